This is an optimization exercise on Yosys and OpenROAD, whose aim is small area, not a production implementation. In this exercise RTL edits were held to simulation tests only and were not proved equivalent to the original. Order is by start time. A run may have started before the one above it ended, and the first run may already hold edits. Not every run is shown, and edits may drop behaviour that the tests do not exercise. Power and IR drop assume default switching activity.

## flow/config.mk

```make
export PLATFORM = sky130hd
export DESIGN_NAME = i2c_controller
export DESIGN_NICKNAME = i2c_controller
export VERILOG_FILES = /design/flow/design.v
export SDC_FILE = /design/flow/constraint.sdc
export NUM_CORES = 4
export LEC_CHECK = 0
export CAP_MARGIN = 20
export CORE_MARGIN = 2
export CORE_UTILIZATION = 40
export PLACE_DENSITY = 0.6
export SLEW_MARGIN = 20
```

## flow/constraint.sdc

```tcl
create_clock -name core_clock -period 10.0 [get_ports {clk_i}]
set_input_delay 2.0000 -clock core_clock [delete_from_list [all_inputs] [get_ports {clk_i}]]
set_output_delay 2.0000 -clock core_clock [all_outputs]
set_load 0.01 [all_outputs]
```

## flow/design.v

```verilog
module i2c_transmitter #(
    parameter SCL_DIV = 60
)  (
    input clock,
    input reset,
    input frame_mode_i,
    input [1:0] frame_end_condition_i,
    input do_rd_ack_i,
    input [7:0] wr_data_i,
    input start_frame_strobe_i,
    output logic ready_o,
    output logic nak_in_o,
    output logic nak_in_valid_o,
    output logic [7:0] read_data_o,
    output logic read_data_valid_o,
    output sda_o,
    output scl_o,
    input sda_i
);
    reg sda, scl;
    assign sda_o = sda;
    assign scl_o = scl;
    logic [15:0] scl_counter;
    logic scl_freq, scl_freq_prev, scl_freq_rose, scl_freq_fell;
    always_ff @(posedge clock) begin
        scl_counter <= scl_counter + 1;
        if (scl_counter == (SCL_DIV - 1)) begin
            scl_counter <= 0;
        end
        {scl_freq_rose, scl_freq_fell} <= '0;
        if (scl_counter == 0) scl_freq_fell <= 1;
        if (scl_counter == (SCL_DIV >> 1)) scl_freq_rose <= 1;
        if (reset) scl_counter <= 0;
    end
    enum logic [2:0] {
        IDLE=0,
        PRE_START_COND=1,
        START_COND=2,
        TXRX_FRAME = 3,
        TERMINATE_REGULAR_COND = 5,
        TERMINATE_RS_COND = 6,
        TERMINATE_STOP_COND = 7
    } state;
    logic frame_mode_latch;
    logic [1:0] frame_end_condition_latch;
    logic do_rd_ack_latch;
    logic [7:0] wr_data_latch;
    logic [7:0] rd_data_latch;
    logic start_cond_needed;
    logic [3:0] bit_addr;
    always_ff @(posedge clock) begin
        nak_in_valid_o <= 0;
        read_data_valid_o <= 0;
        case (state)
            IDLE: begin
                scl <= start_cond_needed ? '1 : '0;
                ready_o <= '1;
                frame_mode_latch <= frame_mode_i;
                frame_end_condition_latch <= frame_end_condition_i;
                do_rd_ack_latch <= do_rd_ack_i;
                wr_data_latch <= wr_data_i;
                if (start_frame_strobe_i) begin
                    ready_o <= '0;
                    state <= PRE_START_COND;
                end
            end
            PRE_START_COND: begin
                if (scl_freq_fell) state <= START_COND;
            end
            START_COND: begin
                if (scl_freq_rose) begin
                    sda <= '0;
                    state <= TXRX_FRAME;
                    bit_addr <= '0;
                end
            end
            TXRX_FRAME: begin
                logic in_rx_mode;
                in_rx_mode = (frame_mode_latch == 1'b1);
                if (scl_freq_fell) begin
                    scl <= '0;
                    if (in_rx_mode && (bit_addr == 4'h9)) begin
                        read_data_o <= rd_data_latch;
                        rd_data_latch <= 'x;
                        read_data_valid_o <= '1;
                    end
                    if (bit_addr >= 4'h8) begin
                        sda <= 1'b1;
                        if (in_rx_mode && do_rd_ack_latch) sda <= 1'b0;
                    end else begin
                        if (in_rx_mode) sda <= '1;
                        else sda <= wr_data_latch[7 - bit_addr];
                    end
                end
                if (scl_freq_rose) begin
                    if (bit_addr == 4'h9) begin
                        case (frame_end_condition_latch)
                            2'b00: state <= TERMINATE_REGULAR_COND;
                            2'b01: state <= TERMINATE_RS_COND;
                            2'b10: state <= TERMINATE_STOP_COND;
                        endcase
                        bit_addr <= '0;
                    end else if (bit_addr == 4'h8) begin
                        if (!in_rx_mode) {nak_in_o, nak_in_valid_o} <= {sda_i, 1'b1};
                        scl <= '1;
                        bit_addr <= bit_addr + 1;
                    end else begin
                        scl <= '1;
                        bit_addr <= bit_addr + 1;
                        if (in_rx_mode) rd_data_latch[7 - bit_addr] <= sda_i;
                    end
                end
            end
            TERMINATE_REGULAR_COND: begin
                scl <= '0;
                sda <= '1;
                if (scl_freq_fell) begin
                    bit_addr <= bit_addr + 1;
                end
                if (scl_freq_rose) begin
                    start_cond_needed <= '0;
                    bit_addr <= 0;
                    state <= IDLE;
                end
            end
            TERMINATE_RS_COND: begin
                if (scl_freq_fell) begin
                    bit_addr <= bit_addr + 1;
                    sda <= (bit_addr >= 1) ? '1 : '0;
                    scl <= (bit_addr >= 2) ? '1 : '0;
                end
                if (scl_freq_rose) begin
                    if (bit_addr == 2) begin
                        start_cond_needed <= '1;
                        state <= IDLE;
                        ready_o <= '1;
                    end
                end
            end
            TERMINATE_STOP_COND: begin
                if (scl_freq_fell) begin
                    bit_addr <= bit_addr + 1;
                    if (bit_addr == 0) scl <= '0;
                    sda <= (bit_addr >= 2) ? '1 : '0;
                end
                if (scl_freq_rose) begin
                    scl <= '1;
                    if (bit_addr == 2) begin
                        start_cond_needed <= '1;
                        state <= IDLE;
                        ready_o <= '1;
                        sda <= '1;
                    end
                end
            end
        endcase  
        if (reset) begin
            state <= IDLE;
            sda <= '1;
            scl <= '1;
            start_cond_needed <= '1;
        end
    end
endmodule
module i2c_transmitter_controller (
    input clock,
    input reset,
    output logic [11:0] imem_addr_o,
    input [15:0] imem_data_i,
    output logic frame_mode_o,
    output logic [1:0] frame_end_condition_o,
    output logic do_rd_ack_o,
    output logic [7:0] wr_data_o,
    output logic start_frame_strobe_o,
    input i2c_transmitter_ready_i,
    input nak_in_i,
    input nak_in_valid_i,
    output logic nak_o,
    output logic nak_valid_o,
    input [7:0] transmitter_read_data_i,
    input transmitter_read_data_valid_i,
    output logic [11:0] read_tag_o,
    output logic [7:0] read_data_o,
    output logic read_data_valid_o,
    output logic [5:0] trigger_o,
    input [5:0] trigger_i
);
    logic signed [11:0] pc;
    assign imem_addr_o = pc;
    localparam logic [3:0] OPCODE_XFER = 4'b0000;
    localparam logic [3:0] OPCODE_SET_READ_TAG = 4'b0001;
    localparam logic [3:0] OPCODE_WAIT = 4'b0100;
    localparam logic [3:0] OPCODE_TRIG = 4'b0101;
    localparam logic [3:0] OPCODE_OUTPUT_TRIG = 4'b0110;
    localparam logic [3:0] OPCODE_JMP = 4'b1000;
    localparam logic [3:0] OPCODE_JMP_RELATIVE = 4'b1001;
    localparam logic [3:0] OPCODE_JMP_COND = 4'b1010;
    logic [15:0] ir;
    logic [31:0] arg;
    logic [7:0] arg_count;
    logic [23:0] cycle_count;
    logic set_read_tag;
    logic [11:0] read_tag_base;
    enum logic [3:0] {
        FETCH=0,
        DECODE=1,
        XFER_FETCH=2,
        XFER_EX=3,
        COND_BRANCH_EX=4
    } state;
    logic [5:0] trigger_signals;
    always_ff @(posedge clock) begin
        trigger_signals <= trigger_i;
        start_frame_strobe_o <= 0;
        set_read_tag <= 0;
        cycle_count <= cycle_count + 1;
        case (state)
            FETCH: begin
                ir <= imem_data_i;
                pc <= pc + 1;
                state <= DECODE;
                cycle_count <= '0;
            end
            DECODE: begin
                case (ir[12 +: 4])
                    OPCODE_XFER: begin
                        if (ir[10] == 0) frame_mode_o <= 1'b0;
                        else frame_mode_o <= 1'b1;
                        arg_count <= 0;
                        state <= XFER_FETCH;
                    end
                    OPCODE_SET_READ_TAG: begin
                        if (i2c_transmitter_ready_i) begin
                            set_read_tag <= 1;
                            read_tag_base <= ir[0 +: 12];
                            state <= FETCH;
                        end
                    end
                    OPCODE_WAIT: begin
                        if (cycle_count == 0) arg <= ir[0 +: 8] << ir [8 +: 4];
                        if ((cycle_count == arg) || (arg == 0)) state <= FETCH;
                    end
                    OPCODE_TRIG: begin
                        logic high_sig_detected;
                        logic low_sig_detected;
                        high_sig_detected = |(ir[0 +: 6] & trigger_signals);
                        low_sig_detected = |(ir[6 +: 6] & ~trigger_signals);
                        if (high_sig_detected || low_sig_detected) begin
                            state <= FETCH;
                        end
                    end
                    OPCODE_OUTPUT_TRIG: begin
                        trigger_o <= ir[0 +: 6];
                        state <= FETCH;
                    end
                    OPCODE_JMP_RELATIVE: begin
                        pc <= signed'(pc) + signed'(ir[0 +: 12]);
                        state <= FETCH;
                    end
                    OPCODE_JMP: begin
                        pc <= ir[0 +: 12];
                        state <= FETCH;
                    end
                    OPCODE_JMP_COND: begin
                        if (i2c_transmitter_ready_i) begin
                            arg <= imem_data_i;
                            pc <= pc + 1;
                            state <= COND_BRANCH_EX;
                        end
                    end
                    default: begin
                        state <= FETCH;
                    end
                endcase
            end
            XFER_FETCH: begin
                if ((arg_count[0] == 0) && (ir[10] == 0)) begin
                    arg <= imem_data_i;
                    pc <= pc + 1;
                end
                state <= XFER_EX;
            end
            XFER_EX: begin
                start_frame_strobe_o <= 0;
                if (i2c_transmitter_ready_i) begin
                    if ((arg_count + 1) == ir[0 +: 8]) begin
                        case (ir[8 +: 2])
                            2'b00: frame_end_condition_o <= 2'b00;
                            2'b01: frame_end_condition_o <= 2'b01;
                            2'b10: frame_end_condition_o <= 2'b10;
                        endcase
                        do_rd_ack_o <= ~ir[11];
                    end else begin
                        frame_end_condition_o <= 2'b00;
                        do_rd_ack_o <= 1;
                    end
                    wr_data_o <= arg_count[0] ? arg[0 +: 8] : arg[8 +: 8];
                    start_frame_strobe_o <= 1;
                    arg_count <= arg_count + 1;
                    if ((arg_count + 1) == ir[0 +: 8]) state <= FETCH;
                    else state <= XFER_FETCH;
                end
            end
            COND_BRANCH_EX: begin
                logic high_bits_ok;
                logic low_bits_ok;
                high_bits_ok = &((read_data_o & arg[0 +: 8]) | ~arg[0 +: 8]);
                low_bits_ok  = &((~read_data_o & arg[8 +: 8]) | ~arg[8 +: 8]);
                if (!(high_bits_ok && low_bits_ok)) begin
                    pc <= ir[0 +: 12];
                end else begin
                end
                state <= FETCH;
            end
        endcase
        if (reset) begin
            pc <= 0;
            state <= FETCH;
            trigger_o <= 0;
            read_tag_base <= 0;
        end
    end
    logic [11:0] read_tag;
    always_ff @(posedge clock) begin
        read_data_valid_o <= 0;
        nak_valid_o <= 0;
        if (transmitter_read_data_valid_i) begin
            read_data_o <= transmitter_read_data_i;
            read_data_valid_o <= 1;
            read_tag <= read_tag + 1;
            read_tag_o <= read_tag;
        end
        if (set_read_tag) read_tag <= read_tag_base;
        if (reset) read_tag <= 0;
        if (nak_in_valid_i) begin
            nak_o <= nak_in_i;
            nak_valid_o <= 1;
            read_tag_o <= 0;
        end
    end
endmodule  
module i2c_controller #(
    parameter SCL_DIV = 60
)  (
    input clk_i,
    input reset_i,
    output sda_o,
    output scl_o,
    input sda_i,
    output [11:0] imem_addr_o,
    input [15:0] imem_data_i,
    output logic [11:0] read_tag_o,
    output logic [7:0] read_data_o,
    output logic read_data_valid_o,
    output logic nak_o,
    output logic nak_valid_o,
    output logic [5:0] trigger_o,
    input [5:0] trigger_i
);
    wire frame_mode;
    wire [1:0] frame_end_condition;
    wire do_rd_ack;
    wire [7:0] wr_data;
    wire start_frame_strobe;
    wire i2c_transmitter_ready;
    wire nak_in;
    wire nak_in_valid;
    wire [7:0] transmitter_read_data;
    wire transmitter_read_data_valid;
    i2c_transmitter_controller controller (
        .clock(clk_i), .reset(reset_i),
        .imem_addr_o(imem_addr_o), .imem_data_i(imem_data_i),
        .frame_mode_o(frame_mode), .frame_end_condition_o(frame_end_condition),
        .do_rd_ack_o(do_rd_ack), .wr_data_o(wr_data), .start_frame_strobe_o(start_frame_strobe),
        .i2c_transmitter_ready_i(i2c_transmitter_ready),
        .nak_in_i(nak_in), .nak_in_valid_i(nak_in_valid),
        .transmitter_read_data_i(transmitter_read_data),
        .transmitter_read_data_valid_i(transmitter_read_data_valid),
        .read_tag_o(read_tag_o), .read_data_o(read_data_o), .read_data_valid_o(read_data_valid_o),
        .nak_o(nak_o), .nak_valid_o(nak_valid_o),
        .trigger_o(trigger_o), .trigger_i(trigger_i)
    );
    i2c_transmitter #(.SCL_DIV(SCL_DIV)) transmitter (
        .clock(clk_i), .reset(reset_i),
        .frame_mode_i(frame_mode), .frame_end_condition_i(frame_end_condition),
        .do_rd_ack_i(do_rd_ack), .wr_data_i(wr_data), .start_frame_strobe_i(start_frame_strobe),
        .ready_o(i2c_transmitter_ready),
        .nak_in_o(nak_in), .nak_in_valid_o(nak_in_valid),
        .read_data_o(transmitter_read_data), .read_data_valid_o(transmitter_read_data_valid),
        .sda_o(sda_o), .scl_o(scl_o), .sda_i(sda_i)
    );
endmodule
```

## flow/run.sh

```bash
#!/bin/bash
# synth_recipe.tcl (not shown) runs the flow's synth.tcl, then flattens the netlist and writes it again
# the make line also repeats each setting of config.mk as NAME=value (left out here)
make -C /OpenROAD-flow-scripts/flow DESIGN_CONFIG=/design/flow/config.mk WORK_HOME=/design/flow/orfs CLKGATE_MAP_FILE= SYNTH_SCRIPT=/design/flow/synth_recipe.tcl finish
```

==> results of run 1 <==
-- where the power goes --
| part | switching, mW | internal [mW] |
|---|---|---|
| sequential | 0.0650 | 0.971 |
| clock | 0.363 | 0.548 |
| combinational | 0.143 | 0.128 |
-- routing by layer --
layer | up-vias | GRT usage, %
li1 | 4392 | -
met1 | 4291 | 26.28
met2 | 213 | 30.18
met3 | 53 | 2.588
met4 | 0 | 4.867
met5 | - | 0
-- area by class of cell --
| class | count | area (um^2) |
|---|---|---|
| Inverter | 32 | 120.1 |
| Tap cell | 384 | 480.5 |
| Sequential cell | 219 | 5405 |
| Timing Repair Buffer | 76 | 733.2 |
| Multi-Input combinational cell | 877 | 5771 |
| Clock buffer | 31 | 668.1 |
| Fill cell | 2768 | 15230 |
| Clock inverter | 12 | 141.4 |
-- cells in the mapped netlist (all sizes together) (27+ instances only) --
master / n
dfxtp: 117
edfxtp: 102
o21ai: 50
nor2: 154
nand4: 27
clkbuf: 38
ha: 36
nand3: 32
a21oi: 64
nand2: 113
mux2i: 47
xor2: 31
inv: 31
xnor2: 61
-- path summary, 6_finish.rpt --
kind,endpoint,start,slack [ns]
worst max-delay path,imem_addr_o[2],controller.pc[2]$_SDFFE_PP0P_,6.35
worst min-delay path,transmitter.do_rd_ack_latch$_DFFE_PN_,controller.do_rd_ack_o$_SDFFCE_PP1P_,0.42
worst max register to register,transmitter.rd_data_latch[4]$_DFFE_PP_,transmitter.bit_addr[0]$_SDFFCE_PN0P_,6.79
worst min register to register,transmitter.do_rd_ack_latch$_DFFE_PN_,controller.do_rd_ack_o$_SDFFCE_PP1P_,0.42
-- state kept, by name (all words and copies together) (netlist names), 4 cells and up --
signal / flops
controller.cycle_count: 24
controller.arg: 23
controller.ir: 16
transmitter.scl_counter: 16
controller.pc: 12
controller.read_tag: 12
controller.read_tag_base: 12
controller.read_tag_o: 12
controller.arg_count: 8
controller.read_data_o: 8
controller.wr_data_o: 8
transmitter.rd_data_latch: 8
transmitter.read_data_o: 8
transmitter.wr_data_latch: 8
controller.trigger_o: 6
controller.trigger_signals: 6
transmitter.bit_addr: 4
-- metrics by stage --
| step | total power, mW | util, % | area, um^2 |
|---|---|---|---|
| 2_1_floorplan | 1.227 | - | 11520 |
| 3_3_place_gp | 1.320 | 43.79 | 12500 |
| 3_5_place_dp | 1.323 | 43.79 | 12500 |
| 4_1_cts | 2.242 | 46.63 | 13310 |
| 5_1_grt | 2.312 | 46.66 | 13320 |
| 6_report | 2.218 | 46.66 | 13320 |
-- cells in the final DEF (no fill, tap or decap), types with 5 or more instances in the layout --
cell type	instances
xor2_1	31
mux2_2	23
and2_1	7
nor2b_1	6
edfxtp_1	102
clkdlybuf4s50_1	66
buf_4	9
clkbuf_16	25
inv_1	31
nor2_1	153
xnor2_1	61
nor4_1	25
and3_1	13
a22o_1	8
a21oi_1	64
nand3b_1	6
o22ai_1	7
nand2b_1	7
or3_1	15
mux2i_1	47
a2111oi_0	5
o211ai_1	6
nand3_1	32
nand4_1	26
dfxtp_1	117
a211oi_1	16
nand2_1	112
ha_1	36
a221oi_1	7
and4_1	5
o21a_1	7
o21ai_0	49
nor3_1	20
-- logic make-up (layout without fill, tap and decap cells) --
group                    count (synthesis)  count (layout)  share of synthesized area [%]
AO/OA/AOI/OAI                          217             217                          12.34
XOR/XNOR                                93              93                          7.190
adder cells (fa/ha/maj)                 37              37                          4.084
buffers and inverters                   89             151                          3.150
flip-flops                             219             219                          46.92
multiplexers                            73              73                          6.821
AND/OR/NAND/NOR                        457             457                          19.50
==> qor.txt, run 1 <==
final setup TNS -> 0 ns
P_leak -> 4.689 nW
CP Data Required Time -> 8.00 ns
Worst-Skew Late Latency -> 0.52 ns
type of origin of the critical path -> flop
worst setup margin -> 6.349 ns
Worst path slowest cell -> clkdlybuf4s50_1
status -> timing/DRC/antenna clean
gr ovfl total -> 0
Placed Instances -> 1,587
Starting Density -> 40.35%
CP cell instances -> clkdlybuf4s50_1
top routing layer in use -> met4
Reg2Reg Depth -> 11
ys async rst share -> 0%
sequential area share after synthesis -> 46.92%
period utilisation layout -> 36.51%
post-synth cell types -> 84
Crit Path Class -> flop to output port
Post-Layout Cell Count -> 1,631
met3 wire len -> 1421 um
post-route DRC violation count -> 0
metal2 WL -> 13,050 um
# clock sinks -> 219
Gate Count Post-Synth -> 1,185
Synthesis Warnings -> 2
fin nets -> 1,293
Post-Syn Area -> 0.01152 mm^2
routed via count -> 8,949
routed wire length -> 28,490 um
Fmax -> 273.9 MHz
Synth Register Bits -> 219
IO Count -> 68
synth-to-layout area growth -> 15.62%
Min-Delay Path Class -> flop to flop
crit-path max FO -> 8
max_cap viols -> 0
critical path depth in cells -> 1
Chip Width -> 173.7 um
CTS Hold Bufs -> 0
core area -> 0.02855 mm^2
Via density -> 5.487
Worst EP arrival -> 1.65 ns
Post-CTS Resized -> 0
Slew @ Worst Pin -> 1.044 ns
CTS HTree Levels -> 1
CTS tree -> done
layout cell share with drive strength beyond 1 -> 7.618%
biggest area consumer among synthesized cells -> edfxtp_1
main area contributors after synthesis -> edfxtp_1 (27%), dfxtp_1 (20%), nor2_1 (5.0%), xnor2_1 (4.6%), mux2i_1 (4.1%)
CTS max path bufs -> 3
Die Ht -> 173.7 um
initial antenna violation count -> 0
max-slew violation count -> 0
TritonRoute pass-1 iters -> 5
clock skew -> 0.008802 ns
n_diodes -> 0
Final Setup Violations -> 0
RSZ-0062 raised after global routing -> false
Cells on Worst Hold Path -> 0
Main synth FF type -> dfxtp_1
setup bufs post-CTS -> 0
Relative slew margins -> 30.43%
antenna viol nets, final -> 0
Final min period -> 3.651 ns
Avg Inst Size Synth -> 9.721 um^2
crit end category -> output port
GRT Overall Usage -> 18.63%
Root Driver -> clkbuf_16
CTS clock-pin slew for the worst setup and hold paths -> 0.06 ns
Metal-1 WL -> 13,400 um
wire per inst -> 17.47 um
WHS -> 0.4160 ns
vias in the first global route -> 8,506
Pwr Density -> 166.6 mW/mm^2
synthesized net count -> 1,247
# port buffers -> 67
global-route wire length before repair -> 45,890 um
cts bufs inserted -> 25
1st-iter DRT viols -> 608
Place WS -> 6.266 ns
worst path bufs/invs -> 1
Rows -> 62
Die ar. -> 0.03017 mm^2
gpl congestion -> 0.8844
worst vdd ir -> 0.0001137 V
final hold vios -> 0
post-DP HPWL -> 20,000 um
Post-synth EDFFs -> 102
crit-path leading delay family -> buffers and inverters
largest net degree at the start of global routing -> 48
Yosys top cell area share -> 26.59%
CP peak stage delay -> 0.61 ns
==> inputs of run 2 (changes only) <==
==> flow/design.v (replaced) <==
module i2c_controller #(
    parameter SCL_DIV = 60
)  (
    input clk_i,
    input reset_i,
    output sda_o,
    output scl_o,
    input sda_i,
    output [11:0] imem_addr_o,
    input [15:0] imem_data_i,
    output [11:0] read_tag_o,
    output [7:0] read_data_o,
    output read_data_valid_o,
    output nak_o,
    output nak_valid_o,
    output logic [5:0] trigger_o,
    input [5:0] trigger_i
);
    localparam CW = 6;   
    localparam [CW-1:0] C_LAST = SCL_DIV - 1;
    localparam [CW-1:0] C_FELL = 1;
    localparam [CW-1:0] C_ROSE = (SCL_DIV >> 1) + 1;
    localparam [CW-1:0] C_IDLE = (SCL_DIV >> 1) + 2;
    localparam [2:0] T_IDLE = 3'd0, T_ARMED = 3'd1, T_PRE = 3'd2, T_START = 3'd3,
                     T_TXRX = 3'd4, T_TREG = 3'd5, T_TRS = 3'd6, T_TSTOP = 3'd7;
    logic [CW-1:0] cnt;
    logic [2:0] tstate;
    logic [3:0] bit_addr;
    logic sda, scl, scn;
    logic mode;              
    logic [1:0] fec;         
    logic rdack;
    logic [7:0] wr;          
    logic [7:0] rd;          
    logic tx_ev;             
    logic ev_o;              
    wire fell = (cnt == C_FELL);
    wire rose = (cnt == C_ROSE);
    wire ready = (tstate[2:1] == 2'b00);
    assign sda_o = sda;
    assign scl_o = scl;
    assign read_data_o = rd;
    assign nak_o = wr[0];
    assign read_data_valid_o = ev_o & mode;
    assign nak_valid_o = ev_o & ~mode;
    localparam [2:0] C_FETCH = 3'd0, C_DECODE = 3'd1, C_XF = 3'd2, C_XE = 3'd3,
                     C_CB = 3'd4, C_WAIT = 3'd5;
    logic [2:0] cstate;
    logic [11:0] pc;
    logic [15:0] ir;
    logic [15:0] arg;
    logic zflag;
    logic hit;
    logic [11:0] read_tag;
    assign imem_addr_o = pc;
    assign read_tag_o = read_tag;
    wire [3:0] op = ir[15:12];
    wire dec = (cstate == C_DECODE);
    wire xe_go = (cstate == C_XE) && ready;
    wire last = (ir[7:0] == 8'd1);
    wire n_zero = (ir[7:0] == 8'd0);
    wire imem_zero = (imem_data_i == 16'd0);
    logic tick;
    always_comb begin
        tick = 1'b1;
        for (int i = 0; i < 15; i++)
            if (i < ir[11:8]) tick = tick & arg[i];
    end
    wire wait_done = n_zero | (last & tick);
    wire cb_ok = &((rd & arg[7:0]) | ~arg[7:0]) & &((~rd & arg[15:8]) | ~arg[15:8]);
    wire jrel = dec && (op == 4'b1001);
    wire jabs = (dec && (op == 4'b1000)) || ((cstate == C_CB) && !cb_ok);
    wire ld_arg = (dec && (op == 4'b1010) && ready) ||
                  ((cstate == C_XF) && !ir[13] && !ir[10]);
    wire pc_inc = (cstate == C_FETCH) || ld_arg;
    wire [11:0] pc_sum = pc + (jrel ? ir[11:0] : 12'd1);
    logic [15:0] ir_d;
    always_comb begin
        ir_d = ir;
        if (cstate == C_FETCH) ir_d = imem_data_i;
        else begin
            if (xe_go) ir_d[13] = ~ir[13];
            if ((xe_go && !n_zero) || ((cstate == C_WAIT) && tick)) ir_d[7:0] = ir[7:0] - 8'd1;
        end
    end
    wire set_tag = (cstate == C_FETCH) && (op == 4'b0001);
    always_ff @(posedge clk_i) begin
        ir <= ir_d;
        hit <= |(ir_d[5:0] & trigger_i) | |(ir_d[11:6] & ~trigger_i);
        ev_o <= tx_ev;
        if (jabs) pc <= ir[11:0];
        else if (pc_inc || jrel) pc <= pc_sum;
        if (ld_arg) begin
            arg <= imem_data_i;
            zflag <= imem_zero;
        end
        if (dec && (op == 4'b0100)) begin
            arg <= '0;
            zflag <= n_zero;
        end
        if (cstate == C_WAIT) arg[14:0] <= arg[14:0] + 15'd1;
        case (cstate)
            C_FETCH: cstate <= C_DECODE;
            C_DECODE: begin
                case (op)
                    4'b0000: cstate <= C_XF;
                    4'b0001: if (ready) cstate <= C_FETCH;
                    4'b0100: cstate <= zflag ? C_FETCH : C_WAIT;
                    4'b0101: if (hit) cstate <= C_FETCH;
                    4'b0110: begin
                        trigger_o <= ir[5:0];
                        cstate <= C_FETCH;
                    end
                    4'b1010: if (ready) cstate <= C_CB;
                    default: cstate <= C_FETCH;
                endcase
            end
            C_XF: cstate <= C_XE;
            C_XE: if (ready) cstate <= last ? C_FETCH : C_XF;
            C_CB: cstate <= C_FETCH;
            C_WAIT: if (wait_done) cstate <= C_FETCH;
            default: cstate <= C_FETCH;
        endcase
        if (!tx_ev) begin
            if (reset_i) read_tag <= '0;
            else if (set_tag) read_tag <= ir[11:0];
            else if (read_data_valid_o) read_tag <= read_tag + 12'd1;
        end
        if (reset_i) begin
            pc <= '0;
            cstate <= C_FETCH;
            trigger_o <= '0;
        end
    end
    always_ff @(posedge clk_i) begin
        cnt <= (cnt == C_LAST) ? '0 : cnt + 1'b1;
        tx_ev <= 1'b0;
        if (xe_go) begin
            mode <= ir[10];
            if (last) begin
                if (ir[9:8] != 2'b11) fec <= ir[9:8];
                rdack <= ~ir[11];
            end else begin
                fec <= 2'b00;
                rdack <= 1'b1;
            end
            wr <= ir[13] ? arg[7:0] : arg[15:8];
            tstate <= T_ARMED;
        end
        case (tstate)
            T_IDLE: scl <= scn;
            T_ARMED: begin
                scl <= scn;
                tstate <= T_PRE;
            end
            T_PRE: if (fell) tstate <= T_START;
            T_START: if (rose) begin
                sda <= 1'b0;
                tstate <= T_TXRX;
                bit_addr <= '0;
            end
            T_TXRX: begin
                if (fell) begin
                    scl <= 1'b0;
                    if (bit_addr[3]) sda <= ~(mode & rdack);
                    else sda <= mode | wr[7];
                    if (mode && (bit_addr == 4'd9)) tx_ev <= 1'b1;
                end
                if (rose) begin
                    if (bit_addr == 4'd9) begin
                        case (fec)
                            2'b00: tstate <= T_TREG;
                            2'b01: tstate <= T_TRS;
                            2'b10: tstate <= T_TSTOP;
                            default: ;
                        endcase
                        bit_addr <= '0;
                    end else begin
                        scl <= 1'b1;
                        bit_addr <= bit_addr + 1'b1;
                        if (!mode) wr <= {wr[6:0], sda_i};
                        else if (!bit_addr[3]) rd <= {rd[6:0], sda_i};
                        if (!mode && bit_addr[3]) tx_ev <= 1'b1;
                    end
                end
            end
            T_TREG: begin
                scl <= 1'b0;
                sda <= 1'b1;
                if (fell) bit_addr <= bit_addr + 1'b1;
                if ((cnt == C_IDLE) && bit_addr[0]) begin
                    scn <= 1'b0;
                    tstate <= T_IDLE;
                end
            end
            T_TRS: begin
                if (fell) begin
                    bit_addr <= bit_addr + 1'b1;
                    sda <= (bit_addr >= 4'd1);
                    scl <= (bit_addr >= 4'd2);
                end
                if (rose && (bit_addr == 4'd2)) begin
                    scn <= 1'b1;
                    tstate <= T_IDLE;
                end
            end
            T_TSTOP: begin
                if (fell) begin
                    bit_addr <= bit_addr + 1'b1;
                    if (bit_addr == 4'd0) scl <= 1'b0;
                    sda <= (bit_addr >= 4'd2);
                end
                if (rose) begin
                    scl <= 1'b1;
                    if (bit_addr == 4'd2) begin
                        scn <= 1'b1;
                        tstate <= T_IDLE;
                        sda <= 1'b1;
                    end
                end
            end
        endcase
        if (reset_i) begin
            cnt <= '0;
            tstate <= T_IDLE;
            sda <= 1'b1;
            scl <= 1'b1;
            scn <= 1'b1;
        end
    end
endmodule
==> run 2 against run 1 <==
  * Area after synthesis fell by 44%
  * Wire length fell by 40%
  * Worst hold slack got worse by 0.045 ns
  * Highest routed layer unchanged
  * Critical path depth grew 13
  * Final cell count decreased by 39%
  * Clock-buffer cell count is 18 lower
  * Sequential cell count is 114 lower
  * Register-to-register slack worse by 0.96 ns
  * Largest power group unchanged
  * Sequential share of layout area down 6.4 points
  * Clock power is about 60% lower
  * Global-route usage increased by 1.1 points
==> qor.txt, run 2 <==
Min-Delay Path Class -> flop to flop
Main synth FF type -> dfxtp_1
Multi-input gate area -> 0.003617 mm^2
Placed Instances -> 986
Post-Syn Area -> 0.006467 mm^2
Final min period -> 4.168 ns
global-route wire length before repair -> 27,920 um
final setup TNS -> 0 ns
ys async rst share -> 0%
post-route DRC violation count -> 0
most frequent cells in the layout -> nand2_1 (86), nor2_1 (78), clkdlybuf4s50_1 (67)
total power -> 1.106 mW
biggest regs -> arg: 16 flops, ir: 16 flops
Place WS -> 5.752 ns
Via density -> 5.603
wire per inst -> 16.97 um
Synth Register Bits -> 105
gpl congestion -> 0.8629
TritonRoute pass-1 iters -> 5
Starting Density -> 40.86%
Rows -> 46
M3 GR Usage -> 2.392%
worst setup margin -> 5.832 ns
met2 Use GR -> 32.11%
Die Ht -> 131.2 um
initial antenna violation count -> 0
gr ovfl total -> 0
Post-synth EDFFs -> 48
CP Data Required Time -> 10.21 ns
most frequent cell after synthesis -> nand2_1
CTS HTree Levels -> 3
type of origin of the critical path -> flop
commonest non-fill, non-tap cell in the layout -> nand2_1
synth-to-layout area growth -> 16.95%
layout cell share with drive strength beyond 1 -> 4.326%
met1 Use GR -> 26.62%
Chip Width -> 131.2 um
sequential area share after synthesis -> 39.93%
RSZ-0062 raised after global routing -> false
GRT Overall Usage -> 19.72%
Post-DP Area -> 0.007261 mm^2
n_diodes -> 0
routed wire length -> 17,010 um
routed via count -> 5,614
core area -> 0.01583 mm^2
period utilisation layout -> 41.68%
number of fill cells in the layout -> 1,487
cts bufs inserted -> 9
Synthesis Warnings -> 1
CTS tree -> done
Worst-Skew Late Latency -> 0.35 ns
Post-synth top cells -> nand2_1 (86), nor2_1 (78), dfxtp_1 (57)
main area contributors after synthesis -> edfxtp_1 (22%), dfxtp_1 (18%), ha_1 (5.2%), nand2_1 (5.0%), nor2_1 (4.5%)
crit-path max FO -> 15
# clock sinks -> 105
busiest grt layer -> met2
CTS clock-pin slew for the worst setup and hold paths -> 0.07 ns
Avg Inst Size Synth -> 8.681 um^2
Post-Layout Cell Count -> 1,002
Final Setup Violations -> 0
CTS max path bufs -> 2
Relative slew margins -> 34.87%
P_leak -> 2.921 nW
biggest area consumer among synthesized cells -> edfxtp_1
Worst EP arrival -> 4.38 ns
status -> timing/DRC/antenna clean
worst vdd ir -> 0.00009582 V
post-DP HPWL -> 12,270 um
Pwr Density -> 146.2 mW/mm^2
IO Count -> 68
max-slew violation count -> 0
crit end category -> flop
Die ar. -> 0.01720 mm^2
max_cap viols -> 0
post-synth cell types -> 65
Slew @ Worst Pin -> 0.9740 ns
Fmax -> 239.9 MHz
# port buffers -> 67
final hold vios -> 0
setup bufs post-CTS -> 0
Gate Count Post-Synth -> 745
Design Area, Final -> 0.007564 mm^2
Crit Path Class -> flop to flop
fin nets -> 834
CTS Hold Bufs -> 0
Yosys top cell area share -> 22.29%
vias in the first global route -> 5,467
synthesized net count -> 798
Root Driver -> clkbuf_16
clock skew -> 0.01164 ns
fin util -> 47.79%
1st-iter DRT viols -> 488
WHS -> 0.3708 ns
Post-CTS Resized -> 0
largest net degree at the start of global routing -> 42
FF/Latch Area -> 0.002582 mm^2
antenna viol nets, final -> 0
[run 2: cell types whose count changed in the layout (fill, tap and decap cells not counted), moves of 16 or more]
cell	previous run	this run
a21oi_1	64	45
clkbuf_16	25	9
dfxtp_1	117	57
edfxtp_1	102	48
mux2i_1	47	25
nand2_1	112	86
nand4_1	26	9
nor2_1	153	78
xnor2_1	61	22
[run 2: where the power goes]
part           switching (mW)  internal, mW  total (mW)  leakage [nW]
Combinational           0.102        0.0948       0.197          1.86
Sequential             0.0587         0.488       0.547         0.917
Clock                   0.155         0.207       0.362         0.147
Total                   0.316         0.790        1.11          2.92
[run 2: cell families (layout without fill, tap and decap cells)]
family                     Yosys count  in the layout  synth area share (%)
AOI/OAI and AO/OA                  182            182                 17.78
muxes                               35             35                 5.610
xor gates and xnor gates            42             42                 5.688
and+or+nand+nor                    282            282                 21.18
DFF                                105            105                 39.93
adders and majority gates           28             28                 5.533
buffers and inverters               71            112                 4.275
[run 2: cell type report]
cell class                 instances  share of cell area [%]
timing repair buffer              71                   9.264
clock inverter                     3                  0.5128
multi-input combinational        569                   47.82
tap                              216                   3.573
clock buffer                      13                   3.441
inverter                          25                   1.241
sequential                       105                   34.14
[run 2: final timing paths]
kind,start,to,slack (ns),cells past startpoint
max,ir[13]$_DFFE_PP_,pc[11]$_SDFFE_PP0P_,5.83,14
min,tx_ev$_SDFF_PN0_,ev_o$_DFF_P_,0.37,0
max reg2reg,ir[13]$_DFFE_PP_,pc[11]$_SDFFE_PP0P_,5.83,14
min reg2reg,tx_ev$_SDFF_PN0_,ev_o$_DFF_P_,0.37,0
[run 2: routing by layer]
layer	share of wire, %	vias to the layer above
met4	2.6	0
li1	-	2765
met3	4.6	35
met2	47	152
met5	0	-
met1	46	2662
[run 2: critical path, cell delays in order (launching register included)]
cell and delay (ns):
edfxtp_1 0.66, nand2b_1 0.33, nor2_1 0.64, nand2_1 0.22
inv_1 0.10, ha_1 0.23, a211oi_1 0.29, o21ai_0 0.15
a31oi_1 0.26, o21bai_1 0.09, a21oi_1 0.22, o21a_1 0.23
mux2_2 0.35, a22oi_1 0.15, a21oi_1 0.09
==> inputs of run 3 (changes only) <==
==> flow/flow/run.sh (new file) <==
#!/bin/bash
# Standard ORFS layout (standard.sh, unchanged synthesis and steps),
# with the port buffers made from the smallest buffer cell (buf_1) instead of
# the resizer's default choice. Every input and output port still gets its own
# buffer. The full make output goes to standard_flow.log in the work folder.
set -euo pipefail
export BUFFER_PORTS_ARGS="-buffer_cell sky130_fd_sc_hd__buf_1"
bash standard.sh finish > standard_flow.log 2>&1
==> flow/standard.sh (new file) <==
#!/bin/bash
# synth_recipe.tcl (not shown) runs the flow's synth.tcl, then flattens the netlist and writes it again
# the make line also repeats each setting of config.mk as NAME=value (left out here)
make -C /OpenROAD-flow-scripts/flow DESIGN_CONFIG=/design/flow/config.mk WORK_HOME=/design/flow/orfs CLKGATE_MAP_FILE= SYNTH_SCRIPT=/design/flow/synth_recipe.tcl "${@:-finish}"
removed: flow/run.sh
==> run 3 against run 2 <==
  * Still clean
  * Non-clock buffer count fell by 1
  * Worst setup slack got worse by 0.18 ns
  * Critical endpoint unchanged
  * Highest routed layer unchanged
  * Core utilization fell by 2.9 points
  * Clock power fell by about 10%
  * Critical path type unchanged
==> qor.txt, run 3 <==
Multi-input gate area -> 0.003617 mm^2
Final min period -> 4.343 ns
number of fill cells in the layout -> 1,585
FF/Latch Area -> 0.002582 mm^2
Via density -> 5.591
vias in the first global route -> 5,360
RSZ-0062 raised after global routing -> false
Avg Inst Size Synth -> 8.681 um^2
met3 wire len -> 685 um
final hold vios -> 0
ys async rst share -> 0%
Fmax -> 230.2 MHz
most frequent cell after synthesis -> nand2_1
launching point of the worst reg2reg path -> ir[13]$_DFFE_PP_
Relative slew margins -> 35.31%
CTS max path bufs -> 2
global-route wire length before repair -> 27,700 um
biggest regs -> arg: 16 flops, ir: 16 flops
CP cell instances -> nand2b_1 -> nor2_1 -> nand2_1 -> inv_1 -> ha_1 -> a211oi_1 -> o21ai_0 -> a31oi_1 -> o21bai_1 -> a21oi_1 -> o21a_1 -> mux2_2 -> a22oi_1 -> a21oi_1
Chip Width -> 131.2 um
Synth Register Bits -> 105
CTS Hold Bufs -> 0
Worst EP arrival -> 4.54 ns
Post-CTS Resized -> 0
IO Count -> 68
R2R setup slack -> 5.66 ns
Final Setup Violations -> 0
clock skew -> 0.006329 ns
TritonRoute pass-1 iters -> 5
Root Driver -> clkbuf_16
core area -> 0.01583 mm^2
main area contributors after synthesis -> edfxtp_1 (22%), dfxtp_1 (18%), ha_1 (5.2%), nand2_1 (5.0%), nor2_1 (4.5%)
1st-iter DRT viols -> 410
total power -> 1.047 mW
routed wire length -> 16,850 um
CTS HTree Levels -> 3
worst setup margin -> 5.657 ns
Placed Instances -> 985
antenna viol nets, final -> 0
type of origin of the critical path -> flop
post-synth cell types -> 65
Place WS -> 5.761 ns
CP peak stage delay -> 0.69 ns
max_cap viols -> 0
crit-path max FO -> 15
cell mode on critical path -> a21oi_1
cts bufs inserted -> 9
Slew @ Worst Pin -> 0.9674 ns
synth-to-layout area growth -> 9.750%
CTS tree -> done
r2r endpoint -> pc[11]$_SDFFE_PP0P_
# clock sinks -> 105
Die ar. -> 0.01720 mm^2
fin nets -> 833
max-slew violation count -> 0
most frequent cells in the layout -> nand2_1 (86), nor2_1 (78), buf_1 (66)
post-DP HPWL -> 12,160 um
setup bufs post-CTS -> 0
Design Area, Final -> 0.007098 mm^2
routed via count -> 5,597
Worst Setup SP -> ir[13]$_DFFE_PP_
Rows -> 46
Metal-1 WL -> 7867 um
initial antenna violation count -> 0
synthesized net count -> 798
commonest non-fill, non-tap cell in the layout -> nand2_1
Die Ht -> 131.2 um
Reg2Reg Depth -> 14
Post-Layout Cell Count -> 1,001
crit end category -> flop
Crit Path Class -> flop to flop
Post-synth EDFFs -> 48
Post-Syn Area -> 0.006467 mm^2
top routing layer in use -> met4
Worst setup endpoint -> pc[11]$_SDFFE_PP0P_
CP Data Required Time -> 10.20 ns
GRT Overall Usage -> 19.48%
Post-DP Area -> 0.006835 mm^2
wire per inst -> 16.84 um
Post-synth top cells -> nand2_1 (86), nor2_1 (78), dfxtp_1 (57)
Worst-Skew Late Latency -> 0.35 ns
Yosys top cell area share -> 22.29%
worst vdd ir -> 0.00007475 V
Starting Density -> 40.86%
# port buffers -> 67
gpl congestion -> 0.8679
biggest area consumer among synthesized cells -> edfxtp_1
Worst path slowest cell -> nor2_1
CTS clock-pin slew for the worst setup and hold paths -> 0.07 ns
gr ovfl total -> 0
Min-Delay Path Class -> flop to flop
sequential area share after synthesis -> 39.93%
largest net degree at the start of global routing -> 42
layout cell share with drive strength beyond 1 -> 4.331%
metal2 WL -> 7855 um
Pwr Density -> 147.5 mW/mm^2
n_diodes -> 0
P_leak -> 2.725 nW
Synthesis Warnings -> 1
Main synth FF type -> dfxtp_1
post-route DRC violation count -> 0
status -> timing/DRC/antenna clean
final setup TNS -> 0 ns
period utilisation layout -> 43.43%
Gate Count Post-Synth -> 745
[run 3: cell types whose count changed in the layout (fill, tap and decap cells not counted), sizes merged]
cell,before,now
bufinv,1,0
clkinv,3,4
buf,4,69
clkinvlp,0,1
clkdlybuf4s50,67,0
[run 3: worst min path at each step]
stage | cells after the start | slack (ns) | start | endpoint
global route | 0 | 0.38 | tx_ev$_SDFF_PN0_ | ev_o$_DFF_P_
floorplan | 0 | 0.33 | tx_ev$_SDFF_PN0_ | ev_o$_DFF_P_
CTS | 0 | 0.36 | tx_ev$_SDFF_PN0_ | ev_o$_DFF_P_
finish | 0 | 0.37 | tx_ev$_SDFF_PN0_ | ev_o$_DFF_P_
detailed placement | 0 | 0.34 | tx_ev$_SDFF_PN0_ | ev_o$_DFF_P_
global placement | 0 | 0.35 | tx_ev$_SDFF_PN0_ | ev_o$_DFF_P_
[run 3: per-layer routing]
metal,GRT usage (%),vias up
met5,0,-
met4,8.394,0
met3,2.469,29
met2,31.46,148
met1,26.30,2665
li1,-,2755
[run 3: cell families (layout without fill, tap and decap cells)]
family,count (synthesis),in the layout,synth area share (%)
buf+inv,71,111,4.275
flops,105,105,39.93
fa+ha+maj,28,28,5.533
compound gates,182,182,17.78
xor+xnor,42,42,5.688
mux,35,35,5.610
simple gates,282,282,21.18
[run 3: critical path: cells and delay by family, from the launching register on]
family	cells	cell delay, ns
multiplexers	1	0.35
buffers and inverters	1	0.11
flip-flops	1	0.67
adder cells (fa/ha/maj)	1	0.24
AND/OR/NAND/NOR	3	1.26
AO/OA/AOI/OAI	8	1.55
[run 3: where the power goes]
group          switching, mW  total (mW)  internal, mW
combinational          0.102       0.176        0.0747
clock                  0.157       0.325         0.168
sequential            0.0571       0.545         0.488
total                  0.316        1.05         0.731
[run 3: layout make-up]
cell class              count  area share (%)
inverters                  25           1.322
clock buffers              12           3.332
clock inverters             4          0.3173
repair buffers             70           3.878
multi-input cells         569           50.96
flip-flops and latches    105           36.38
well taps                 216           3.808
[run 3: per-stage QoR]
| stage | hold WS (ns) | utilization, % |
|---|---|---|
| 6_report | 0.3680 | 44.85 |
| 5_1_grt | 0.3815 | 44.85 |
| 4_1_cts | 0.3627 | 44.82 |
| 3_5_place_dp | 0.3433 | 43.19 |
| 3_3_place_gp | 0.3516 | 43.15 |
| 2_1_floorplan | 0.3315 | - |
==> inputs of run 4 (changes only) <==
==> flow/flow/run.sh (replaced) <==
#!/bin/bash
# Standard ORFS layout (standard.sh, unchanged synthesis and steps) with:
#  - port buffers made from the smallest buffer cell (buf_1); every input and
#    output port still gets its own buffer;
#  - a smaller clock tree: clkbuf_8 leaf/root buffers, larger sink clusters,
#    no dummy loads.
# The full make output goes to standard_flow.log in the work folder.
set -euo pipefail
export BUFFER_PORTS_ARGS="-buffer_cell sky130_fd_sc_hd__buf_1"
export CTS_ARGS="-sink_clustering_enable -repair_clock_nets -buf_list sky130_fd_sc_hd__clkbuf_8 -sink_clustering_size 20 -sink_clustering_max_diameter 60 -dont_use_dummy_load"
bash standard.sh finish > standard_flow.log 2>&1
==> run 4 against run 3 <==
  * Critical endpoint unchanged
  * Final cell count shrank 0.70%
  * Clock skew grew 0.012 ns
  * Register-to-register slack gained 0.02 ns
  * Critical path depth is the same
  * Clock-buffer cell count shrank 3
  * Die area is the same
  * Non-clock buffer count is the same
  * Still clean
  * Final area shrank 1.9%
==> qor.txt, run 4 <==
CTS HTree Levels -> 3
Post-Syn Area -> 0.006467 mm^2
final setup TNS -> 0 ns
Synth Register Bits -> 105
# port buffers -> 67
Post-synth top cells -> nand2_1 (86), nor2_1 (78), dfxtp_1 (57)
max-slew violation count -> 0
crit end category -> flop
crit-path max FO -> 15
Relative slew margins -> 37.17%
Design Area, Final -> 0.006963 mm^2
synth-to-layout area growth -> 7.661%
wire per inst -> 16.84 um
status -> timing/DRC/antenna clean
gr ovfl total -> 0
Crit Path Class -> flop to flop
period utilisation layout -> 43.28%
max_cap viols -> 0
# clock sinks -> 105
worst setup margin -> 5.672 ns
gpl congestion -> 0.8679
RSZ-0062 raised after global routing -> false
setup bufs post-CTS -> 0
CTS max path bufs -> 2
synthesized net count -> 798
Synthesis Warnings -> 1
most frequent cells in the layout -> nand2_1 (86), nor2_1 (78), buf_1 (66)
Slew @ Worst Pin -> 0.9397 ns
antenna viol nets, final -> 0
post-synth cell types -> 65
FF/Latch Area -> 0.002582 mm^2
Min-Delay Path Class -> flop to flop
GRT Overall Usage -> 19.44%
CTS Hold Bufs -> 0
global-route wire length before repair -> 27,560 um
final hold vios -> 0
Pwr Density -> 134.4 mW/mm^2
Gate Count Post-Synth -> 745
CTS clock-pin slew for the worst setup and hold paths -> 0.09 ns
Post-synth EDFFs -> 48
Post-CTS Resized -> 0
biggest regs -> arg: 16 flops, ir: 16 flops
biggest area consumer among synthesized cells -> edfxtp_1
Rows -> 46
number of fill cells in the layout -> 1,592
Final min period -> 4.328 ns
main area contributors after synthesis -> edfxtp_1 (22%), dfxtp_1 (18%), ha_1 (5.2%), nand2_1 (5.0%), nor2_1 (4.5%)
cts bufs inserted -> 9
type of origin of the critical path -> flop
Yosys top cell area share -> 22.29%
routed wire length -> 16,740 um
Die Ht -> 131.2 um
worst vdd ir -> 0.00007052 V
commonest non-fill, non-tap cell in the layout -> nand2_1
IO Count -> 68
largest net degree at the start of global routing -> 42
ys async rst share -> 0%
TritonRoute pass-1 iters -> 5
clock skew -> 0.01808 ns
Main synth FF type -> dfxtp_1
post-route DRC violation count -> 0
Worst-Skew Late Latency -> 0.38 ns
n_diodes -> 0
core area -> 0.01583 mm^2
Post-DP Area -> 0.006835 mm^2
sequential area share after synthesis -> 39.93%
routed via count -> 5,613
total power -> 0.9361 mW
vias in the first global route -> 5,349
Via density -> 5.647
Fmax -> 231.0 MHz
Die ar. -> 0.01720 mm^2
most frequent cell after synthesis -> nand2_1
Root Driver -> clkbuf_8
Multi-input gate area -> 0.003617 mm^2
post-DP HPWL -> 12,160 um
Chip Width -> 131.2 um
initial antenna violation count -> 0
P_leak -> 2.664 nW
CTS tree -> done
Final Setup Violations -> 0
layout cell share with drive strength beyond 1 -> 3.856%
Avg Inst Size Synth -> 8.681 um^2
fin nets -> 833
Starting Density -> 40.86%
Place WS -> 5.761 ns
CP Data Required Time -> 10.22 ns
1st-iter DRT viols -> 393
Worst EP arrival -> 4.55 ns
run 4: cell types whose count changed in the layout (fill, tap and decap cells not counted):
cell        delta
clkinvlp_4     -1
clkbuf_16      -9
clkbuf_8       +9
clkinv_2       -3
clkbuf_1       -3
run 4: metrics by stage:
stage	hold WS [ns]	cells	util [%]
global route	0.3866	994	43.99
floorplan	0.3315	745	-
global placement	0.3516	985	43.15
finish	0.3740	994	43.99
CTS	0.3665	994	43.97
detailed placement	0.3433	985	43.19
run 4: area by class of cell:
type / count / area share, %
Tap cell: 216 / 3.881
Multi-Input combinational cell: 569 / 51.95
Timing Repair Buffer: 70 / 3.953
Inverter: 25 / 1.348
Sequential cell: 105 / 37.09
Clock buffer: 9 / 1.779
run 4: routing by layer:
metal | up-vias | part of all wire [%] | global-route usage [%]
met3 | 33 | 4.4 | 2.469
met5 | - | 0 | 0
met4 | 0 | 2.9 | 8.937
met1 | 2673 | 46 | 26.08
li1 | 2754 | - | -
met2 | 153 | 47 | 31.32
run 4: worst paths after layout:
path | startpoint | endpoint | slack, ns | depth (start not counted)
worst max-delay path | ir[13]$_DFFE_PP_ | pc[11]$_SDFFE_PP0P_ | 5.67 | 14
worst max register to register | ir[13]$_DFFE_PP_ | pc[11]$_SDFFE_PP0P_ | 5.67 | 14
worst min register to register | tx_ev$_SDFF_PN0_ | ev_o$_DFF_P_ | 0.37 | 0
worst min-delay path | tx_ev$_SDFF_PN0_ | ev_o$_DFF_P_ | 0.37 | 0
run 4: worst max-delay path, stage by stage (launching register included):
cell	delay [ns]
edfxtp_1	0.69
nand2b_1	0.34
nor2_1	0.66
nand2_1	0.23
inv_1	0.10
ha_1	0.24
a211oi_1	0.31
o21ai_0	0.14
a31oi_1	0.27
o21bai_1	0.10
a21oi_1	0.23
o21a_1	0.23
mux2_2	0.35
a22oi_1	0.17
a21oi_1	0.09
run 4: cells by family after synthesis:
group                    count (synthesis)  synth area share (%)
AND/OR/NAND/NOR                        282                 21.18
XOR/XNOR                                42                 5.688
multiplexers                            35                 5.610
adder cells (fa/ha/maj)                 28                 5.533
AO/OA/AOI/OAI                          182                 17.78
flip-flops                             105                 39.93
buffers and inverters                   71                 4.275
run 4: report_power, final:
| part | internal [mW] | switching (mW) |
|---|---|---|
| combinational | 0.0747 | 0.102 |
| clock | 0.0812 | 0.134 |
| sequential | 0.488 | 0.0568 |
| total | 0.644 | 0.292 |
==> inputs of run 5 (changes only) <==
--- a/flow/flow/run.sh
+++ b/flow/flow/run.sh
@@ -5,3 +5,5 @@
 #  - a smaller clock tree: clkbuf_8 leaf/root buffers, larger sink clusters,
-#    no dummy loads.
+#    no dummy loads;
+#  - power recovery after global routing (RECOVER_POWER), which downsizes
+#    cells on paths with timing slack to spare.
 # The full make output goes to standard_flow.log in the work folder.
@@ -10,2 +12,3 @@
 export CTS_ARGS="-sink_clustering_enable -repair_clock_nets -buf_list sky130_fd_sc_hd__clkbuf_8 -sink_clustering_size 20 -sink_clustering_max_diameter 60 -dont_use_dummy_load"
+export RECOVER_POWER=100
 bash standard.sh finish > standard_flow.log 2>&1
==> run 5 against run 4 <==
  * The layout now fails its checks (capacitance limit, slew limit)
  * Final cell count is the same
  * Sequential share of layout area grew 0.10 points
  * First-iteration DRC count fell by 0.25%
  * Core utilization is 0.12 points lower
  * Critical path type is now input port to flop
  * Critical endpoint is now read_tag[0]$_SDFFCE_PP0P_
==> qor.txt, run 5 <==
status -> complete, but fails checks
SO Viols -> capacitance limit, slew limit
biggest regs -> arg: 16 flops, ir: 16 flops
most frequent cells in the layout -> nand2_1 (86), nor2_1 (78), buf_1 (66)
Worst Setup SP -> reset_i
Relative slew margins -> -27.60%
main area contributors after synthesis -> edfxtp_1 (22%), dfxtp_1 (18%), ha_1 (5.2%), nand2_1 (5.0%), nor2_1 (4.5%)
final hold vios -> 0
core area -> 0.01583 mm^2
P_leak -> 2.650 nW
period utilisation layout -> 44.24%
CTS max path bufs -> 2
commonest non-fill, non-tap cell in the layout -> nand2_1
Starting Density -> 40.86%
TritonRoute pass-1 iters -> 5
R2R setup slack -> 5.59 ns
CP Data Required Time -> 10.00 ns
sequential area share after synthesis -> 39.93%
clock skew -> 0.01762 ns
# clock sinks -> 105
Post-synth EDFFs -> 48
Worst EP arrival -> 4.42 ns
Final min period -> 4.424 ns
vias in the first global route -> 5,349
Gate Count Post-Synth -> 745
post-synth cell types -> 65
wire per inst -> 16.77 um
post-route DRC violation count -> 0
Pwr Density -> 135.1 mW/mm^2
global-route wire length before repair -> 27,560 um
crit-path leading delay family -> buffers and inverters
Multi-input gate area -> 0.003603 mm^2
CTS HTree Levels -> 3
Die Ht -> 131.2 um
Root Driver -> clkbuf_8
1st-iter DRT viols -> 392
setup bufs post-CTS -> 0
CP cell instances -> clkbuf_1 -> nor2_1 -> a21oi_1
total power -> 0.9379 mW
r2r endpoint -> pc[11]$_SDFFE_PP0P_
worst vdd ir -> 0.00007094 V
worst path bufs/invs -> 1
Via density -> 5.656
Crit Path Class -> input port to flop
CTS clock-pin slew for the worst setup and hold paths -> 0.09 ns
Synthesis Warnings -> 1
post-DP HPWL -> 12,160 um
RSZ-0062 raised after global routing -> false
Fmax -> 226.0 MHz
GRT Overall Usage -> 19.44%
Synth Register Bits -> 105
gpl congestion -> 0.8679
Final Setup Violations -> 0
routed wire length -> 16,670 um
Post-synth top cells -> nand2_1 (86), nor2_1 (78), dfxtp_1 (57)
Min-Delay Path Class -> flop to flop
synth-to-layout area growth -> 7.371%
Rows -> 46
routed via count -> 5,622
Chip Width -> 131.2 um
launching point of the worst reg2reg path -> ir[13]$_DFFE_PP_
type of origin of the critical path -> input port
Post-Syn Area -> 0.006467 mm^2
Cells on Worst Hold Path -> 0
ys async rst share -> 0%
gr ovfl total -> 0
max_cap viols -> 1
number of fill cells in the layout -> 1,596
CTS Hold Bufs -> 0
layout cell share with drive strength beyond 1 -> 3.213%
Reg2Reg Depth -> 14
WHS -> 0.3645 ns
Die ar. -> 0.01720 mm^2
Main synth FF type -> dfxtp_1
crit end category -> flop
crit-path max FO -> 41
antenna viol nets, final -> 0
worst hold start -> tx_ev$_SDFF_PN0_
Yosys top cell area share -> 22.29%
cts bufs inserted -> 9
IO Count -> 68
CP peak stage delay -> 1.35 ns
Min-Delay Endpoint -> ev_o$_DFF_P_
biggest area consumer among synthesized cells -> edfxtp_1
CTS tree -> done
fin nets -> 833
synthesized net count -> 798
FF/Latch Area -> 0.002582 mm^2
most frequent cell after synthesis -> nand2_1
Post-CTS Resized -> 0
Worst path slowest cell -> clkbuf_1
final setup TNS -> 0 ns
largest net degree at the start of global routing -> 42
n_diodes -> 0
# port buffers -> 67
Avg Inst Size Synth -> 8.681 um^2
Slew @ Worst Pin -> 1.914 ns
max-slew violation count -> 42
initial antenna violation count -> 0
Worst-Skew Late Latency -> 0.38 ns
run 5: stage by stage:
stage                     instance area (um^2)  instances  util, %  setup slack [ns]
after floorplan                           6467        745        -             6.445
after global routing                      6944        994    43.87             5.260
after CTS                                 6959        994    43.97             5.740
after global placement                    6830        985    43.15             5.947
final                                     6944        994    43.87             5.576
after detailed placement                  6835        985    43.19             5.761
run 5: area by class of cell:
type	count	area share (%)
well taps	216	3.892
repair buffers	70	3.892
inverters	25	1.351
clock buffers	9	1.784
multi-input cells	569	51.89
flip-flops and latches	105	37.19
run 5: cells by family after synthesis:
group,share of synthesized area [%]
AO/OA/AOI/OAI,17.78
XOR/XNOR,5.688
adder cells (fa/ha/maj),5.533
buffers and inverters,4.275
flip-flops,39.93
multiplexers,5.610
AND/OR/NAND/NOR,21.18
run 5: worst reg2reg max path: cells and delay by family, from the launching register on:
family	cells	cell delay [ns]
AO/OA/AOI/OAI	8	1.58
AND/OR/NAND/NOR	3	1.24
flip-flops	1	0.69
multiplexers	1	0.35
adder cells (fa/ha/maj)	1	0.24
buffers and inverters	1	0.11
run 5: worst max path at each step:
stage	to	slack [ns]	cells after the start
after global placement	read_tag[3]$_SDFFCE_PP0P_	5.95	3
after CTS	pc[11]$_SDFFE_PP0P_	5.74	14
after floorplan	read_tag[0]$_SDFFCE_PP0P_	6.45	4
after detailed placement	pc[11]$_SDFFE_PP0P_	5.76	14
final	read_tag[0]$_SDFFCE_PP0P_	5.58	3
after global routing	read_tag[0]$_SDFFCE_PP0P_	5.26	3
run 5: report_power, final:
group | internal, mW | leakage (nW) | switching, mW
sequential | 0.488 | 0.917 | 0.0571
combinational | 0.0746 | 1.67 | 0.101
clock | 0.0812 | 0.0647 | 0.136
run 5: layer usage:
layer	track usage (%)	vias up	part of all wire (%)
li1	-	2747	-
met1	26.08	2669	46
met2	31.32	174	47
met3	2.469	32	4.8
met4	8.937	0	2.5
met5	0	-	0
==> inputs of run 6 (changes only) <==
--- a/flow/config.mk
+++ b/flow/config.mk
@@ -9,4 +9,4 @@
 export CORE_MARGIN = 2
-export CORE_UTILIZATION = 40
-export PLACE_DENSITY = 0.6
+export CORE_UTILIZATION = 60
+export PLACE_DENSITY = 0.7
 export SLEW_MARGIN = 20
==> run 6 against run 5 <==
  * Still fails the layout checks on capacitance limit, slew limit
  * Area after synthesis did not move
  * Maximum frequency grew 1.2%
  * Via count grew 0.11%
  * Clock skew is 0.015 ns higher
  * Non-clock buffer count rose by 1
  * Sequential power about the same
  * Worst setup slack improved by 0.051 ns
  * Clock-buffer cell count stayed put
==> qor.txt, run 6 <==
largest net degree at the start of global routing -> 42
worst hold start -> tx_ev$_SDFF_PN0_
Starting Density -> 62.09%
Final Setup Violations -> 0
Final min period -> 4.373 ns
CTS max path bufs -> 2
CTS tree -> done
crit end category -> flop
Synthesis Warnings -> 1
Slew @ Worst Pin -> 1.811 ns
Post-Synth Simple-Gate Area -> 21.18%
Worst EP arrival -> 4.37 ns
SO Viols -> capacitance limit, slew limit
type of origin of the critical path -> input port
Reg2Reg Depth -> 14
routed wire length -> 15,950 um
Main synth FF type -> dfxtp_1
CTS clock-pin slew for the worst setup and hold paths -> 0.09 ns
Die ar. -> 0.01163 mm^2
status -> complete, but fails checks
Compound-Gate Fraction of Synth Area -> 17.78%
biggest area consumer among synthesized cells -> edfxtp_1
Via density -> 6.151
P_leak -> 2.651 nW
commonest non-fill, non-tap cell in the layout -> nand2_1
Synth Area in XOR/XNOR -> 5.688%
max-slew violation count -> 42
vias in the first global route -> 5,183
Fmax -> 228.7 MHz
r2r endpoint -> pc[11]$_SDFFE_PP0P_
worst vdd ir -> 0.0001342 V
Root Driver -> clkbuf_8
GRT Overall Usage -> 28.12%
Post-CTS Resized -> 0
global-route wire length before repair -> 25,360 um
Cells on Worst Hold Path -> 0
Worst-Skew Late Latency -> 0.39 ns
Gate Count Post-Synth -> 745
Avg Inst Size Synth -> 8.681 um^2
biggest regs -> arg: 16 flops, ir: 16 flops
post-route DRC violation count -> 0
fin util -> 65.78%
gpl congestion -> 0.9180
IO Count -> 68
post-DP HPWL -> 11,400 um
synthesized net count -> 798
CP Data Required Time -> 10.00 ns
gr ovfl total -> 0
Crit Path Class -> input port to flop
Post-Syn Area -> 0.006467 mm^2
adder-cell share of the synthesized area -> 5.533%
TritonRoute pass-1 iters -> 5
# clock sinks -> 105
final setup TNS -> 0 ns
main area contributors after synthesis -> edfxtp_1 (22%), dfxtp_1 (18%), ha_1 (5.2%), nand2_1 (5.0%), nor2_1 (4.5%)
Yosys top cell area share -> 22.29%
CTS Hold Bufs -> 0
Synth Register Bits -> 105
most frequent cells in the layout -> nand2_1 (86), nor2_1 (78), buf_1 (64)
launching point of the worst reg2reg path -> ir[13]$_DFFE_PP_
CTS HTree Levels -> 3
ys async rst share -> 0%
most frequent cell after synthesis -> nand2_1
Min-Delay Endpoint -> ev_o$_DFF_P_
post-synth cell types -> 65
Pwr Density -> 136.7 mW/mm^2
multiplexer share of the synthesized area -> 5.610%
layout cell share with drive strength beyond 1 -> 3.081%
synth-to-layout area growth -> 5.939%
Chip Width -> 107.8 um
fin nets -> 834
antenna viol nets, final -> 0
period utilisation layout -> 43.73%
Relative slew margins -> -20.74%
Rows -> 37
Post-synth EDFFs -> 48
Post-synth top cells -> nand2_1 (86), nor2_1 (78), dfxtp_1 (57)
# port buffers -> 67
core area -> 0.01042 mm^2
n_diodes -> 0
routed via count -> 5,628
main combinational cell family by area after synthesis -> simple AND/OR/NAND/NOR gates
setup bufs post-CTS -> 0
wire per inst -> 17.43 um
final hold vios -> 0
Die Ht -> 107.8 um
R2R setup slack -> 5.74 ns
crit-path max FO -> 41
cts bufs inserted -> 9
Min-Delay Path Class -> flop to flop
initial antenna violation count -> 0
sequential area share after synthesis -> 39.93%
max_cap viols -> 1
RSZ-0062 raised after global routing -> false
clock skew -> 0.03247 ns
1st-iter DRT viols -> 462
==> run 6: cell counts after synthesis <==
Identical to the previous run, type by type.
==> run 6: worst max path at each step <==
stage,from,end
floorplan,reset_i,read_tag[0]$_SDFFCE_PP0P_
global placement,reset_i,read_tag[0]$_SDFFCE_PP0P_
detailed placement,reset_i,read_tag[0]$_SDFFCE_PP0P_
CTS,ir[13]$_DFFE_PP_,pc[11]$_SDFFE_PP0P_
global route,reset_i,read_tag[2]$_SDFFCE_PP0P_
finish,reset_i,read_tag[9]$_SDFFCE_PP0P_
==> run 6: critical path, cell delays in order <==
cell and delay [ns]:
clkbuf_1 1.27, nor2_1 0.12, a21oi_1 0.97
==> run 6: metrics by stage <==
step	setup slack (ns)	instance area (um^2)	instances	hold slack (ns)	total power, mW
floorplan	6.445	6467	745	0.3315	0.6674
global placement	5.943	6738	906	0.3557	0.7219
detailed placement	5.814	6738	906	0.3399	0.7284
CTS	5.790	6862	915	0.3536	0.9410
global route	5.305	6852	915	0.3653	0.9824
finish	5.627	6852	915	0.3504	0.9369
==> run 6: layer usage <==
| layer | share of wire (%) | track usage, % | wire length (um) |
|---|---|---|---|
| met1 | 44 | 36.94 | 7027 |
| met2 | 48 | 45.28 | 7602 |
| met4 | 2.2 | 11.17 | 344 |
| met3 | 6.1 | 5.932 | 971 |
| met5 | 0 | 0 | 0 |
==> run 6: cell families (layout without fill, tap and decap cells) <==
logic type	Yosys count	after routing
xor gates and xnor gates	42	42
AOI/OAI and AO/OA	182	182
DFF	105	105
muxes	35	35
and+or+nand+nor	282	282
adders and majority gates	28	28
buffers and inverters	71	105
==> run 6: power breakdown <==
part | internal [mW] | switching (mW) | total (mW)
Combinational | 0.0745 | 0.101 | 0.175
Sequential | 0.488 | 0.0581 | 0.546
Clock | 0.0812 | 0.134 | 0.216
Total | 0.644 | 0.293 | 0.937
==> run 6: cell type report <==
type	count	area (um^2)
clock buffer	9	123.9
fill	913	3565
inverter	25	93.84
multi-input combinational	569	3603
sequential	105	2582
tap	136	170.2
timing repair buffer	71	277.8
==> inputs of run 7 (changes only) <==
--- a/flow/design.v
+++ b/flow/design.v
@@ -18,3 +18,3 @@
 );
-    localparam CW = 6;   
+    localparam CW = (SCL_DIV <= 64) ? 6 : 16;   
     localparam [CW-1:0] C_LAST = SCL_DIV - 1;
--- a/flow/flow/run.sh
+++ b/flow/flow/run.sh
@@ -5,5 +5,3 @@
 #  - a smaller clock tree: clkbuf_8 leaf/root buffers, larger sink clusters,
-#    no dummy loads;
-#  - power recovery after global routing (RECOVER_POWER), which downsizes
-#    cells on paths with timing slack to spare.
+#    no dummy loads.
 # The full make output goes to standard_flow.log in the work folder.
@@ -12,3 +10,2 @@
 export CTS_ARGS="-sink_clustering_enable -repair_clock_nets -buf_list sky130_fd_sc_hd__clkbuf_8 -sink_clustering_size 20 -sink_clustering_max_diameter 60 -dont_use_dummy_load"
-export RECOVER_POWER=100
 bash standard.sh finish > standard_flow.log 2>&1
--- a/flow/config.mk
+++ b/flow/config.mk
@@ -9,4 +9,4 @@
 export CORE_MARGIN = 2
-export CORE_UTILIZATION = 60
-export PLACE_DENSITY = 0.7
+export CORE_UTILIZATION = 40
+export PLACE_DENSITY = 0.6
 export SLEW_MARGIN = 20
==> run 7 against run 6 <==
  * Now clean on timing, DRC and antenna
  * Synthesized cell count unchanged
  * Die area up 48%
  * Maximum frequency up 1.0%
  * Non-clock buffer count down 1
==> qor.txt, run 7 <==
Main synth FF type -> dfxtp_1
Avg Inst Size Synth -> 8.681 um^2
clock skew -> 0.01808 ns
Clk pwr share -> 23.0%
synth-to-layout area growth -> 7.661%
GRT Overall Usage -> 19.44%
1st-iter DRT viols -> 393
Comb pwr share -> 18.8%
antenna viol nets, final -> 0
Fmax -> 231.0 MHz
gpl congestion -> 0.8679
Reg2Reg Depth -> 14
post-DP HPWL -> 12,160 um
TritonRoute pass-1 iters -> 5
most frequent cells in the layout -> nand2_1 (86), nor2_1 (78), buf_1 (66)
routed wire length -> 16,740 um
Pwr Density -> 134.4 mW/mm^2
ys async rst share -> 0%
Post-Syn Area -> 0.006467 mm^2
Min-Delay Path Class -> flop to flop
Root Driver -> clkbuf_8
# port buffers -> 67
launching point of the worst reg2reg path -> ir[13]$_DFFE_PP_
worst setup margin -> 5.672 ns
period utilisation layout -> 43.28%
total power -> 0.9361 mW
Synth Register Bits -> 105
biggest area consumer among synthesized cells -> edfxtp_1
final setup TNS -> 0 ns
fin nets -> 833
commonest non-fill, non-tap cell in the layout -> nand2_1
vias in the first global route -> 5,349
synthesized net count -> 798
Final min period -> 4.328 ns
Yosys top cell area share -> 22.29%
most frequent cell after synthesis -> nand2_1
main area contributors after synthesis -> edfxtp_1 (22%), dfxtp_1 (18%), ha_1 (5.2%), nand2_1 (5.0%), nor2_1 (4.5%)
max_cap viols -> 0
Rows -> 46
CTS tree -> done
Starting Density -> 40.86%
Worst Setup SP -> ir[13]$_DFFE_PP_
initial antenna violation count -> 0
type of origin of the critical path -> flop
Die ar. -> 0.01720 mm^2
Post-DP Area -> 0.006835 mm^2
Post-synth EDFFs -> 48
# clock sinks -> 105
wire per inst -> 16.84 um
CTS max path bufs -> 2
Post-CTS Resized -> 0
CTS clock-pin slew for the worst setup and hold paths -> 0.09 ns
setup bufs post-CTS -> 0
gr ovfl total -> 0
Worst EP arrival -> 4.55 ns
CTS Hold Bufs -> 0
Seq pwr share -> 58.2%
routed via count -> 5,613
sw frac -> 31.22%
Post-synth top cells -> nand2_1 (86), nor2_1 (78), dfxtp_1 (57)
final hold vios -> 0
CTS HTree Levels -> 3
Worst-Skew Late Latency -> 0.38 ns
Slew @ Worst Pin -> 0.9397 ns
P_leak -> 2.664 nW
Power Internal -> 0.6438 mW
Die Ht -> 131.2 um
worst hold start -> tx_ev$_SDFF_PN0_
Via density -> 5.647
largest net degree at the start of global routing -> 42
post-synth cell types -> 65
Gate Count Post-Synth -> 745
Synthesis Warnings -> 1
Relative slew margins -> 37.17%
post-route DRC violation count -> 0
core area -> 0.01583 mm^2
Cells on Worst Hold Path -> 0
Crit Path Class -> flop to flop
crit end category -> flop
Chip Width -> 131.2 um
RSZ-0062 raised after global routing -> false
Place WS -> 5.761 ns
sequential area share after synthesis -> 39.93%
IO Count -> 68
max-slew violation count -> 0
Design Area, Final -> 0.006963 mm^2
fin util -> 43.99%
layout cell share with drive strength beyond 1 -> 3.856%
crit-path max FO -> 15
global-route wire length before repair -> 27,560 um
status -> timing/DRC/antenna clean
CP Data Required Time -> 10.22 ns
n_diodes -> 0
Final Setup Violations -> 0
biggest regs -> arg: 16 flops, ir: 16 flops
switching pwr -> 0.2922 mW
worst vdd ir -> 0.00007052 V
cts bufs inserted -> 9
==> run 7: critical path, cell delays in order (launching register included) <==
cell and delay (ns):
edfxtp_1 0.69, nand2b_1 0.34, nor2_1 0.66, nand2_1 0.23, inv_1 0.10, ha_1 0.24
a211oi_1 0.31, o21ai_0 0.14, a31oi_1 0.27, o21bai_1 0.10, a21oi_1 0.23, o21a_1 0.23
mux2_2 0.35, a22oi_1 0.17, a21oi_1 0.09
==> run 7: final timing paths <==
kind,slack (ns),end
max reg2reg,5.67,pc[11]$_SDFFE_PP0P_
min reg2reg,0.37,ev_o$_DFF_P_
max,5.67,pc[11]$_SDFFE_PP0P_
min,0.37,ev_o$_DFF_P_
==> run 7: power groups by stage <==
stage               sequential (mW)  combinational (mW)  clock (mW)
global placement              0.553               0.171           0
floorplan                     0.525               0.143           0
finish                        0.545               0.176       0.215
CTS                           0.545               0.176       0.224
detailed placement            0.555               0.175           0
global route                  0.552               0.199       0.233
==> run 7: per-stage QoR <==
step / hold slack, ns / std cells
after floorplan: 0.3315 / 745
after global placement: 0.3516 / 985
after detailed placement: 0.3433 / 985
after CTS: 0.3665 / 994
after global routing: 0.3866 / 994
final: 0.3740 / 994
==> run 7: area by class of cell <==
type	instances	area, um^2
Sequential cell	105	2582
Fill cell	1592	8865
Clock buffer	9	123.9
Tap cell	216	270.3
Inverter	25	93.84
Multi-Input combinational cell	569	3617
Timing Repair Buffer	70	275.3
==> run 7: logic make-up (layout without fill, tap and decap cells) <==
kind of cell             after synthesis  count (layout)  synth area share, %
multiplexers                          35              35                5.610
AND/OR/NAND/NOR                      282             282                21.18
XOR/XNOR                              42              42                5.688
buffers and inverters                 71             104                4.275
AO/OA/AOI/OAI                        182             182                17.78
flip-flops                           105             105                39.93
adder cells (fa/ha/maj)               28              28                5.533
==> run 7: per-layer routing <==
| layer | GRT usage (%) | up-vias | share of wire (%) |
|---|---|---|---|
| li1 | - | 2754 | - |
| met1 | 26.08 | 2673 | 46 |
| met2 | 31.32 | 153 | 47 |
| met3 | 2.469 | 33 | 4.4 |
| met4 | 8.937 | 0 | 2.9 |
| met5 | 0 | - | 0 |
==> inputs of run 8 (changes only) <==
==> flow/flow/run.sh (replaced) <==
#!/bin/bash
# Standard ORFS layout (standard.sh and its synthesis script) with:
#  - ABC mapping for area (flow/synth.tcl wraps synth_recipe.tcl and swaps in
#    flow/abc_area.script); registers are untouched;
#  - port buffers made from the smallest buffer cell (buf_1); every input and
#    output port still gets its own buffer;
#  - a smaller clock tree: clkbuf_8 buffers, sink clusters of up to 20 flops,
#    no dummy loads.
# The full make output goes to standard_flow.log in the work folder.
set -euo pipefail
export FLOW_WORK="$PWD"
export FLOW_ABC_SCRIPT="$PWD/flow/abc_area.script"
export BUFFER_PORTS_ARGS="-buffer_cell sky130_fd_sc_hd__buf_1"
export CTS_ARGS="-sink_clustering_enable -repair_clock_nets -buf_list sky130_fd_sc_hd__clkbuf_8 -sink_clustering_size 20 -sink_clustering_max_diameter 60 -dont_use_dummy_load"
bash standard.sh "SYNTH_SCRIPT=$PWD/flow/synth.tcl" finish > standard_flow.log 2>&1
==> flow/flow/abc_area.script (new file) <==
&get -n
&st
&dch
&nf -R 1000
&put
==> flow/flow/synth.tcl (new file) <==
# The standard synthesis (synth_recipe.tcl in the work folder, run unchanged),
# with ABC's combinational mapping done by flow/abc_area.script (choice
# computation, then area-recovering mapping) instead of ORFS's delay-oriented
# abc_speed.script. Flip-flops are mapped before ABC runs, so the registers,
# their names and cell types are those of the standard synthesis.
proc abc {args} {
  set i [lsearch $args -script]
  if {$i >= 0} {
    set args [lreplace $args [expr {$i + 1}] [expr {$i + 1}] $::env(FLOW_ABC_SCRIPT)]
  }
  yosys abc {*}$args
}
source $::env(FLOW_WORK)/synth_recipe.tcl
==> run 8 against run 7 <==
  * Core utilization is 1.3 points higher
  * Clock-buffer cell count is the same
  * Critical path depth rose by 2
  * Die area fell by 8.4%
  * Global-route usage rose by 0.34 points
  * Wire length decreased by 8.2%
  * First-iteration DRC count is 2.3% lower
  * Via count fell by 5.4%
  * Register-to-register slack improved by 0.78 ns
  * Highest routed layer unchanged
==> qor.txt, run 8 <==
status -> timing/DRC/antenna clean
Pwr Density -> 140.4 mW/mm^2
routed wire length -> 15,370 um
global-route wire length before repair -> 25,210 um
WHS -> 0.3682 ns
post-route DRC violation count -> 0
Relative slew margins -> 39.54%
layout cell share with drive strength beyond 1 -> 2.011%
CTS max path bufs -> 2
Synthesis Warnings -> 1
cts bufs inserted -> 9
main combinational cell family by area after synthesis -> simple AND/OR/NAND/NOR gates
Via density -> 5.709
CP Data Required Time -> 10.23 ns
fin nets -> 801
Root Driver -> clkbuf_8
main area contributors after synthesis -> edfxtp_1 (24%), dfxtp_1 (19%), ha_1 (5.7%), nor2_1 (5.0%), a21oi_1 (4.7%)
setup bufs post-CTS -> 0
Slew @ Worst Pin -> 0.9070 ns
sequential area share after synthesis -> 43.71%
# clock sinks -> 105
r2r endpoint -> pc[11]$_SDFFE_PP0P_
final hold vios -> 0
Rows -> 44
Synth Register Bits -> 105
routed via count -> 5,309
max_cap viols -> 0
most frequent cells in the layout -> nor2_1 (78), nand2_1 (73), buf_1 (66)
adder-cell share of the synthesized area -> 6.057%
final setup TNS -> 0 ns
number of fill cells in the layout -> 1,429
initial antenna violation count -> 0
Chip Width -> 125.5 um
Post-Syn Area -> 0.005908 mm^2
n_diodes -> 0
biggest area consumer among synthesized cells -> edfxtp_1
worst vdd ir -> 0.00006693 V
largest net degree at the start of global routing -> 42
Cells on Worst Hold Path -> 0
Die ar. -> 0.01576 mm^2
Post-Synth Simple-Gate Area -> 21.26%
clock skew -> 0.02265 ns
Yosys top cell area share -> 24.40%
RSZ-0062 raised after global routing -> false
Die Ht -> 125.5 um
CTS Hold Bufs -> 0
core area -> 0.01448 mm^2
gpl congestion -> 0.9160
CTS HTree Levels -> 3
commonest non-fill, non-tap cell in the layout -> nor2_1
period utilisation layout -> 35.49%
Compound-Gate Fraction of Synth Area -> 18.72%
biggest regs -> arg: 16 flops, ir: 16 flops
crit-path max FO -> 13
gr ovfl total -> 0
R2R setup slack -> 6.45 ns
Post-synth top cells -> nor2_1 (78), nand2_1 (73), dfxtp_1 (57)
CTS clock-pin slew for the worst setup and hold paths -> 0.10 ns
Worst EP arrival -> 3.78 ns
Reg2Reg Depth -> 16
Min-Delay Endpoint -> ev_o$_DFF_P_
max-slew violation count -> 0
post-DP HPWL -> 11,280 um
Avg Inst Size Synth -> 8.858 um^2
P_leak -> 2.339 nW
Final Setup Violations -> 0
Worst-Skew Late Latency -> 0.38 ns
Post-synth EDFFs -> 48
crit end category -> flop
multiplexer share of the synthesized area -> 2.033%
1st-iter DRT viols -> 384
Crit Path Class -> flop to flop
ys async rst share -> 0%
Synth Area in XOR/XNOR -> 5.930%
CTS tree -> done
Min-Delay Path Class -> flop to flop
post-synth cell types -> 48
most frequent cell after synthesis -> nor2_1
GRT Overall Usage -> 19.77%
Main synth FF type -> dfxtp_1
type of origin of the critical path -> flop
Post-CTS Resized -> 0
launching point of the worst reg2reg path -> ir[13]$_DFFE_PP_
vias in the first global route -> 5,090
# port buffers -> 67
Gate Count Post-Synth -> 667
worst hold start -> tx_ev$_SDFF_PN0_
Starting Density -> 40.81%
wire per inst -> 16.53 um
TritonRoute pass-1 iters -> 6
Fmax -> 281.8 MHz
synth-to-layout area growth -> 10.97%
IO Count -> 68
antenna viol nets, final -> 0
Final min period -> 3.549 ns
synthesized net count -> 720
==> run 8: worst max path at each step <==
stage                           startpoint                        end  slack (ns)  depth (start not counted)
final                     ir[13]$_DFFE_PP_        pc[11]$_SDFFE_PP0P_        6.45                         16
after global placement             reset_i  read_tag[1]$_SDFFCE_PP0P_        5.94                          3
after floorplan           ir[13]$_DFFE_PP_        pc[10]$_SDFFE_PP0P_        6.69                         14
after CTS                          reset_i  read_tag[3]$_SDFFCE_PP0P_        6.30                          3
after detailed placement           reset_i  read_tag[1]$_SDFFCE_PP0P_        5.89                          3
after global routing      ir[13]$_DFFE_PP_        pc[11]$_SDFFE_PP0P_        6.12                         16
==> run 8: cell type report <==
type,instances,area (um^2),share of cell area (%)
clock buffers,9,123.9,1.889
inverters,36,135.1,2.061
multi-input cells,526,3209,48.95
flip-flops and latches,105,2582,39.39
well taps,184,230.2,3.511
repair buffers,70,275.3,4.198
==> run 8: stage by stage <==
stage	area [um^2]	std cells	power, mW	utilization, %	setup slack [ns]
2_1_floorplan	5908	667	0.6504	-	6.685
3_3_place_gp	6420	921	0.7110	44.34	5.939
3_5_place_dp	6420	921	0.7161	44.34	5.887
4_1_cts	6544	930	0.9284	45.20	6.297
5_1_grt	6556	930	0.9720	45.28	6.120
6_report	6556	930	0.9205	45.28	6.451
==> run 8: logic make-up (layout without fill, tap and decap cells) <==
logic type | count (synthesis) | in the layout
DFF | 105 | 105
xor gates and xnor gates | 40 | 40
and+or+nand+nor | 268 | 268
AOI/OAI and AO/OA | 178 | 178
adders and majority gates | 28 | 28
muxes | 12 | 12
buffers and inverters | 36 | 115
==> run 8: where the power goes <==
| part | switching (mW) | internal, mW |
|---|---|---|
| logic | 0.0907 | 0.0643 |
| clock network | 0.133 | 0.0811 |
| registers | 0.0583 | 0.493 |
| total | 0.282 | 0.639 |
==> run 8: worst max-delay path, stage by stage (launching register included) <==
cell and delay [ns]:
edfxtp_1 0.64, nand2b_1 0.30, nor3_1 0.21, buf_4 0.22, and2_0 0.15, ha_1 0.27
a21oi_1 0.16, nand2_1 0.10, nand3_1 0.09, nand2_1 0.09, a31oi_1 0.32, o21ai_0 0.19
a21o_1 0.21, a21oi_1 0.18, nand2_1 0.07, o211ai_1 0.09, a21oi_1 0.09
==> run 8: routing by layer <==
metal / up-vias / global-route usage (%) / share of wire (%)
met5: - / 0 / 0
met1: 2504 / 26.62 / 45
met3: 22 / 2.867 / 5.2
met4: 0 / 8.824 / 1.9
li1: 2602 / - / -
met2: 181 / 31.64 / 48
==> inputs of run 9 (changes only) <==
--- a/flow/design.v
+++ b/flow/design.v
@@ -132,2 +132,3 @@
             trigger_o <= '0;
+            ir[12] <= 1'b0;
         end
==> run 9 against run 8 <==
  * Die area barely moved
  * Via count rose by 1.8%
  * Worst setup slack got worse by 0.044 ns
  * Worst hold slack improved by 0.0041 ns
  * Clock skew fell by 0.0044 ns
  * Sequential share of layout area fell by 0.37 points
  * Clock power barely moved
==> qor.txt, run 9 <==
status -> timing/DRC/antenna clean
Starting Density -> 40.85%
Avg Inst Size Synth -> 8.827 um^2
CTS clock-pin slew for the worst setup and hold paths -> 0.09 ns
final hold vios -> 0
CTS HTree Levels -> 3
RSZ-0062 raised after global routing -> false
most frequent cell after synthesis -> nor2_1
Min-Delay Path Class -> flop to flop
Fmax -> 278.3 MHz
crit end category -> flop
# clock sinks -> 105
Main synth FF type -> dfxtp_1
routed via count -> 5,404
fin nets -> 808
final setup TNS -> 0 ns
Chip Width -> 125.6 um
antenna viol nets, final -> 0
crit-path max FO -> 15
post-synth cell types -> 51
Worst EP arrival -> 3.84 ns
Min-Delay Endpoint -> ev_o$_DFF_P_
IO Count -> 68
worst vdd ir -> 0.00007374 V
Post-synth top cells -> nor2_1 (74), nand2_1 (71), dfxtp_1 (58)
initial antenna violation count -> 0
Synth Register Bits -> 105
P_leak -> 2.328 nW
launching point of the worst reg2reg path -> ir[13]$_DFFE_PP_
Rows -> 44
Yosys top cell area share -> 23.86%
Via density -> 5.767
Seq pwr share -> 57.8%
Pwr Density -> 153.3 mW/mm^2
Power Internal -> 0.6711 mW
GRT Overall Usage -> 20.47%
sw frac -> 33.57%
wire per inst -> 17.04 um
total power -> 1.010 mW
routed wire length -> 15,970 um
adder-cell share of the synthesized area -> 6.050%
Die Ht -> 125.6 um
Slew @ Worst Pin -> 0.9141 ns
post-route DRC violation count -> 0
sequential area share after synthesis -> 43.49%
Synthesis Warnings -> 1
biggest area consumer among synthesized cells -> edfxtp_1
period utilisation layout -> 35.93%
Worst-Skew Late Latency -> 0.38 ns
global-route wire length before repair -> 26,190 um
biggest regs -> arg: 16 flops, ir: 16 flops
gpl congestion -> 0.9273
core area -> 0.01448 mm^2
Crit Path Class -> flop to flop
multiplexer share of the synthesized area -> 2.031%
CP cell instances -> nand2b_1 -> nor3_1 -> buf_4 -> nand2_1 -> ha_1 -> clkinv_1 -> fa_1 -> o21ai_0 -> a21oi_1 -> o21bai_1 -> nand3_1 -> nand2_1 -> a21o_1 -> a21oi_1 -> xnor2_1 -> a22oi_1 -> a21oi_1
clock skew -> 0.01822 ns
Reg2Reg Depth -> 17
R2R setup slack -> 6.41 ns
Final Setup Violations -> 0
Post-CTS Resized -> 0
largest net degree at the start of global routing -> 44
CTS Hold Bufs -> 0
Root Driver -> clkbuf_8
cts bufs inserted -> 9
Post-synth EDFFs -> 47
Placed Instances -> 928
Synth Area in XOR/XNOR -> 5.331%
gr ovfl total -> 0
worst hold start -> tx_ev$_SDFF_PN0_
Die ar. -> 0.01577 mm^2
layout cell share with drive strength beyond 1 -> 2.523%
crit-path leading delay family -> compound AO/OA/AOI/OAI gates
Cells on Worst Hold Path -> 0
Post-Layout Cell Count -> 937
Relative slew margins -> 38.83%
# port buffers -> 67
TritonRoute pass-1 iters -> 6
CP Data Required Time -> 10.25 ns
Worst path slowest cell -> edfxtp_1
ys async rst share -> 0%
setup bufs post-CTS -> 0
post-DP HPWL -> 11,620 um
Compound-Gate Fraction of Synth Area -> 19.15%
1st-iter DRT viols -> 551
Post-Syn Area -> 0.005914 mm^2
CTS tree -> done
Gate Count Post-Synth -> 670
switching pwr -> 0.3392 mW
max-slew violation count -> 0
main area contributors after synthesis -> edfxtp_1 (24%), dfxtp_1 (20%), ha_1 (5.7%), a21oi_1 (4.8%), nor2_1 (4.7%)
type of origin of the critical path -> flop
worst path bufs/invs -> 2
Comb pwr share -> 20.7%
vias in the first global route -> 5,077
synth-to-layout area growth -> 11.47%
commonest non-fill, non-tap cell in the layout -> nor2_1
n_diodes -> 0
synthesized net count -> 723
CP peak stage delay -> 0.76 ns
main combinational cell family by area after synthesis -> simple AND/OR/NAND/NOR gates
CTS max path bufs -> 2
most frequent cells in the layout -> nor2_1 (74), nand2_1 (71), buf_1 (66)
Clk pwr share -> 21.5%
Post-Synth Simple-Gate Area -> 21.60%
Final min period -> 3.593 ns
max_cap viols -> 0
r2r endpoint -> pc[10]$_SDFFE_PP0P_
cell mode on critical path -> a21oi_1
==> run 9: worst max path at each step <==
stage / from / to / slack [ns] / depth (start not counted)
after floorplan: ir[13]$_DFFE_PP_ / pc[10]$_SDFFE_PP0P_ / 6.57 / 14
after global placement: reset_i / read_tag[1]$_SDFFCE_PP0P_ / 6.13 / 4
after detailed placement: reset_i / read_tag[1]$_SDFFCE_PP0P_ / 6.05 / 4
after CTS: reset_i / read_tag[9]$_SDFFCE_PP0P_ / 6.41 / 4
after global routing: ir[13]$_DFFE_PP_ / pc[10]$_SDFFE_PP0P_ / 6.09 / 17
final: ir[13]$_DFFE_PP_ / pc[10]$_SDFFE_PP0P_ / 6.41 / 17
==> run 9: final cells by class <==
| type | instances | area, um^2 |
|---|---|---|
| well taps | 184 | 230.2 |
| repair buffers | 74 | 305.3 |
| multi-input cells | 528 | 3222 |
| flip-flops and latches | 105 | 2572 |
| inverters | 37 | 138.9 |
| fillers | 1440 | 7886 |
| clock buffers | 9 | 123.9 |
==> run 9: per-stage QoR <==
step                hold slack, ns  worst slack (ns)  instance area [um^2]  util [%]
floorplan                   0.3315             6.571                  5914         -
global placement            0.3572             6.133                  6456     44.59
global route                0.3772             6.088                  6593     45.53
CTS                         0.3637             6.414                  6580     45.45
finish                      0.3723             6.407                  6593     45.53
detailed placement          0.3386             6.046                  6456     44.59
==> run 9: kinds of logic (layout without fill, tap and decap cells) <==
group,after synthesis,count (layout)
DFF,105,105
xor gates and xnor gates,36,36
muxes,12,12
adders and majority gates,28,28
and+or+nand+nor,269,269
buffers and inverters,37,120
AOI/OAI and AO/OA,183,183
==> run 9: routing by layer <==
layer,GRT usage [%],vias up,share of wire [%]
met3,2.567,28,5.4
met1,28.77,2564,46
li1,-,2638,-
met4,7.843,0,2.1
met2,32.27,174,46
met5,0,-,0
==> run 9: worst register-to-register path, cell delays in order (launching register included) <==
cell and delay [ns]:
edfxtp_1 0.76, nand2b_1 0.28, nor3_1 0.08, buf_4 0.18, nand2_1 0.08, ha_1 0.17
clkinv_1 0.08, fa_1 0.40, o21ai_0 0.32, a21oi_1 0.12, o21bai_1 0.20, nand3_1 0.10
nand2_1 0.11, a21o_1 0.12, a21oi_1 0.07, xnor2_1 0.12, a22oi_1 0.18, a21oi_1 0.08
==> run 9: power groups by stage <==
stage / Combinational, mW / Clock, mW / Sequential (mW)
after floorplan: 0.144 / 0 / 0.571
after global placement: 0.203 / 0 / 0.590
after detailed placement: 0.208 / 0 / 0.593
after CTS: 0.209 / 0.222 / 0.583
after global routing: 0.238 / 0.238 / 0.593
final: 0.210 / 0.217 / 0.584
==> inputs of run 10 (changes only) <==
--- a/flow/design.v
+++ b/flow/design.v
@@ -18,13 +18,27 @@
 );
-    localparam CW = (SCL_DIV <= 64) ? 6 : 16;   
-    localparam [CW-1:0] C_LAST = SCL_DIV - 1;
-    localparam [CW-1:0] C_FELL = 1;
-    localparam [CW-1:0] C_ROSE = (SCL_DIV >> 1) + 1;
-    localparam [CW-1:0] C_IDLE = (SCL_DIV >> 1) + 2;
-    localparam [2:0] T_IDLE = 3'd0, T_ARMED = 3'd1, T_PRE = 3'd2, T_START = 3'd3,
-                     T_TXRX = 3'd4, T_TREG = 3'd5, T_TRS = 3'd6, T_TSTOP = 3'd7;
+    localparam USE_LFSR = (SCL_DIV <= 63);
+    localparam CW = USE_LFSR ? 6 : 16;
+    function automatic [CW-1:0] cnt_at(input integer k);
+        integer i;
+        begin
+            if (USE_LFSR) begin
+                cnt_at = 1;
+                for (i = 0; i < k; i = i + 1)
+                    cnt_at = {cnt_at[CW-2:0], cnt_at[CW-1] ^ cnt_at[CW-2]};
+            end else begin
+                cnt_at = k;
+            end
+        end
+    endfunction
+    localparam [CW-1:0] C_ZERO = cnt_at(0);
+    localparam [CW-1:0] C_LAST = cnt_at(SCL_DIV - 1);
+    localparam [CW-1:0] C_FELL = cnt_at(1);
+    localparam [CW-1:0] C_ROSE = cnt_at((SCL_DIV >> 1) + 1);
+    localparam [CW-1:0] C_IDLE = cnt_at((SCL_DIV >> 1) + 2);
+    localparam [4:0] P_IDLE0 = 5'b00000, P_IDLE1 = 5'b00010, P_PRE = 5'b00110,
+                     P_START = 5'b00111, P_TREG = 5'b00100, P_TRS = 5'b01000,
+                     P_TSTOP = 5'b01100, P_TXRX = 5'b10000;
     logic [CW-1:0] cnt;
-    logic [2:0] tstate;
-    logic [3:0] bit_addr;
-    logic sda, scl, scn;
+    logic [4:0] ph;
+    logic sda, scl;
     logic mode;              
@@ -36,5 +50,6 @@
     logic ev_o;              
+    wire [CW-1:0] cnt_inc = USE_LFSR ? {cnt[CW-2:0], cnt[CW-1] ^ cnt[CW-2]} : cnt + 1'b1;
     wire fell = (cnt == C_FELL);
     wire rose = (cnt == C_ROSE);
-    wire ready = (tstate[2:1] == 2'b00);
+    wire ready = (ph[4:2] == 3'b000);
     assign sda_o = sda;
@@ -136,3 +151,3 @@
     always_ff @(posedge clk_i) begin
-        cnt <= (cnt == C_LAST) ? '0 : cnt + 1'b1;
+        cnt <= (cnt == C_LAST) ? C_ZERO : cnt_inc;
         tx_ev <= 1'b0;
@@ -148,83 +163,76 @@
             wr <= ir[13] ? arg[7:0] : arg[15:8];
-            tstate <= T_ARMED;
-        end
-        case (tstate)
-            T_IDLE: scl <= scn;
-            T_ARMED: begin
-                scl <= scn;
-                tstate <= T_PRE;
-            end
-            T_PRE: if (fell) tstate <= T_START;
-            T_START: if (rose) begin
-                sda <= 1'b0;
-                tstate <= T_TXRX;
-                bit_addr <= '0;
-            end
-            T_TXRX: begin
-                if (fell) begin
-                    scl <= 1'b0;
-                    if (bit_addr[3]) sda <= ~(mode & rdack);
-                    else sda <= mode | wr[7];
-                    if (mode && (bit_addr == 4'd9)) tx_ev <= 1'b1;
-                end
-                if (rose) begin
-                    if (bit_addr == 4'd9) begin
-                        case (fec)
-                            2'b00: tstate <= T_TREG;
-                            2'b01: tstate <= T_TRS;
-                            2'b10: tstate <= T_TSTOP;
-                            default: ;
-                        endcase
-                        bit_addr <= '0;
+            ph <= {3'b000, ph[1], 1'b1};
+        end
+        if (ph[4]) begin
+            if (fell) begin
+                scl <= 1'b0;
+                if (ph[3]) sda <= ~(mode & rdack);
+                else sda <= mode | wr[7];
+                if (mode && (ph[3:0] == 4'd9)) tx_ev <= 1'b1;
+            end
+            if (rose) begin
+                if (ph[3:0] == 4'd9) begin
+                    case (fec)
+                        2'b00: ph <= P_TREG;
+                        2'b01: ph <= P_TRS;
+                        2'b10: ph <= P_TSTOP;
+                        default: ph <= P_TXRX;
+                    endcase
+                end else begin
+                    scl <= 1'b1;
+                    ph[3:0] <= ph[3:0] + 1'b1;
+                    if (!mode) wr <= {wr[6:0], sda_i};
+                    else if (!ph[3]) rd <= {rd[6:0], sda_i};
+                    if (!mode && ph[3]) tx_ev <= 1'b1;
+                end
+            end
+        end else begin
+            case (ph[3:2])
+                2'b00: begin
+                    scl <= ph[1];
+                    if (ph[0]) ph <= P_PRE;
+                end
+                2'b01: begin
+                    if (ph[1]) begin
+                        if (!ph[0] && fell) ph <= P_START;
+                        if (ph[0] && rose) begin
+                            sda <= 1'b0;
+                            ph <= P_TXRX;
+                        end
                     end else begin
+                        scl <= 1'b0;
+                        sda <= 1'b1;
+                        if (fell) ph[0] <= 1'b1;
+                        if ((cnt == C_IDLE) && ph[0]) ph <= P_IDLE0;
+                    end
+                end
+                2'b10: begin
+                    if (fell) begin
+                        ph[1:0] <= ph[1:0] + 1'b1;
+                        sda <= (ph[1:0] >= 2'd1);
+                        scl <= ph[1];
+                    end
+                    if (rose && ph[1]) ph <= P_IDLE1;
+                end
+                2'b11: begin
+                    if (fell) begin
+                        ph[1:0] <= ph[1:0] + 1'b1;
+                        if (ph[1:0] == 2'd0) scl <= 1'b0;
+                        sda <= ph[1];
+                    end
+                    if (rose) begin
                         scl <= 1'b1;
-                        bit_addr <= bit_addr + 1'b1;
-                        if (!mode) wr <= {wr[6:0], sda_i};
-                        else if (!bit_addr[3]) rd <= {rd[6:0], sda_i};
-                        if (!mode && bit_addr[3]) tx_ev <= 1'b1;
-                    end
-                end
-            end
-            T_TREG: begin
-                scl <= 1'b0;
-                sda <= 1'b1;
-                if (fell) bit_addr <= bit_addr + 1'b1;
-                if ((cnt == C_IDLE) && bit_addr[0]) begin
-                    scn <= 1'b0;
-                    tstate <= T_IDLE;
-                end
-            end
-            T_TRS: begin
-                if (fell) begin
-                    bit_addr <= bit_addr + 1'b1;
-                    sda <= (bit_addr >= 4'd1);
-                    scl <= (bit_addr >= 4'd2);
-                end
-                if (rose && (bit_addr == 4'd2)) begin
-                    scn <= 1'b1;
-                    tstate <= T_IDLE;
-                end
-            end
-            T_TSTOP: begin
-                if (fell) begin
-                    bit_addr <= bit_addr + 1'b1;
-                    if (bit_addr == 4'd0) scl <= 1'b0;
-                    sda <= (bit_addr >= 4'd2);
-                end
-                if (rose) begin
-                    scl <= 1'b1;
-                    if (bit_addr == 4'd2) begin
-                        scn <= 1'b1;
-                        tstate <= T_IDLE;
-                        sda <= 1'b1;
-                    end
-                end
-            end
-        endcase
+                        if (ph[1]) begin
+                            ph <= P_IDLE1;
+                            sda <= 1'b1;
+                        end
+                    end
+                end
+            endcase
+        end
         if (reset_i) begin
-            cnt <= '0;
-            tstate <= T_IDLE;
+            cnt <= C_ZERO;
+            ph <= P_IDLE1;
             sda <= 1'b1;
             scl <= 1'b1;
-            scn <= 1'b1;
         end
--- a/flow/flow/run.sh
+++ b/flow/flow/run.sh
@@ -3,3 +3,4 @@
 #  - ABC mapping for area (flow/synth.tcl wraps synth_recipe.tcl and swaps in
-#    flow/abc_area.script); registers are untouched;
+#    flow/abc_area.script), with adders left to ABC too (ADDER_MAP_FILE empty)
+#    instead of being mapped to half/full adder cells; registers are untouched;
 #  - port buffers made from the smallest buffer cell (buf_1); every input and
@@ -14,2 +15,2 @@
 export CTS_ARGS="-sink_clustering_enable -repair_clock_nets -buf_list sky130_fd_sc_hd__clkbuf_8 -sink_clustering_size 20 -sink_clustering_max_diameter 60 -dont_use_dummy_load"
-bash standard.sh "SYNTH_SCRIPT=$PWD/flow/synth.tcl" finish > standard_flow.log 2>&1
+bash standard.sh "SYNTH_SCRIPT=$PWD/flow/synth.tcl" ADDER_MAP_FILE= finish > standard_flow.log 2>&1
==> flow/flow/abc_area.script (replaced) <==
&get -n
&st
&dc2
&dch
&nf -R 1000
&put
==> flow/flow/synth.tcl (replaced) <==
# The standard synthesis (synth_recipe.tcl in the work folder, run unchanged),
# with ABC's combinational mapping done by flow/abc_area.script (logic
# rewriting and choice computation, then area-recovering mapping) instead of
# ORFS's delay-oriented abc_speed.script. Flip-flops are mapped before ABC
# runs, so the registers, their names and cell types are those of the
# standard synthesis.
proc abc {args} {
  set i [lsearch $args -script]
  if {$i >= 0} {
    set args [lreplace $args [expr {$i + 1}] [expr {$i + 1}] $::env(FLOW_ABC_SCRIPT)]
  }
  yosys abc {*}$args
}
source $::env(FLOW_WORK)/synth_recipe.tcl
==> run 10 against run 9 <==
  * Still clean on timing, DRC and antenna
  * Core utilization rose by 0.38 points
  * Global-route usage up 0.56 points
  * Wire length shrank 5.8%
  * Register-to-register slack worse by 0.77 ns
  * First-iteration DRC count is 20% lower
  * Critical path depth down 2
  * Clock power shrank 2%
  * Sequential cell count decreased by 3
  * Non-clock buffer count is 3 lower
  * Power decreased by 3.2%
  * Critical path type unchanged
  * Largest cell class unchanged
==> qor.txt, run 10 <==
status -> timing/DRC/antenna clean
Synthesis Warnings -> 1
Avg Inst Size Synth -> 8.580 um^2
routed wire length -> 15,050 um
crit-path max FO -> 24
R2R setup slack -> 5.63 ns
Relative slew margins -> 46.13%
period utilisation layout -> 43.66%
CTS clock-pin slew for the worst setup and hold paths -> 0.09 ns
max_cap viols -> 0
Slew @ Worst Pin -> 0.8081 ns
Post-synth top cells -> nor2_1 (86), nand2_1 (66), dfxtp_1 (59)
ys async rst share -> 0%
Crit Path Class -> flop to flop
Post-synth EDFFs -> 43
gr ovfl total -> 0
Via density -> 5.794
post-DP HPWL -> 10,680 um
Worst-Skew Late Latency -> 0.39 ns
commonest non-fill, non-tap cell in the layout -> nor2_1
Pwr Density -> 160.3 mW/mm^2
Main synth FF type -> dfxtp_1
clock skew -> 0.01857 ns
wire per inst -> 16.85 um
max-slew violation count -> 0
most frequent cells in the layout -> nor2_1 (86), nand2_1 (66), buf_1 (66)
post-route DRC violation count -> 0
sequential area share after synthesis -> 45.24%
Seq pwr share -> 59.0%
CTS max path bufs -> 2
biggest area consumer among synthesized cells -> edfxtp_1
type of origin of the critical path -> flop
Post-Layout Cell Count -> 893
vias in the first global route -> 4,774
Power Internal -> 0.6504 mW
number of fill cells in the layout -> 1,363
Root Driver -> clkbuf_8
main area contributors after synthesis -> edfxtp_1 (24%), dfxtp_1 (22%), nor2_1 (5.9%), a21oi_1 (5.2%), nand2_1 (4.5%)
initial antenna violation count -> 0
IO Count -> 68
global-route wire length before repair -> 24,160 um
cts bufs inserted -> 9
CP Data Required Time -> 10.30 ns
CTS HTree Levels -> 3
fin nets -> 744
# clock sinks -> 102
Die Ht -> 120.9 um
core area -> 0.01330 mm^2
Worst Setup SP -> cstate[0]$_SDFFE_PP0P_
Clk pwr share -> 21.7%
setup bufs post-CTS -> 0
final setup TNS -> 0 ns
CTS tree -> done
Final min period -> 4.366 ns
# port buffers -> 67
Placed Instances -> 883
1st-iter DRT viols -> 442
Final Setup Violations -> 0
launching point of the worst reg2reg path -> cstate[0]$_SDFFE_PP0P_
post-synth cell types -> 51
switching pwr -> 0.3279 mW
Comb pwr share -> 19.3%
P_leak -> 2.057 nW
TritonRoute pass-1 iters -> 5
layout cell share with drive strength beyond 1 -> 2.232%
worst vdd ir -> 0.00008764 V
Post-Syn Area -> 0.005465 mm^2
Chip Width -> 120.9 um
Multi-input gate area -> 0.002927 mm^2
sw frac -> 33.51%
GRT Overall Usage -> 21.03%
Gate Count Post-Synth -> 637
synth-to-layout area growth -> 11.70%
Post-CTS Resized -> 0
Yosys top cell area share -> 23.63%
RSZ-0062 raised after global routing -> false
routed via count -> 5,174
CTS Hold Bufs -> 0
antenna viol nets, final -> 0
most frequent cell after synthesis -> nor2_1
biggest regs -> arg: 16 flops, ir: 16 flops
worst hold start -> tx_ev$_SDFF_PN0_
Die ar. -> 0.01461 mm^2
Min-Delay Path Class -> flop to flop
largest net degree at the start of global routing -> 46
gpl congestion -> 0.8931
Fmax -> 229.0 MHz
FF/Latch Area -> 0.002472 mm^2
Rows -> 42
Starting Density -> 41.11%
Synth Register Bits -> 102
Worst EP arrival -> 4.67 ns
synthesized net count -> 662
n_diodes -> 0
crit end category -> flop
final hold vios -> 0
run 10: cell count changes in the layout (fill, tap and decap cells not counted), moves of 8 or more:
cell,change
ha_1,-27
xor2_1,-8
clkinv_1,-17
nor2_1,+12
a31oi_1,+8
nor2b_1,+10
run 10: cell families after synthesis:
family	after synthesis	share of synthesized area, %
compound gates	194	22.21
xor+xnor	26	4.167
buf+inv	20	1.374
flops	102	45.24
mux	13	2.381
simple gates	282	24.63
run 10: per-layer routing:
| metal | vias to the layer above | share of wire [%] | global-route usage, % |
|---|---|---|---|
| met5 | - | 0 | 0 |
| met4 | 0 | 2.2 | 7.776 |
| met3 | 25 | 5.9 | 3.759 |
| met2 | 166 | 46 | 32.72 |
| met1 | 2436 | 46 | 29.20 |
| li1 | 2547 | - | - |
run 10: cell type report:
type	count	share of cell area [%]
multi-input combinational	515	47.94
clock buffer	9	2.029
timing repair buffer	71	4.694
tap	176	3.607
inverter	20	1.230
sequential	102	40.50
run 10: power by group through the flow:
stage / Sequential (mW) / Combinational (mW) / Clock, mW
finish: 0.577 / 0.189 / 0.212
global route: 0.584 / 0.214 / 0.233
CTS: 0.575 / 0.189 / 0.215
detailed placement: 0.584 / 0.189 / 0
global placement: 0.582 / 0.184 / 0
floorplan: 0.558 / 0.130 / 0
run 10: worst paths after layout:
path | endpoint | cells after the start
hold reg to reg | ev_o$_DFF_P_ | 0
hold / removal | ev_o$_DFF_P_ | 0
setup reg to reg | pc[10]$_SDFFE_PP0P_ | 15
setup / recovery | pc[10]$_SDFFE_PP0P_ | 15
run 10: critical path, cell delays in order, from the launching register on:
cell and delay (ns):
dfxtp_1 0.47, nor3b_1 0.60, and3_1 0.80, nand2_1 0.15
xnor2_1 0.24, nand2b_1 0.11, a21oi_1 0.19, a31oi_1 0.09
nor2_1 0.15, a31oi_1 0.08, o311ai_0 0.72, clkinv_1 0.14
o21ai_0 0.23, xnor2_1 0.14, nand2_1 0.07, a21oi_1 0.14
run 10: per-stage QoR:
stage	power, mW	cell area (um^2)	worst slack (ns)	util (%)	hold WS [ns]
final	0.9783	6105	5.634	45.92	0.3777
after floorplan	0.6883	5465	6.376	-	0.3315
after CTS	0.9794	6085	5.658	45.77	0.3744
after global routing	1.031	6105	4.997	45.92	0.3939
after global placement	0.7667	5961	5.792	44.83	0.3596
after detailed placement	0.7724	5961	5.697	44.83	0.3577
==> inputs of run 11 (changes only) <==
--- a/flow/design.v
+++ b/flow/design.v
@@ -116,2 +116,3 @@
         if (cstate == C_WAIT) arg[14:0] <= arg[14:0] + 15'd1;
+        if (xe_go) arg[15:8] <= arg[7:0];
         case (cstate)
@@ -162,3 +163,3 @@
             end
-            wr <= ir[13] ? arg[7:0] : arg[15:8];
+            wr <= arg[15:8];
             ph <= {3'b000, ph[1], 1'b1};
==> run 11 against run 10 <==
  * Power fell by 3.9%
  * Maximum frequency rose by 9.8%
  * Core utilization is 0.054 points lower
  * Sequential power down 3%
  * Critical endpoint is now pc[11]$_SDFFE_PP0P_
  * Largest power group unchanged
==> qor.txt, run 11 <==
status -> timing/DRC/antenna clean
Yosys top cell area share -> 24.39%
final setup TNS -> 0 ns
Die ar. -> 0.01449 mm^2
Chip Width -> 120.4 um
most frequent cell after synthesis -> nor2_1
routed via count -> 5,193
fin nets -> 738
most frequent cells in the layout -> nor2_1 (81), nand2_1 (70), a21oi_1 (67)
post-route DRC violation count -> 0
vias in the first global route -> 4,615
global-route wire length before repair -> 24,210 um
TritonRoute pass-1 iters -> 5
Main synth FF type -> dfxtp_1
clock skew -> 0.03089 ns
Gate Count Post-Synth -> 630
layout cell share with drive strength beyond 1 -> 2.672%
ys async rst share -> 0%
main combinational cell family by area after synthesis -> simple AND/OR/NAND/NOR gates
Synth Area in XOR/XNOR -> 3.880%
multiplexer share of the synthesized area -> 1.663%
sequential area share after synthesis -> 45.82%
Via density -> 5.855
main area contributors after synthesis -> edfxtp_1 (24%), dfxtp_1 (21%), a21oi_1 (6.3%), nor2_1 (5.6%), nand2_1 (4.8%)
Relative slew margins -> 41.88%
worst vdd ir -> 0.0001031 V
initial antenna violation count -> 0
synth-to-layout area growth -> 12.10%
GRT Overall Usage -> 21.27%
biggest area consumer among synthesized cells -> edfxtp_1
antenna viol nets, final -> 0
Slew @ Worst Pin -> 0.8717 ns
wire per inst -> 17.19 um
Synthesis Warnings -> 1
Die Ht -> 120.4 um
# port buffers -> 67
period utilisation layout -> 39.78%
Cells on Worst Hold Path -> 0
Crit Path Class -> flop to flop
CTS HTree Levels -> 3
CTS Hold Bufs -> 0
gpl congestion -> 0.8978
Avg Inst Size Synth -> 8.600 um^2
post-synth cell types -> 51
Reg2Reg Depth -> 15
P_leak -> 2.102 nW
Pwr Density -> 154.7 mW/mm^2
routed wire length -> 15,250 um
Post-synth EDFFs -> 44
max_cap viols -> 0
Compound-Gate Fraction of Synth Area -> 22.75%
commonest non-fill, non-tap cell in the layout -> nor2_1
type of origin of the critical path -> flop
Post-Syn Area -> 0.005418 mm^2
Worst-Skew Late Latency -> 0.39 ns
crit-path max FO -> 24
biggest regs -> arg: 16 flops, ir: 16 flops
Starting Density -> 40.91%
setup bufs post-CTS -> 0
Rows -> 42
synthesized net count -> 655
Place WS -> 6.075 ns
Final min period -> 3.978 ns
post-DP HPWL -> 11,090 um
cts bufs inserted -> 9
Root Driver -> clkbuf_8
adder-cell share of the synthesized area -> 0%
# clock sinks -> 102
RSZ-0062 raised after global routing -> false
Min-Delay Path Class -> flop to flop
Synth Register Bits -> 102
CTS max path bufs -> 2
gr ovfl total -> 0
final hold vios -> 0
Post-CTS Resized -> 0
Final Setup Violations -> 0
Post-synth top cells -> nor2_1 (81), nand2_1 (70), a21oi_1 (68)
CTS clock-pin slew for the worst setup and hold paths -> 0.09 ns
Fmax -> 251.4 MHz
largest net degree at the start of global routing -> 46
IO Count -> 68
core area -> 0.01324 mm^2
1st-iter DRT viols -> 600
Worst EP arrival -> 4.21 ns
Post-Synth Simple-Gate Area -> 24.57%
CP Data Required Time -> 10.23 ns
n_diodes -> 0
CTS tree -> done
crit end category -> flop
max-slew violation count -> 0
worst setup margin -> 6.022 ns
[run 11: cell count changes after synthesis, sizes merged, moves of 4 or more]
cell	change
or3	+4
a21oi	+11
nand2	+4
nor3	+5
nand3	-7
xnor2	-5
mux2i	-4
o21ai	-5
nor2	-5
[run 11: through the flow]
stage / util [%] / cell area [um^2] / power, mW / instances / hold WS [ns]
detailed placement: 44.86 / 5941 / 0.7367 / 878 / 0.3996
CTS: 45.80 / 6065 / 0.9462 / 887 / 0.4177
finish: 45.86 / 6073 / 0.9398 / 887 / 0.4128
global route: 45.86 / 6073 / 0.9893 / 887 / 0.4289
floorplan: - / 5418 / 0.6592 / 630 / 0.3315
global placement: 44.86 / 5941 / 0.7312 / 878 / 0.4040
[run 11: per-layer routing]
metal	part of all wire [%]	up-vias	wire length [um]	global-route usage, %
li1	-	2529	-	-
met1	46	2466	6986	30.07
met2	47	173	7123	33.02
met3	5.4	25	828	3.019
met4	2.0	0	310	8.140
met5	0	-	0	0
[run 11: cell type report]
cell class	count	area [um^2]
repair buffers	72	290.3
flip-flops and latches	102	2482
inverters	19	71.32
multi-input cells	509	2885
clock buffers	9	123.9
well taps	176	220.2
fillers	1316	7169
[run 11: logic make-up (layout without fill, tap and decap cells)]
group | count (synthesis) | count (layout)
muxes | 9 | 9
and+or+nand+nor | 280 | 280
AOI/OAI and AO/OA | 196 | 196
DFF | 102 | 102
xor gates and xnor gates | 24 | 24
buffers and inverters | 19 | 100
[run 11: final timing paths]
path,startpoint,endpoint,slack [ns]
worst max register to register,cstate[0]$_SDFFE_PP0P_,pc[11]$_SDFFE_PP0P_,6.02
worst min register to register,tx_ev$_SDFF_PN0_,ev_o$_DFF_P_,0.41
worst max-delay path,cstate[0]$_SDFFE_PP0P_,pc[11]$_SDFFE_PP0P_,6.02
worst min-delay path,tx_ev$_SDFF_PN0_,ev_o$_DFF_P_,0.41
[run 11: report_power, final]
group | internal (mW) | switching [mW] | leakage (nW) | total (mW)
Combinational | 0.0666 | 0.104 | 1.15 | 0.171
Sequential | 0.486 | 0.0727 | 0.892 | 0.558
Clock | 0.0811 | 0.130 | 0.0647 | 0.211
[run 11: critical path: stages, from the launching register on]
cell,delay (ns)
dfxtp_1,0.44
or3b_1,0.46
nor3_2,0.21
buf_4,0.27
nand2_1,0.10
xnor2_1,0.23
nand2b_1,0.12
a31o_1,0.24
o311ai_0,0.52
a21oi_1,0.19
o221a_1,0.28
nor3_1,0.19
nor3_1,0.09
or3_1,0.34
nand3_1,0.09
a21oi_1,0.08
==> inputs of run 12 (changes only) <==
--- a/flow/design.v
+++ b/flow/design.v
@@ -139,7 +139,5 @@
         endcase
-        if (!tx_ev) begin
-            if (reset_i) read_tag <= '0;
-            else if (set_tag) read_tag <= ir[11:0];
-            else if (read_data_valid_o) read_tag <= read_tag + 12'd1;
-        end
+        if (reset_i && !tx_ev) read_tag <= '0;
+        else if (set_tag && !reset_i) read_tag <= ir[11:0];
+        else if (read_data_valid_o) read_tag <= read_tag + 12'd1;
         if (reset_i) begin
--- a/flow/flow/run.sh
+++ b/flow/flow/run.sh
@@ -7,3 +7,3 @@
 #    output port still gets its own buffer;
-#  - a smaller clock tree: clkbuf_8 buffers, sink clusters of up to 20 flops,
+#  - a smaller clock tree: clkbuf_8 buffers, sink clusters of up to 30 flops,
 #    no dummy loads.
@@ -14,3 +14,3 @@
 export BUFFER_PORTS_ARGS="-buffer_cell sky130_fd_sc_hd__buf_1"
-export CTS_ARGS="-sink_clustering_enable -repair_clock_nets -buf_list sky130_fd_sc_hd__clkbuf_8 -sink_clustering_size 20 -sink_clustering_max_diameter 60 -dont_use_dummy_load"
+export CTS_ARGS="-sink_clustering_enable -repair_clock_nets -buf_list sky130_fd_sc_hd__clkbuf_8 -sink_clustering_size 30 -sink_clustering_max_diameter 100 -dont_use_dummy_load"
 bash standard.sh "SYNTH_SCRIPT=$PWD/flow/synth.tcl" ADDER_MAP_FILE= finish > standard_flow.log 2>&1
==> run 12 against run 11 <==
  * Core utilization fell by 0.60 points
  * Sequential power fell by 3.6%
  * Final cell count rose by 0.56%
  * Final area fell by 2.1%
  * Combinational power fell by 12%
  * Critical path depth rose by 1
  * Sequential share of layout area fell by 1.2 points
  * Synthesized cell count rose by 0.95%
  * Worst setup slack got worse by 0.56 ns
  * Maximum frequency fell by 12%
  * Area after synthesis fell by 1.8%
==> qor.txt, run 12 <==
initial antenna violation count -> 0
final setup TNS -> 0 ns
Worst-Skew Late Latency -> 0.38 ns
Post-synth top cells -> nor2_1 (76), nand2_1 (73), dfxtp_1 (70)
n_diodes -> 0
synth-to-layout area growth -> 11.81%
post-synth cell types -> 50
most frequent cells in the layout -> nor2_1 (76), nand2_1 (73), dfxtp_1 (70)
CTS tree -> done
CP peak stage delay -> 0.77 ns
most frequent cell after synthesis -> nor2_1
Final Setup Violations -> 0
# port buffers -> 67
Post-Syn Area -> 0.005319 mm^2
Slew @ Worst Pin -> 0.9128 ns
Pwr Density -> 151.1 mW/mm^2
Synth Register Bits -> 102
sequential area share after synthesis -> 44.41%
Die Ht -> 119.3 um
Die ar. -> 0.01424 mm^2
Chip Width -> 119.3 um
r2r endpoint -> pc[11]$_SDFFE_PP0P_
# clock sinks -> 102
Rows -> 42
status -> timing/DRC/antenna clean
vias in the first global route -> 4,680
Post-DP Area -> 0.005818 mm^2
gpl congestion -> 0.9204
Crit Path Class -> flop to flop
post-route DRC violation count -> 0
Via density -> 5.779
TritonRoute pass-1 iters -> 6
commonest non-fill, non-tap cell in the layout -> nor2_1
synthesized net count -> 661
Cells on Worst Hold Path -> 0
crit-path max FO -> 24
Gate Count Post-Synth -> 636
post-DP HPWL -> 10,870 um
launching point of the worst reg2reg path -> cstate[0]$_SDFFE_PP0P_
CTS clock-pin slew for the worst setup and hold paths -> 0.09 ns
Final min period -> 4.535 ns
CTS Hold Bufs -> 0
crit end category -> flop
Min-Delay Path Class -> flop to flop
clock skew -> 0.02214 ns
Yosys top cell area share -> 26.35%
biggest area consumer among synthesized cells -> dfxtp_1
cts bufs inserted -> 9
P_leak -> 2.052 nW
fin util -> 45.27%
GRT Overall Usage -> 21.20%
setup bufs post-CTS -> 0
Starting Density -> 40.49%
final hold vios -> 0
Relative slew margins -> 38.97%
Main synth FF type -> dfxtp_1
1st-iter DRT viols -> 473
antenna viol nets, final -> 0
Design Area, Final -> 0.005947 mm^2
routed via count -> 5,155
Worst path slowest cell -> and3_1
max_cap viols -> 0
Post-synth EDFFs -> 32
max-slew violation count -> 0
CP Data Required Time -> 10.30 ns
Post-CTS Resized -> 0
worst vdd ir -> 0.00008446 V
type of origin of the critical path -> flop
main area contributors after synthesis -> dfxtp_1 (26%), edfxtp_1 (18%), a21oi_1 (6.5%), nor2_1 (5.4%), nand2_1 (5.2%)
cell mode on critical path -> a31oi_1
Fmax -> 220.5 MHz
fin nets -> 743
Worst EP arrival -> 4.83 ns
biggest regs -> arg: 16 flops, ir: 16 flops
CP cell instances -> nor3b_1 -> and3_1 -> nand2_1 -> xnor2_1 -> nand2b_1 -> a21oi_1 -> a31oi_1 -> o41ai_1 -> a31oi_1 -> nor3_1 -> nor3_1 -> or2_0 -> a31oi_1 -> xnor2_1 -> nand2_1 -> a21oi_1
period utilisation layout -> 45.35%
Place WS -> 5.581 ns
gr ovfl total -> 0
global-route wire length before repair -> 24,120 um
R2R setup slack -> 5.47 ns
total power -> 0.8984 mW
IO Count -> 68
Min-Delay Endpoint -> ev_o$_DFF_P_
largest net degree at the start of global routing -> 37
Root Driver -> clkbuf_8
layout cell share with drive strength beyond 1 -> 1.955%
core area -> 0.01314 mm^2
worst hold start -> tx_ev$_SDFF_PN0_
CTS max path bufs -> 2
Avg Inst Size Synth -> 8.363 um^2
CTS HTree Levels -> 3
ys async rst share -> 0%
wire per inst -> 16.76 um
Reg2Reg Depth -> 16
routed wire length -> 14,950 um
Synthesis Warnings -> 1
RSZ-0062 raised after global routing -> false
worst setup margin -> 5.465 ns
run 12: changes by cell type after synthesis, moves of 5 or more:
cell	change
a211oi_1	-5
a22oi_1	+8
a31oi_1	+6
clkinv_1	+7
dfxtp_1	+12
edfxtp_1	-12
nand2b_1	-7
nor2_1	-5
o211ai_1	+5
run 12: final cells by class:
| type | count | area (um^2) |
|---|---|---|
| Tap cell | 176 | 220.2 |
| Clock buffer | 9 | 123.9 |
| Inverter | 26 | 97.59 |
| Sequential cell | 102 | 2362 |
| Fill cell | 1349 | 7191 |
| Multi-Input combinational cell | 508 | 2864 |
| Timing Repair Buffer | 71 | 279.0 |
run 12: worst max-delay path: cells and delay by family, from the launching register on:
family | cells | cell delay, ns
flops | 1 | 0.50
xor+xnor | 2 | 0.39
compound gates | 6 | 1.44
simple gates | 8 | 2.10
run 12: worst max path at each step:
stage	startpoint	end	slack, ns	cells after the start
floorplan	cstate[0]$_SDFFE_PP0P_	pc[11]$_SDFFE_PP0P_	6.19	16
finish	cstate[0]$_SDFFE_PP0P_	pc[11]$_SDFFE_PP0P_	5.47	16
global placement	cstate[0]$_SDFFE_PP0P_	pc[11]$_SDFFE_PP0P_	5.76	16
CTS	cstate[0]$_SDFFE_PP0P_	pc[11]$_SDFFE_PP0P_	5.52	16
detailed placement	cstate[0]$_SDFFE_PP0P_	pc[11]$_SDFFE_PP0P_	5.58	16
global route	cstate[0]$_SDFFE_PP0P_	pc[11]$_SDFFE_PP0P_	5.07	16
run 12: through the flow:
step | hold slack (ns) | instances
floorplan | 0.3436 | 636
global placement | 0.3695 | 882
detailed placement | 0.3631 | 882
CTS | 0.3907 | 891
global route | 0.4052 | 892
finish | 0.3894 | 892
run 12: per-layer routing:
metal	track usage, %	routed length, um
met5	0	0
met4	6.471	232
met3	4.741	944
met2	34.09	7042
met1	28.52	6733
run 12: kinds of logic after synthesis:
family / after synthesis / synth area share [%]
DFF: 102 / 44.41
and+or+nand+nor: 267 / 23.85
buffers and inverters: 26 / 1.835
xor gates and xnor gates: 22 / 3.623
AOI/OAI and AO/OA: 207 / 24.02
muxes: 12 / 2.258
run 12: report_power, final:
| group | switching [mW] | internal (mW) |
|---|---|---|
| logic | 0.0922 | 0.0584 |
| clock network | 0.129 | 0.0811 |
| registers | 0.0641 | 0.474 |
| total | 0.285 | 0.613 |
==> inputs of run 13 (changes only) <==
--- a/flow/flow/run.sh
+++ b/flow/flow/run.sh
@@ -7,3 +7,3 @@
 #    output port still gets its own buffer;
-#  - a smaller clock tree: clkbuf_8 buffers, sink clusters of up to 30 flops,
+#  - a smaller clock tree: clkbuf_8 buffers, sink clusters of up to 20 flops,
 #    no dummy loads.
@@ -14,3 +14,3 @@
 export BUFFER_PORTS_ARGS="-buffer_cell sky130_fd_sc_hd__buf_1"
-export CTS_ARGS="-sink_clustering_enable -repair_clock_nets -buf_list sky130_fd_sc_hd__clkbuf_8 -sink_clustering_size 30 -sink_clustering_max_diameter 100 -dont_use_dummy_load"
+export CTS_ARGS="-sink_clustering_enable -repair_clock_nets -buf_list sky130_fd_sc_hd__clkbuf_8 -sink_clustering_size 20 -sink_clustering_max_diameter 60 -dont_use_dummy_load"
 bash standard.sh "SYNTH_SCRIPT=$PWD/flow/synth.tcl" ADDER_MAP_FILE= finish > standard_flow.log 2>&1
==> flow/flow/abc_area.script (replaced) <==
&get -n
&st
&dc2
&dc2
&dc2
&dch
&nf -R 1000
&put
==> run 13 against run 12 <==
  * Non-clock buffer count shrank 2
  * Power decreased by 0.39%
  * Core utilization grew 0.84 points
  * Area after synthesis decreased by 1.7%
  * Synthesized cell count down 1.9%
  * Sequential share of layout area increased by 0.71 points
  * Critical path type unchanged
==> qor.txt, run 13 <==
status -> timing/DRC/antenna clean
CTS HTree Levels -> 3
RSZ-0062 raised after global routing -> false
worst vdd ir -> 0.0001169 V
M3 GR Usage -> 4.730%
CP Data Required Time -> 10.31 ns
antenna viol nets, final -> 0
synth-to-layout area growth -> 11.78%
busiest grt layer -> met2
WHS -> 0.3671 ns
biggest regs -> arg: 16 flops, ir: 16 flops
Post-Layout Cell Count -> 874
Worst-Skew Late Latency -> 0.40 ns
Main synth FF type -> dfxtp_1
layout cell share with drive strength beyond 1 -> 1.852%
Fmax -> 212.5 MHz
P_leak -> 2.036 nW
max-slew violation count -> 0
TritonRoute pass-1 iters -> 7
ys async rst share -> 0%
initial antenna violation count -> 0
Rows -> 41
Place WS -> 5.411 ns
Post-CTS Resized -> 0
met1 Use GR -> 27.79%
vias in the first global route -> 4,701
met2 Use GR -> 34.21%
fin nets -> 729
GRT Overall Usage -> 21.37%
# clock sinks -> 102
Gate Count Post-Synth -> 624
biggest area consumer among synthesized cells -> dfxtp_1
CTS max path bufs -> 2
post-route DRC violation count -> 0
type of origin of the critical path -> flop
Final Setup Violations -> 0
CTS tree -> done
crit-path max FO -> 21
Final min period -> 4.706 ns
Crit Path Class -> flop to flop
main area contributors after synthesis -> dfxtp_1 (27%), edfxtp_1 (18%), a21oi_1 (7.4%), nor2_1 (5.3%), nand2_1 (5.0%)
Chip Width -> 118.3 um
Pwr Density -> 153.2 mW/mm^2
final setup TNS -> 0 ns
Yosys top cell area share -> 26.81%
sequential area share after synthesis -> 45.20%
Placed Instances -> 865
commonest non-fill, non-tap cell in the layout -> a21oi_1
Worst EP arrival -> 5.02 ns
Die ar. -> 0.01400 mm^2
global-route wire length before repair -> 23,990 um
Synth Register Bits -> 102
IO Count -> 68
post-synth cell types -> 45
wire per inst -> 16.91 um
Starting Density -> 41.25%
CTS Hold Bufs -> 0
Min-Delay Path Class -> flop to flop
core area -> 0.01267 mm^2
gr ovfl total -> 0
clock skew -> 0.03746 ns
post-DP HPWL -> 10,660 um
1st-iter DRT viols -> 403
routed wire length -> 14,780 um
crit end category -> flop
Post-synth top cells -> a21oi_1 (77), nor2_1 (74), dfxtp_1 (70)
Root Driver -> clkbuf_8
Synthesis Warnings -> 1
routed via count -> 5,043
most frequent cell after synthesis -> a21oi_1
Slew @ Worst Pin -> 0.8754 ns
most frequent cells in the layout -> a21oi_1 (77), nor2_1 (74), dfxtp_1 (70)
Post-synth EDFFs -> 32
final hold vios -> 0
R2R setup slack -> 5.29 ns
n_diodes -> 0
setup bufs post-CTS -> 0
Avg Inst Size Synth -> 8.375 um^2
cts bufs inserted -> 9
synthesized net count -> 649
largest net degree at the start of global routing -> 37
Post-Syn Area -> 0.005226 mm^2
worst setup margin -> 5.294 ns
Die Ht -> 118.3 um
number of fill cells in the layout -> 1,312
# port buffers -> 67
period utilisation layout -> 47.06%
Relative slew margins -> 41.64%
max_cap viols -> 0
CTS clock-pin slew for the worst setup and hold paths -> 0.09 ns
Via density -> 5.770
gpl congestion -> 0.9228
run 13: critical path, cell delays in order (launching register included):
cell and delay, ns:
dfxtp_1 0.49, nor3b_1 0.41, and3_1 0.69, nand2_1 0.14, xnor2_1 0.24, nand2b_1 0.10
a21oi_1 0.19, a31oi_1 0.09, maj3_1 0.42, nor2_1 0.10, nor2_1 0.06, nor2_1 0.11
a31oi_1 0.08, a21oi_1 0.25, nor2b_1 0.21, o21ai_0 0.13, or3_1 0.35, a31oi_1 0.22
xnor2_1 0.14, nand2_1 0.07, a21oi_1 0.13
run 13: per-layer routing:
layer | up-vias | share of wire, %
met5 | - | 0
met4 | 0 | 1.8
met3 | 21 | 5.5
met2 | 157 | 48
met1 | 2392 | 45
li1 | 2473 | -
run 13: logic make-up after synthesis:
logic type	count (synthesis)	share of synthesized area, %
compound gates	199	22.82
xor+xnor	22	3.687
fa+ha+maj	1	0.1915
buf+inv	21	1.508
flops	102	45.20
mux	10	1.915
simple gates	269	24.68
run 13: area by class of cell:
type / count / area (um^2) / area share (%)
timing repair buffer: 69 / 266.5 / 4.562
clock buffer: 9 / 123.9 / 2.120
inverter: 21 / 78.83 / 1.349
tap: 172 / 215.2 / 3.684
sequential: 102 / 2362 / 40.44
multi-input combinational: 501 / 2795 / 47.85
run 13: final timing paths:
check,startpoint,to,depth (start not counted)
worst min register to register,tx_ev$_SDFF_PN0_,ev_o$_DFF_P_,0
worst max-delay path,cstate[0]$_SDFFE_PP0P_,pc[11]$_SDFFE_PP0P_,20
worst max register to register,cstate[0]$_SDFFE_PP0P_,pc[11]$_SDFFE_PP0P_,20
worst min-delay path,tx_ev$_SDFF_PN0_,ev_o$_DFF_P_,0
run 13: stage by stage:
| step | instance area, um^2 | total power, mW | utilization [%] |
|---|---|---|---|
| 3_3_place_gp | 5708 | 0.6867 | 45.05 |
| 6_report | 5842 | 0.8950 | 46.10 |
| 3_5_place_dp | 5708 | 0.6909 | 45.05 |
| 5_1_grt | 5842 | 0.9407 | 46.10 |
| 2_1_floorplan | 5226 | 0.6229 | - |
| 4_1_cts | 5832 | 0.8990 | 46.03 |
run 13: where the power goes:
part,leakage (nW),switching (mW),total (mW),internal [mW]
Clock,0.0647,0.129,0.210,0.0810
Combinational,1.11,0.0946,0.152,0.0574
Sequential,0.865,0.0612,0.533,0.471
==> inputs of run 14 (changes only) <==
--- a/flow/config.mk
+++ b/flow/config.mk
@@ -7,3 +7,3 @@
 export LEC_CHECK = 0
-export CAP_MARGIN = 20
+export CAP_MARGIN = 5
 export CORE_MARGIN = 2
@@ -11,2 +11,2 @@
 export PLACE_DENSITY = 0.6
-export SLEW_MARGIN = 20
+export SLEW_MARGIN = 5
==> run 14 against run 13 <==
  * Final cell count unchanged
  * Register-to-register slack about the same
  * First-iteration DRC count up 2.0%
  * Largest power group unchanged
  * Critical path depth unchanged
  * Power about the same
  * Worst setup slack better by 0.0050 ns
  * Clock power about the same
  * Wire length up 0.12%
  * Largest cell class unchanged
==> qor.txt, run 14 <==
status -> timing/DRC/antenna clean
type of origin of the critical path -> flop
gpl congestion -> 0.9228
largest net degree at the start of global routing -> 37
max_cap viols -> 0
main area contributors after synthesis -> dfxtp_1 (27%), edfxtp_1 (18%), a21oi_1 (7.4%), nor2_1 (5.3%), nand2_1 (5.0%)
IO Count -> 68
cts bufs inserted -> 9
CP Data Required Time -> 10.31 ns
layout cell share with drive strength beyond 1 -> 1.567%
CTS tree -> done
Post-synth EDFFs -> 32
Post-CTS Resized -> 0
top routing layer in use -> met4
Min-Delay Path Class -> flop to flop
Relative slew margins -> 28.15%
Gate Count Post-Synth -> 624
Post-DP Area -> 0.005708 mm^2
Fmax -> 212.7 MHz
adder-cell share of the synthesized area -> 0.1915%
synthesized net count -> 649
Metal-1 WL -> 6544 um
wire per inst -> 16.93 um
worst vdd ir -> 0.0001169 V
Avg Inst Size Synth -> 8.375 um^2
met3 wire len -> 886 um
CTS HTree Levels -> 3
Die Ht -> 118.3 um
1st-iter DRT viols -> 411
P_leak -> 2.034 nW
Post-Syn Area -> 0.005226 mm^2
routed via count -> 5,076
Starting Density -> 41.25%
core area -> 0.01267 mm^2
Synth Area in XOR/XNOR -> 3.687%
Chip Width -> 118.3 um
Post-Synth Simple-Gate Area -> 24.68%
Post-synth top cells -> a21oi_1 (77), nor2_1 (74), dfxtp_1 (70)
n_diodes -> 0
multiplexer share of the synthesized area -> 1.915%
post-route DRC violation count -> 0
synth-to-layout area growth -> 11.59%
metal2 WL -> 7069 um
most frequent cell after synthesis -> a21oi_1
Compound-Gate Fraction of Synth Area -> 22.82%
crit-path max FO -> 21
sequential area share after synthesis -> 45.20%
Final Setup Violations -> 0
biggest regs -> arg: 16 flops, ir: 16 flops
Slew @ Worst Pin -> 1.069 ns
post-DP HPWL -> 10,660 um
Rows -> 41
RSZ-0062 raised after global routing -> false
total power -> 0.8945 mW
Synthesis Warnings -> 1
fin nets -> 729
CTS clock-pin slew for the worst setup and hold paths -> 0.09 ns
max-slew violation count -> 0
TritonRoute pass-1 iters -> 7
Via density -> 5.808
Crit Path Class -> flop to flop
most frequent cells in the layout -> a21oi_1 (77), nor2_1 (74), dfxtp_1 (70)
Yosys top cell area share -> 26.81%
Main synth FF type -> dfxtp_1
main combinational cell family by area after synthesis -> simple AND/OR/NAND/NOR gates
antenna viol nets, final -> 0
commonest non-fill, non-tap cell in the layout -> a21oi_1
crit end category -> flop
Final min period -> 4.701 ns
CTS Hold Bufs -> 0
routed wire length -> 14,800 um
clock skew -> 0.03733 ns
Worst EP arrival -> 5.01 ns
# clock sinks -> 102
global-route wire length before repair -> 23,990 um
Synth Register Bits -> 102
Die ar. -> 0.01400 mm^2
initial antenna violation count -> 0
period utilisation layout -> 47.01%
gr ovfl total -> 0
Root Driver -> clkbuf_8
post-synth cell types -> 45
Design Area, Final -> 0.005832 mm^2
vias in the first global route -> 4,701
final hold vios -> 0
setup bufs post-CTS -> 0
Worst-Skew Late Latency -> 0.40 ns
biggest area consumer among synthesized cells -> dfxtp_1
GRT Overall Usage -> 21.37%
ys async rst share -> 0%
Pwr Density -> 153.4 mW/mm^2
# port buffers -> 67
CTS max path bufs -> 2
final setup TNS -> 0 ns
-- run 14: path summary, 6_finish.rpt --
check	from	endpoint	slack [ns]	cells after the start
max	cstate[0]$_SDFFE_PP0P_	pc[11]$_SDFFE_PP0P_	5.30	20
min reg2reg	tx_ev$_SDFF_PN0_	ev_o$_DFF_P_	0.37	0
min	tx_ev$_SDFF_PN0_	ev_o$_DFF_P_	0.37	0
max reg2reg	cstate[0]$_SDFFE_PP0P_	pc[11]$_SDFFE_PP0P_	5.30	20
-- run 14: per-stage QoR --
stage	utilization [%]	setup WS, ns	instances	hold WS [ns]
2_1_floorplan	-	5.991	624	0.3436
3_3_place_gp	45.05	5.575	865	0.3654
3_5_place_dp	45.05	5.411	865	0.3615
4_1_cts	46.03	5.379	874	0.3677
5_1_grt	46.03	4.727	874	0.3773
6_report	46.03	5.299	874	0.3672
-- run 14: kinds of logic after synthesis --
logic type,Yosys count
AND/OR/NAND/NOR,269
XOR/XNOR,22
buffers and inverters,21
multiplexers,10
AO/OA/AOI/OAI,199
adder cells (fa/ha/maj),1
flip-flops,102
-- run 14: worst max-delay path, stage by stage, from the launching register on --
cell and delay [ns]:
dfxtp_1 0.49, nor3b_1 0.40, and3_1 0.68, nand2_1 0.14
xnor2_1 0.24, nand2b_1 0.10, a21oi_1 0.19, a31oi_1 0.09
maj3_1 0.42, nor2_1 0.10, nor2_1 0.06, nor2_1 0.11
a31oi_1 0.08, a21oi_1 0.25, nor2b_1 0.21, o21ai_0 0.13
or3_1 0.36, a31oi_1 0.22, xnor2_1 0.14, nand2_1 0.07
a21oi_1 0.14
-- run 14: layout make-up --
| cell class | count | area, um^2 |
|---|---|---|
| well taps | 172 | 215.2 |
| flip-flops and latches | 102 | 2362 |
| repair buffers | 69 | 266.5 |
| fillers | 1312 | 6839 |
| clock buffers | 9 | 123.9 |
| inverters | 21 | 78.83 |
| multi-input cells | 501 | 2785 |
-- run 14: where the power goes --
group	switching, mW	leakage (nW)	total [mW]	internal, mW
Combinational	0.0944	1.10	0.152	0.0574
Sequential	0.0612	0.865	0.533	0.471
Clock	0.129	0.0647	0.210	0.0810
-- run 14: layer usage --
| metal | global-route usage (%) | up-vias |
|---|---|---|
| met5 | 0 | - |
| met4 | 8.961 | 0 |
| met3 | 4.730 | 23 |
| met2 | 34.21 | 170 |
| met1 | 27.79 | 2406 |
| li1 | - | 2477 |

==> re-timing with driven ports <==
In the flow no input, the clock included, has a driving cell. The finished layouts below were timed again as built, in two steps. Step 1, drivers: a clkbuf_16 drives clk_i and a buf_2 each remaining input, both assumed. Step 2 times the ports against the registers' clock, not the clock port: input delays grow and output delays shrink by t, the midpoint of the rising clock arrivals with the driver on. Slacks: ideal / step 1 / step 2; pairs: ideal / step 1.
run | shift t [ns] | setup slack, ns | worst setup path after step 2
run 1 | 0.570 | 6.349 / 6.297 / 6.279 | input to register
run 2 | 0.387 | 5.832 / 5.832 / 5.832 | register to register
run 3 | 0.388 | 5.657 / 5.657 / 5.657 | register to register
run 4 | 0.408 | 5.672 / 5.672 / 5.672 | register to register
run 5 | 0.412 | 5.576 / 5.577 / 5.165 | input to register
run 6 | 0.416 | 5.627 / 5.629 / 5.212 | input to register
run 7 | 0.408 | 5.672 / 5.672 / 5.672 | register to register
run 8 | 0.412 | 6.451 / 6.452 / 6.188 | input to register
run 9 | 0.408 | 6.407 / 6.407 / 6.404 | input to register
run 10 | 0.412 | 5.634 / 5.634 / 5.634 | register to register
run 11 | 0.408 | 6.022 / 6.022 / 6.022 | register to register
run 12 | 0.401 | 5.465 / 5.465 / 5.465 | register to register
run 13 | 0.419 | 5.294 / 5.294 / 5.294 | register to register
run 14 | 0.419 | 5.299 / 5.299 / 5.299 | register to register
For run 6, which loses most, drivers alone change the setup slack by +0.002 ns; drivers and shift together by -0.415 ns.
